Context: an optimization exercise on an open-source flow, tuned for small area and a short achievable clock period. The choices shown serve that exercise and are no tape-out recipe.
RTL that was checked went through simulation tests only; none was proved equivalent to the original.
Runs are listed by start time; runs that overlapped did not see each other's results, and the first one shown may already differ from the original design.
Some runs may be left out. An edit can pass the tests and still lose a function that they never use.
Only the layout flow was run in runs 1 to 3, 5 to 7 and 11; the RTL was not checked for function there.
Power is estimated from default activity; no workload was simulated.

==> run.sh <==
#!/bin/bash
# synth_recipe.tcl (not shown) runs the flow's synth.tcl, then flattens the netlist and writes it again
# the make line also repeats each setting of config.mk as NAME=value (left out here)
make -C /OpenROAD-flow-scripts/flow DESIGN_CONFIG=/design/flow/config.mk WORK_HOME=/design/flow/orfs CLKGATE_MAP_FILE= SYNTH_SCRIPT=/design/flow/synth_recipe.tcl finish
==> config.mk <==
export PLATFORM = sky130hd
export DESIGN_NAME = processor
export DESIGN_NICKNAME = processor
export VERILOG_FILES = /design/flow/design.v
export SDC_FILE = /design/flow/constraint.sdc
export NUM_CORES = 4
export LEC_CHECK = 0
export CAP_MARGIN = 20
export CORE_MARGIN = 2
export CORE_UTILIZATION = 40
export SLEW_MARGIN = 20
==> constraint.sdc <==
create_clock -name core_clock -period 8.5 [get_ports {clk}]
set_input_delay 1.7000 -clock core_clock [delete_from_list [all_inputs] [get_ports {clk}]]
set_output_delay 1.7000 -clock core_clock [all_outputs]
set_load 0.01 [all_outputs]
==> design.v <==
module processor (clk, reset, imem_addr, imem_data, dmem_addr, dmem_wdata, dmem_we, dmem_re, dmem_rdata);
	input clk, reset;
	output [9:0] imem_addr;
	input [31:0] imem_data;
	output [9:0] dmem_addr;
	output [31:0] dmem_wdata;
	output dmem_we, dmem_re;
	input [31:0] dmem_rdata;
	wire [31:0] I = imem_data;
	reg [31:0] pc_p;	 
	reg [11:0] pc_t;	 
	reg        pc_tk;	 
	wire [31:0] pc = pc_tk ? {20'd0, pc_t} : pc_p;
	reg [31:0] rf [0:15];
	reg        ex_ld, ex_st, ex_wr, ex_fw, ex_jal;
	reg [5:0]  ex_op;
	reg        ex_add, ex_ykeep, ex_yinv, ex_cin;
	reg [31:0] ex_a, ex_b;
	reg [3:0]  ex_dst;
	reg        wb_wr, wb_fw, wb_jal;
	reg [31:0] wb_val, wb_pc;
	reg [3:0]  wb_dst;
	reg [1:0]  fl_q;	 
	reg        f0_q, f5_q;
	wire [1:0] cls = I[31:30];
	wire [2:0] jk = I[22:20];
	wire is_alu = (cls == 2'b00);
	wire is_lit = (cls == 2'b01);
	wire is_mem = (cls == 2'b10);
	wire is_jmp = (cls == 2'b11);
	wire is_st  = is_mem & I[8];
	wire is_ld  = is_mem & ~I[8];
	wire is_jal = is_jmp & (jk == 3'b011);
	reg [3:0] ra_idx;
	always @(*) begin
		case (cls)
			2'b00: ra_idx = I[7:4];
			2'b01: ra_idx = I[19:16];
			2'b10: ra_idx = I[8] ? I[7:4] : I[3:0];
			default: ra_idx = I[15:12];
		endcase
	end
	wire [3:0] rb_idx = I[3:0];
	reg [3:0] dst;
	always @(*) begin
		case (cls)
			2'b00: dst = I[11:8];
			2'b01: dst = I[19:16];
			2'b10: dst = I[7:4];
			default: dst = 4'b1111;
		endcase
	end
	reg [5:0] op;
	always @(*) begin
		case (cls)
			2'b00: op = I[17:12];
			2'b01: op = (jk == 3'b000) ? 6'b100000 : {5'b01111, I[21]};
			default: op = 6'b100000;
		endcase
	end
	wire d_add   = (op == 6'd0) | (op == 6'd2) | (op == 6'd3) | (op == 6'd4) | (op == 6'd5) | (op == 6'd6);
	wire d_ykeep = (op == 6'd0) | (op == 6'd2) | (op == 6'd4) | (op == 6'd5);
	wire d_yinv  = (op == 6'd4) | (op == 6'd5) | (op == 6'd6);
	wire d_cin   = (op == 6'd2) | (op == 6'd3) | (op == 6'd4);
	wire fw = (cls == 2'b00) | (cls == 2'b01) | (I[31:8] == 24'h800000) | (I[31:20] == 12'hC03);
	wire wr = is_alu | is_lit | is_ld | is_jal;
	wire [31:0] ra_raw = rf[ra_idx];
	wire [31:0] rb_raw = rf[rb_idx];
	wire [31:0] ex_res;
	wire [31:0] pc1 = pc + 32'd1;
	reg [31:0] a_in, b_in;
	always @(*) begin
		if (is_jal)
			a_in = pc1;
		else if (ex_fw && ex_dst == ra_idx)
			a_in = ex_res;
		else if (wb_fw && wb_dst == ra_idx)
			a_in = wb_val;
		else
			a_in = ra_raw;
		if (is_lit)
			b_in = {{16{I[15]}}, I[15:0]};
		else if (ex_fw && ex_dst == rb_idx)
			b_in = ex_res;
		else if (wb_fw && wb_dst == rb_idx)
			b_in = wb_val;
		else
			b_in = rb_raw;
	end
	wire [31:0] A = ex_a, B = ex_b;
	wire [31:0] Y = (B & {32{ex_ykeep}}) ^ {32{ex_yinv}};
	wire [31:0] S = A + Y + {31'd0, ex_cin};
	wire o_shl = (ex_op == 6'd13) | (ex_op == 6'd28);
	wire o_shr = (ex_op == 6'd14) | (ex_op == 6'd29);
	wire o_lch = (ex_op == 6'd31);
	reg [3:0] t_lo, t_hi;
	reg one;
	always @(*) begin
		one = 1'b0;
		case (ex_op)
			6'd9, 6'd17: t_lo = 4'b1100;
			6'd16: begin t_lo = 4'b0000; one = 1'b1; end
			6'd18: t_lo = 4'b0011;
			6'd19: t_lo = 4'b1000;
			6'd20: t_lo = 4'b0010;
			6'd21: t_lo = 4'b0111;
			6'd22: t_lo = 4'b1110;
			6'd23: t_lo = 4'b1011;
			6'd24: t_lo = 4'b0001;
			6'd25: t_lo = 4'b0110;
			6'd26, 6'd27: t_lo = 4'b1001;
			6'd30: t_lo = 4'b1010;
			6'd31: t_lo = 4'b1100;
			6'd32: t_lo = 4'b1010;
			default: t_lo = 4'b0000;
		endcase
		t_hi = (ex_op == 6'd30) ? 4'b1100 : t_lo;
	end
	reg [31:0] L;
	integer i;
	always @(*) begin
		for (i = 0; i < 32; i = i + 1) begin
			if (o_shl)
				L[i] = (i == 0) ? 1'b0 : A[i - 1];
			else if (o_shr)
				L[i] = (i == 31) ? (A[31] & (ex_op == 6'd14)) : A[i + 1];
			else if (o_lch && i >= 16)
				L[i] = B[i - 16];
			else if (i >= 16)
				L[i] = B[i] ? (A[i] ? t_hi[3] : t_hi[1]) : (A[i] ? t_hi[2] : t_hi[0]);
			else
				L[i] = (B[i] ? (A[i] ? t_lo[3] : t_lo[1]) : (A[i] ? t_lo[2] : t_lo[0])) | ((i == 0) & one);
		end
	end
	wire [31:0] R = ex_add ? S : L;
	wire [31:0] K = {A[30:0] | Y[30:0], ex_cin};
	wire Z_add = ((A ^ Y) ^ K) == 32'd0;
	wire Z = ex_add ? Z_add : (L == 32'd0);
	wire N = R[31];
	wire hold = (ex_op == 6'd9) | (ex_op == 6'd30) | (ex_op == 6'd31) | (ex_op == 6'd32);
	wire ovf = (A[31] == Y[31]) & (R[31] != A[31]);
	wire f0_new = (ex_add & ovf) |
	              ((ex_op == 6'd5) & (A == 32'd0) & (B == 32'h80000000)) |
	              ((ex_op == 6'd13) & (A[31] ^ A[30]));
	wire f5_new = (ex_add & (ex_op != 6'd6) & (A[31] != Y[31]) & ~R[31]) |
	              ((ex_op == 6'd6) & Z_add) |
	              ((ex_op == 6'd28) & A[31]);
	wire [1:0] fl = hold ? fl_q : {N, Z};
	wire f0 = hold ? f0_q : f0_new;
	wire f5 = hold ? f5_q : f5_new;
	wire [5:0] flags = {f5, ~fl[0], fl[0] ^ fl[1], fl[1] & ~fl[0], fl[0] & ~fl[1], f0};
	assign ex_res = ex_ld ? dmem_rdata : R;
	reg cond;
	always @(*) begin
		case (I[19:16])
			4'd1: cond = flags[0];
			4'd2: cond = flags[1];
			4'd3: cond = flags[2];
			4'd4: cond = flags[3];
			4'd5: cond = flags[4];
			4'd6: cond = flags[5];
			default: cond = ~I[20];
		endcase
	end
	wire taken = cond ~^ I[20];
	wire [31:0] target = {20'd0, I[11:0]};
	wire jreg = is_jmp & (jk == 3'b011 || jk == 3'b100);
	wire tk_next = is_jmp & (jk == 3'b000 || (jk != 3'b011 && jk != 3'b100 && taken));
	always @(posedge clk) begin
		if (reset) begin
			pc_p <= 32'd0;
			pc_tk <= 1'b0;
			ex_ld <= 1'b0;
			ex_st <= 1'b0;
			ex_op <= 6'b100000;
			ex_add <= 1'b0;
			ex_ykeep <= 1'b0;
			ex_yinv <= 1'b0;
			ex_cin <= 1'b0;
			ex_wr <= 1'b0;
			ex_jal <= 1'b0;
			ex_fw <= 1'b0;
			wb_wr <= 1'b0;
			wb_jal <= 1'b0;
			wb_fw <= 1'b0;
			fl_q <= 2'b11;
			f0_q <= 1'b0;
			f5_q <= 1'b0;
		end else begin
			pc_p <= jreg ? ra_raw : pc1;
			pc_tk <= tk_next;
			ex_ld <= is_mem;
			ex_st <= is_st;
			ex_op <= op;
			ex_add <= d_add;
			ex_ykeep <= d_ykeep;
			ex_yinv <= d_yinv;
			ex_cin <= d_cin;
			ex_wr <= wr;
			ex_jal <= is_jal;
			ex_fw <= fw;
			wb_wr <= ex_wr;
			wb_jal <= ex_jal;
			wb_fw <= ex_fw;
			fl_q <= fl;
			f0_q <= f0;
			f5_q <= f5;
		end
		ex_a <= a_in;
		pc_t <= I[11:0];
		ex_b <= b_in;
		ex_dst <= dst;
		wb_val <= ex_res;
		wb_pc <= ex_a;
		wb_dst <= ex_dst;
		if (wb_wr)
			rf[wb_dst] <= wb_jal ? wb_pc : wb_val;
	end
	assign imem_addr = pc[9:0];
	assign dmem_addr = ex_a[9:0];
	assign dmem_wdata = ex_b;
	assign dmem_we = ex_st;
	assign dmem_re = ex_ld;
endmodule
==> results_dict.tcl, run 1 <==
set metrics [dict create \
    final_max_slew_viol_count 0 \
    max_freq_mhz 169 \
    status "finished clean" \
    irDropWorstVdd_v 0.000124 \
    dieArea_sq_mm 0.100 \
    clk-insertion-delay-late_ns 0.63 \
    numPlacedInstances 4666 \
    critPathLaunchType "register" \
    antenna_left 0 \
    min_path_type "reg2reg" \
    p_leak_nw 15.2 \
    setup_tns_ns 0 \
    design_area_sq_mm 0.0436 \
    vias 30578 \
    synth-async-reset-ratio 0 \
    synth-edff-count 512 \
    clk_pin_slew_ns 0.06 \
    grt_max_degree 131 \
    firstDrtPassIters 6 \
    skew_ns 0.0223 \
    setup_viol 0 \
    yosys_register_bits 720 \
    vias_per_cell 6.38 \
    htreeDepth 3 \
    power.density_mw_per_mm2 218 \
    min_period_ns 5.93 \
    grt_pass1_vias 28628 \
    rows 114 \
    tightest_slew_ns 1.16 \
    cts_tree "done" \
    drt_iter0_drc 3802 \
    routabilityCongestion 0.963 \
    fillers 8856 \
    synthFlopType "edfxtp_1" \
    io_buffers 119 \
    numClockSinks 720 \
    cts_resized 0 \
    grt_setup_unrepaired "false" \
    nets 3602 \
    hpwl_microns 85200 \
    grt-ovfl-total 0 \
    antenna_cells 0 \
    final-instance-count-excl-fill 4792 \
    post-route-period-util 0.697 \
    ios 120 \
    postSynthAreaPerCell_sq_um 11.1 \
    final_common_cell "edfxtp_1" \
    track_usage 0.264 \
    place_area_sq_mm 0.0414 \
    hold_buffers 0 \
    synth_cell_type_count 83 \
    area_growth_syn_to_layout_pct 11.8 \
    multiInputGateArea_sq_mm 0.0181 \
    initial_core_util 0.404 \
    yosysSeqAreaShare 0.501 \
    max_slew_margin 0.220 \
    clock_path_buffers 3 \
    maxCapViolations 0 \
    yosys_warnings 17 \
    ff_latch_area_sq_mm 0.0195 \
    die_x_microns 316 \
    postCtsSetupRepairBufs 0 \
    finalHoldViolations 0 \
    antenna_found_initial 1 \
    routed_wirelength_microns 135000 \
    syn_inst 3512 \
    core_sq_mm 0.0967 \
    drcViolationCount 0 \
    cp-end-kind "register" \
    layout_common_cells "512 x edfxtp_1, 453 x nand2_1, 203 x dfxtp_1" \
    crit_fanout 27 \
    synth_area_sq_mm 0.0390 \
    required_ns 9.02 \
    critPathKind "reg2reg" \
    cp_data_arrival_time_ns 6.45 \
    cts-buffers-inserted 73 \
    dieHeight_microns 316 \
    cts_root_buffer "clkbuf_16" \
    avgRoutedWirePerCell_microns 28.2 \
    grt_pass1_wl_microns 196000 \
    syn_nets 3649 \
    drive_gt1_frac 0.133 \
]
-- per-stage QoR --
step	utilization	hold WS, ns	power, mW	worst slack, ns
global route	0.451	0.428	9.81	2.42
finish	0.451	0.407	9.50	2.57
floorplan	-	0.354	5.54	3.89
CTS	0.451	0.407	9.49	2.86
detailed placement	0.428	0.403	6.37	2.22
global placement	0.428	0.400	6.37	2.31
-- where the power goes --
group	internal [mW]	total, mW	switching [mW]
registers	4.08	4.36	0.279
clock network	1.79	3.13	1.35
logic	0.716	2.01	1.29
total	6.58	9.50	2.92
-- cells in the mapped netlist (all sizes together) (8+ instances only) --
master / n / area [sq um]
a221oi: 11 / 109
a211oi: 177 / 1330
inv: 94 / 353
mux2: 60 / 676
o21ai: 157 / 786
and3: 142 / 888
buf: 66 / 309
o31ai: 8 / 60.1
a21o: 58 / 435
xor2: 56 / 490
nand2: 454 / 1700
nand4: 22 / 138
mux4: 176 / 3960
nor4: 35 / 225
xnor2: 67 / 587
dfxtp: 208 / 4160
a21oi: 153 / 766
ha: 69 / 863
nor2b: 19 / 119
a31oi: 83 / 519
nand3b: 10 / 87.6
nor2: 177 / 664
o211ai: 40 / 300
a311oi: 64 / 561
or3: 15 / 93.8
clkbuf: 247 / 927
o22ai: 17 / 106
nand2b: 20 / 125
o221ai: 16 / 140
nand3: 59 / 295
mux2i: 64 / 641
nor3: 35 / 175
edfxtp: 512 / 15400
-- kinds of logic (layout without fill, tap and decap cells) --
| group | count (synthesis) | in the layout | share of synthesized area |
|---|---|---|---|
| buffers and inverters | 408 | 412 | 0.0408 |
| adder cells (fa/ha/maj) | 71 | 71 | 0.0231 |
| AO/OA/AOI/OAI | 861 | 861 | 0.148 |
| flip-flops | 720 | 720 | 0.501 |
| XOR/XNOR | 123 | 123 | 0.0276 |
| multiplexers | 300 | 300 | 0.135 |
| AND/OR/NAND/NOR | 1029 | 1029 | 0.124 |
-- critical path, stage by stage, from the launching register on --
cell     delay, ns
dfxtp_1       0.89
nor2b_1       0.51
nand2_1       0.53
a21oi_1       0.30
nor4_1        0.07
nor3_1        0.89
nand4_1       0.42
nor4_2        0.79
nor2_1        0.19
ha_1          0.25
mux2_2        0.26
a31oi_1       0.17
o31ai_1       0.12
o21a_1        0.20
a211o_1       0.22
-- registers in the layout (all words and copies together), names as in the netlist, 2 cells and up --
| name | cells |
|---|---|
| wb_pc | 32 |
| ex_op | 6 |
| fl_q | 2 |
| rf | 512 |
| ex_dst | 4 |
| pc_p | 32 |
| wb_dst | 4 |
| pc_t | 12 |
| wb_val | 32 |
| t_lo | 4 |
| ex_b | 32 |
| ex_a | 32 |
-- path summary, 6_finish.rpt --
check             startpoint   endpoint  cells past startpoint  slack (ns)
setup / recovery    ex_op[1]      pc_tk                     14        2.57
hold / removal     ex_dst[1]  wb_dst[1]                      0        0.41
setup reg to reg    ex_op[1]      pc_tk                     14        2.57
hold reg to reg    ex_dst[1]  wb_dst[1]                      0        0.41
-- area by class of cell --
cell class,count,area share
Inverter,95,0.00817
Clock inverter,27,0.00591
Clock buffer,99,0.0462
Tap cell,1276,0.0366
Multi-Input combinational cell,2384,0.415
Sequential cell,720,0.448
Timing Repair Buffer,191,0.0404
-- routing by layer --
layer | track usage | wire length [microns] | up-vias
met5 | 0 | 13 | -
met1 | 0.360 | 54300 | 15252
met4 | 0.119 | 6370 | 2
met3 | 0.0347 | 11800 | 350
li1 | - | - | 13295
met2 | 0.422 | 62600 | 1679
==> inputs of run 2 (changes only) <==
--- a/design.v
+++ b/design.v
@@ -15,6 +15,10 @@
 	reg        ex_ld, ex_st, ex_wr, ex_fw, ex_jal;
-	reg [5:0]  ex_op;
-	reg        ex_add, ex_ykeep, ex_yinv, ex_cin;
 	reg [31:0] ex_a, ex_b;
 	reg [3:0]  ex_dst;
+	reg        ex_add, ex_ykeep, ex_yinv, ex_cin;	 
+	reg        ex_shl, ex_shr, ex_asr, ex_lch;	 
+	reg [3:0]  ex_tlo, ex_thi;	 
+	reg        ex_one;	 
+	reg        ex_hold;	 
+	reg        ex_f0m5, ex_f0asl, ex_f5z, ex_f5lsl;	 
 	reg        wb_wr, wb_fw, wb_jal;
@@ -60,6 +64,40 @@
 	end
-	wire d_add   = (op == 6'd0) | (op == 6'd2) | (op == 6'd3) | (op == 6'd4) | (op == 6'd5) | (op == 6'd6);
-	wire d_ykeep = (op == 6'd0) | (op == 6'd2) | (op == 6'd4) | (op == 6'd5);
-	wire d_yinv  = (op == 6'd4) | (op == 6'd5) | (op == 6'd6);
-	wire d_cin   = (op == 6'd2) | (op == 6'd3) | (op == 6'd4);
+	reg d_add, d_ykeep, d_yinv, d_cin, d_shl, d_shr, d_asr, d_lch, d_one, d_hold;
+	reg d_f0m5, d_f0asl, d_f5z, d_f5lsl;
+	reg [3:0] d_tlo, d_thi;
+	always @(*) begin
+		d_add = 1'b0; d_ykeep = 1'b0; d_yinv = 1'b0; d_cin = 1'b0;
+		d_shl = 1'b0; d_shr = 1'b0; d_asr = 1'b0; d_lch = 1'b0; d_one = 1'b0; d_hold = 1'b0;
+		d_f0m5 = 1'b0; d_f0asl = 1'b0; d_f5z = 1'b0; d_f5lsl = 1'b0;
+		d_tlo = 4'b0000;
+		case (op)
+			6'd0: begin d_add = 1'b1; d_ykeep = 1'b1; end
+			6'd2: begin d_add = 1'b1; d_ykeep = 1'b1; d_cin = 1'b1; end
+			6'd3: begin d_add = 1'b1; d_cin = 1'b1; end
+			6'd4: begin d_add = 1'b1; d_ykeep = 1'b1; d_yinv = 1'b1; d_cin = 1'b1; end
+			6'd5: begin d_add = 1'b1; d_ykeep = 1'b1; d_yinv = 1'b1; d_f0m5 = 1'b1; end
+			6'd6: begin d_add = 1'b1; d_yinv = 1'b1; d_f5z = 1'b1; end
+			6'd9: begin d_tlo = 4'b1100; d_hold = 1'b1; end
+			6'd13: begin d_shl = 1'b1; d_f0asl = 1'b1; end
+			6'd14: begin d_shr = 1'b1; d_asr = 1'b1; end
+			6'd16: d_one = 1'b1;
+			6'd17: d_tlo = 4'b1100;
+			6'd18: d_tlo = 4'b0011;
+			6'd19: d_tlo = 4'b1000;
+			6'd20: d_tlo = 4'b0010;
+			6'd21: d_tlo = 4'b0111;
+			6'd22: d_tlo = 4'b1110;
+			6'd23: d_tlo = 4'b1011;
+			6'd24: d_tlo = 4'b0001;
+			6'd25: d_tlo = 4'b0110;
+			6'd26, 6'd27: d_tlo = 4'b1001;
+			6'd28: begin d_shl = 1'b1; d_f5lsl = 1'b1; end
+			6'd29: d_shr = 1'b1;
+			6'd30: begin d_tlo = 4'b1010; d_hold = 1'b1; end
+			6'd31: begin d_tlo = 4'b1100; d_lch = 1'b1; d_hold = 1'b1; end
+			6'd32: begin d_tlo = 4'b1010; d_hold = 1'b1; end
+			default: ;
+		endcase
+		d_thi = (op == 6'd30) ? 4'b1100 : d_tlo;
+	end
 	wire fw = (cls == 2'b00) | (cls == 2'b01) | (I[31:8] == 24'h800000) | (I[31:20] == 12'hC03);
@@ -92,28 +130,2 @@
 	wire [31:0] S = A + Y + {31'd0, ex_cin};
-	wire o_shl = (ex_op == 6'd13) | (ex_op == 6'd28);
-	wire o_shr = (ex_op == 6'd14) | (ex_op == 6'd29);
-	wire o_lch = (ex_op == 6'd31);
-	reg [3:0] t_lo, t_hi;
-	reg one;
-	always @(*) begin
-		one = 1'b0;
-		case (ex_op)
-			6'd9, 6'd17: t_lo = 4'b1100;
-			6'd16: begin t_lo = 4'b0000; one = 1'b1; end
-			6'd18: t_lo = 4'b0011;
-			6'd19: t_lo = 4'b1000;
-			6'd20: t_lo = 4'b0010;
-			6'd21: t_lo = 4'b0111;
-			6'd22: t_lo = 4'b1110;
-			6'd23: t_lo = 4'b1011;
-			6'd24: t_lo = 4'b0001;
-			6'd25: t_lo = 4'b0110;
-			6'd26, 6'd27: t_lo = 4'b1001;
-			6'd30: t_lo = 4'b1010;
-			6'd31: t_lo = 4'b1100;
-			6'd32: t_lo = 4'b1010;
-			default: t_lo = 4'b0000;
-		endcase
-		t_hi = (ex_op == 6'd30) ? 4'b1100 : t_lo;
-	end
 	reg [31:0] L;
@@ -122,12 +134,12 @@
 		for (i = 0; i < 32; i = i + 1) begin
-			if (o_shl)
+			if (ex_shl)
 				L[i] = (i == 0) ? 1'b0 : A[i - 1];
-			else if (o_shr)
-				L[i] = (i == 31) ? (A[31] & (ex_op == 6'd14)) : A[i + 1];
-			else if (o_lch && i >= 16)
+			else if (ex_shr)
+				L[i] = (i == 31) ? (A[31] & ex_asr) : A[i + 1];
+			else if (ex_lch && i >= 16)
 				L[i] = B[i - 16];
 			else if (i >= 16)
-				L[i] = B[i] ? (A[i] ? t_hi[3] : t_hi[1]) : (A[i] ? t_hi[2] : t_hi[0]);
+				L[i] = B[i] ? (A[i] ? ex_thi[3] : ex_thi[1]) : (A[i] ? ex_thi[2] : ex_thi[0]);
 			else
-				L[i] = (B[i] ? (A[i] ? t_lo[3] : t_lo[1]) : (A[i] ? t_lo[2] : t_lo[0])) | ((i == 0) & one);
+				L[i] = (B[i] ? (A[i] ? ex_tlo[3] : ex_tlo[1]) : (A[i] ? ex_tlo[2] : ex_tlo[0])) | ((i == 0) & ex_one);
 		end
@@ -139,13 +151,12 @@
 	wire N = R[31];
-	wire hold = (ex_op == 6'd9) | (ex_op == 6'd30) | (ex_op == 6'd31) | (ex_op == 6'd32);
 	wire ovf = (A[31] == Y[31]) & (R[31] != A[31]);
 	wire f0_new = (ex_add & ovf) |
-	              ((ex_op == 6'd5) & (A == 32'd0) & (B == 32'h80000000)) |
-	              ((ex_op == 6'd13) & (A[31] ^ A[30]));
-	wire f5_new = (ex_add & (ex_op != 6'd6) & (A[31] != Y[31]) & ~R[31]) |
-	              ((ex_op == 6'd6) & Z_add) |
-	              ((ex_op == 6'd28) & A[31]);
-	wire [1:0] fl = hold ? fl_q : {N, Z};
-	wire f0 = hold ? f0_q : f0_new;
-	wire f5 = hold ? f5_q : f5_new;
+	              (ex_f0m5 & (A == 32'd0) & (B == 32'h80000000)) |
+	              (ex_f0asl & (A[31] ^ A[30]));
+	wire f5_new = (ex_add & ~ex_f5z & (A[31] != Y[31]) & ~R[31]) |
+	              (ex_f5z & Z_add) |
+	              (ex_f5lsl & A[31]);
+	wire [1:0] fl = ex_hold ? fl_q : {N, Z};
+	wire f0 = ex_hold ? f0_q : f0_new;
+	wire f5 = ex_hold ? f5_q : f5_new;
 	wire [5:0] flags = {f5, ~fl[0], fl[0] ^ fl[1], fl[1] & ~fl[0], fl[0] & ~fl[1], f0};
@@ -165,3 +176,2 @@
 	wire taken = cond ~^ I[20];
-	wire [31:0] target = {20'd0, I[11:0]};
 	wire jreg = is_jmp & (jk == 3'b011 || jk == 3'b100);
@@ -174,3 +184,5 @@
 			ex_st <= 1'b0;
-			ex_op <= 6'b100000;
+			ex_wr <= 1'b0;
+			ex_jal <= 1'b0;
+			ex_fw <= 1'b0;
 			ex_add <= 1'b0;
@@ -179,5 +191,14 @@
 			ex_cin <= 1'b0;
-			ex_wr <= 1'b0;
-			ex_jal <= 1'b0;
-			ex_fw <= 1'b0;
+			ex_shl <= 1'b0;
+			ex_shr <= 1'b0;
+			ex_asr <= 1'b0;
+			ex_lch <= 1'b0;
+			ex_tlo <= 4'b1010;
+			ex_thi <= 4'b1010;
+			ex_one <= 1'b0;
+			ex_hold <= 1'b1;
+			ex_f0m5 <= 1'b0;
+			ex_f0asl <= 1'b0;
+			ex_f5z <= 1'b0;
+			ex_f5lsl <= 1'b0;
 			wb_wr <= 1'b0;
@@ -193,3 +214,5 @@
 			ex_st <= is_st;
-			ex_op <= op;
+			ex_wr <= wr;
+			ex_jal <= is_jal;
+			ex_fw <= fw;
 			ex_add <= d_add;
@@ -198,5 +221,14 @@
 			ex_cin <= d_cin;
-			ex_wr <= wr;
-			ex_jal <= is_jal;
-			ex_fw <= fw;
+			ex_shl <= d_shl;
+			ex_shr <= d_shr;
+			ex_asr <= d_asr;
+			ex_lch <= d_lch;
+			ex_tlo <= d_tlo;
+			ex_thi <= d_thi;
+			ex_one <= d_one;
+			ex_hold <= d_hold;
+			ex_f0m5 <= d_f0m5;
+			ex_f0asl <= d_f0asl;
+			ex_f5z <= d_f5z;
+			ex_f5lsl <= d_f5lsl;
 			wb_wr <= ex_wr;
@@ -209,5 +241,5 @@
 		ex_a <= a_in;
-		pc_t <= I[11:0];
 		ex_b <= b_in;
 		ex_dst <= dst;
+		pc_t <= I[11:0];
 		wb_val <= ex_res;
==> results_dict.tcl, run 2 <==
set metrics [dict create \
    rows 113 \
    max_freq_mhz 175 \
    avgRoutedWirePerCell_microns 30.9 \
    postLayoutCoreUtil 0.458 \
    synth-async-reset-ratio 0 \
    status "finished clean" \
    cp_data_arrival_time_ns 6.23 \
    irDropWorstVdd_v 0.000156 \
    synth_area_sq_mm 0.0385 \
    critPathLaunchType "register" \
    yosysSeqAreaShare 0.511 \
    skew_ns 0.0239 \
    drive_gt1_frac 0.209 \
    required_ns 9.00 \
    track_usage 0.264 \
    seq_power_share 0.451 \
    grt_pass1_vias 26572 \
    clock_path_buffers 3 \
    grt-ovfl-total 0 \
    tightest_slew_ns 1.29 \
    grt_setup_unrepaired "false" \
    setup_tns_ns 0 \
    total_power_mw 9.67 \
    htreeDepth 3 \
    holdWs_ns 0.416 \
    grtUsageMet1 0.350 \
    min_period_ns 5.72 \
    yosys_warnings 17 \
    grt-busiest-layer "met2" \
    synth_top_cell_by_area "edfxtp_1" \
    numClockSinks 727 \
    cts_root_buffer "clkbuf_16" \
    cts_resized 0 \
    dieHeight_microns 314 \
    clk_pin_slew_ns 0.07 \
    p_int_mw 6.87 \
    vias 26357 \
    syn_inst 2876 \
    final_common_cell "edfxtp_1" \
    dp_slack_ns 2.52 \
    p_leak_nw 14.8 \
    synthFlopType "edfxtp_1" \
    firstDrtPassIters 8 \
    drt_iter0_drc 2958 \
    cts-buffers-inserted 74 \
    syn_nets 3014 \
    grt_use_met3 0.0439 \
    synth_most_common_cell "edfxtp_1" \
    dieArea_sq_mm 0.0988 \
    drcViolationCount 0 \
    p_switching_mw 2.80 \
    synth_cell_type_count 81 \
    antenna_found_initial 1 \
    max_slew_margin 0.139 \
    numPlacedInstances 4109 \
    antenna_cells 0 \
    cp-end-kind "register" \
    synth_area_leaders "edfxtp_1 40%, mux4_2 19%, dfxtp_1 11%" \
    place_area_sq_mm 0.0411 \
    postCtsSetupRepairBufs 0 \
    vias_per_cell 6.21 \
    grt_pass1_wl_microns 189000 \
    grt_use_met2 0.426 \
    routabilityCongestion 1.01 \
    cts_tree "done" \
    design_area_sq_mm 0.0437 \
    critPathKind "reg2reg" \
    combPwrFrac 0.194 \
    ios 120 \
    final_max_slew_viol_count 0 \
    synth_top_area_share 0.399 \
    clk-insertion-delay-late_ns 0.62 \
    setup_viol 0 \
    maxCapViolations 0 \
    core_sq_mm 0.0953 \
    yosys_register_bits 727 \
    synth-edff-count 512 \
    power.density_mw_per_mm2 221 \
    fillers 8438 \
    hpwl_microns 84600 \
    finalHoldViolations 0 \
    area_growth_syn_to_layout_pct 13.3 \
    final-instance-count-excl-fill 4247 \
    nets 3058 \
    initial_core_util 0.404 \
    io_buffers 119 \
    grt_max_degree 130 \
    post-route-period-util 0.674 \
    routed_wirelength_microns 131000 \
    synth_common_cells "512 x edfxtp_1, 318 x mux4_2, 217 x nand2_1, 215 x dfxtp_1, 157 x mux2i_1" \
    clkPwrFrac 0.355 \
    largest_reg_flops 512 \
    layout_common_cells "512 x edfxtp_1, 318 x mux4_2, 217 x nand2_1" \
    antenna_left 0 \
    crit_fanout 22 \
    top_register "rf" \
    min_path_type "reg2reg" \
    setup_ws_ns 2.78 \
    hold_buffers 0 \
    switching_share 0.290 \
    die_x_microns 314 \
    postSynthAreaPerCell_sq_um 13.4 \
]
run 2: changes by cell type after synthesis, moves of 73 or more:
cell / before / now
clkbuf_1: 247 / 123
and3_1: 142 / 11
a211oi_1: 177 / 38
a31oi_1: 83 / 10
nand2_1: 454 / 217
mux2i_1: 64 / 157
mux4_2: 176 / 318
run 2: cells by family (layout without fill, tap and decap cells):
logic type      Yosys count  in the layout  share of synthesized area
mux                     544            544                      0.248
buf+inv                 320            426                     0.0344
fa+ha+maj                72             72                     0.0238
flops                   727            727                      0.511
compound gates          451            451                     0.0745
xor+xnor                127            127                     0.0289
simple gates            635            635                     0.0802
run 2: worst paths after layout:
check	start	to	slack [ns]	depth (start not counted)
max	ex_yinv	pc_tk	2.78	23
min reg2reg	ex_dst[1]	wb_dst[1]	0.42	0
max reg2reg	ex_yinv	pc_tk	2.78	23
min	ex_dst[1]	wb_dst[1]	0.42	0
run 2: cell type report:
class	count	area [sq um]	share of cell area
clock inverter	35	405	0.00928
multi-input combinational	1829	17700	0.406
tap	1265	1580	0.0362
inverter	106	398	0.00911
timing repair buffer	182	1700	0.0390
sequential	727	19700	0.451
clock buffer	103	2160	0.0495
run 2: worst max-delay path, stage by stage (launching register included):
cell and delay, ns:
dfxtp_2 0.84, xnor2_1 0.22, inv_1 0.07, ha_1 0.38, and3_1 0.20, a21boi_0 0.27
nor4_1 0.10, or2_2 0.33, a21oi_2 0.37, a21o_1 0.32, a21oi_1 0.19, xor2_1 0.22
a211oi_1 0.47, nor2_1 0.10, ha_1 0.30, nor3_1 0.04, a31oi_1 0.15, nor2_1 0.06
a41oi_1 0.19, a21oi_1 0.11, a41oi_2 0.16, o41a_2 0.16, a21oi_1 0.06, o31a_1 0.27
run 2: power by group through the flow:
stage	clock network [mW]	registers, mW	logic (mW)
after floorplan	0	4.30	1.18
after global placement	0	4.42	1.82
after detailed placement	0	4.43	1.84
after CTS	3.48	4.35	1.85
after global routing	3.61	4.37	2.00
final	3.43	4.36	1.87
run 2: routing by layer:
layer / part of all wire / vias to the layer above / wire length [microns]
li1: - / 11187 / -
met1: 0.40 / 13681 / 52900
met2: 0.47 / 1252 / 62200
met3: 0.075 / 237 / 9890
met4: 0.048 / 0 / 6340
met5: 0 / - / 0
==> inputs of run 3 (changes only) <==
--- a/config.mk
+++ b/config.mk
@@ -10,2 +10,3 @@
 export CORE_UTILIZATION = 40
+export SETUP_SLACK_MARGIN = 4.0
 export SLEW_MARGIN = 20
==> results_dict.tcl, run 3 <==
set metrics [dict create \
    yosysSeqAreaShare 0.511 \
    max_freq_mhz 212 \
    syn_inst 2876 \
    drt_iter0_drc 3229 \
    required_ns 9.01 \
    crit_fanout 17 \
    cts_root_buffer "clkbuf_16" \
    nets 3090 \
    synth_common_cells "512 x edfxtp_1, 318 x mux4_2, 217 x nand2_1, 215 x dfxtp_1, 157 x mux2i_1" \
    setup_ws_ns 3.78 \
    dieArea_sq_mm 0.0988 \
    drive_gt1_frac 0.245 \
    htreeDepth 3 \
    grt_setup_unrepaired "true" \
    layout_common_cells "512 x edfxtp_1, 318 x mux4_2, 213 x nand2_1" \
    synth_xor_area_frac 0.0289 \
    setup_tns_ns 0 \
    postSynthAreaPerCell_sq_um 13.4 \
    critPathLaunchType "register" \
    antenna_found_initial 2 \
    synth_area_sq_mm 0.0385 \
    firstDrtPassIters 5 \
    synthMuxAreaShare 0.248 \
    min_path_type "reg2reg" \
    postLayoutCoreUtil 0.467 \
    seq_power_share 0.456 \
    switching_share 0.292 \
    dp_slack_ns 2.49 \
    cts_tree "done" \
    numPlacedInstances 4104 \
    dieHeight_microns 314 \
    critPathKind "reg2reg" \
    post-route-period-util 0.555 \
    min_period_ns 4.72 \
    p_switching_mw 2.81 \
    combPwrFrac 0.203 \
    vias 26596 \
    status "finished clean" \
    grt_pass1_wl_microns 189000 \
    largest_reg_flops 512 \
    avgRoutedWirePerCell_microns 30.7 \
    vias_per_cell 6.22 \
    initial_core_util 0.404 \
    synth_cell_type_count 81 \
    syn_nets 3014 \
    yosys_register_bits 727 \
    cp_data_arrival_time_ns 5.23 \
    core_sq_mm 0.0953 \
    die_x_microns 314 \
    top_register "rf" \
    drcViolationCount 0 \
    final-instance-count-excl-fill 4276 \
    yosys_warnings 17 \
    power.density_mw_per_mm2 216 \
    area_growth_syn_to_layout_pct 15.4 \
    irDropWorstVdd_v 0.000110 \
    hpwl_microns 83600 \
    setup_viol 0 \
    synth_top_family_by_area "multiplexers" \
    synth_top_cell_by_area "edfxtp_1" \
    synth_top_area_share 0.399 \
    synth-edff-count 512 \
    io_buffers 119 \
    total_power_mw 9.60 \
    antenna_left 0 \
    max_slew_margin 0.326 \
    synth-async-reset-ratio 0 \
    clk-insertion-delay-late_ns 0.62 \
    final_common_cell "edfxtp_1" \
    tightest_slew_ns 1.01 \
    hold_buffers 0 \
    routabilityCongestion 1.02 \
    track_usage 0.263 \
    clock_path_buffers 3 \
    synthAdderAreaFrac 0.0238 \
    yosys.area_share.simple 0.0802 \
    maxCapViolations 0 \
    finalHoldViolations 0 \
    rows 113 \
    synth_most_common_cell "edfxtp_1" \
    p_leak_nw 15.2 \
    grt_pass1_vias 26827 \
    clk_pin_slew_ns 0.06 \
    synth_area_leaders "edfxtp_1 40%, mux4_2 19%, dfxtp_1 11%" \
    ios 120 \
    cp-end-kind "register" \
    routed_wirelength_microns 131000 \
    numClockSinks 727 \
    cts-buffers-inserted 75 \
    synthFlopType "edfxtp_1" \
    skew_ns 0.0190 \
    p_int_mw 6.79 \
    final_max_slew_viol_count 0 \
    clkPwrFrac 0.341 \
    synth_compound_area_frac 0.0745 \
    grt-ovfl-total 0 \
    grt_max_degree 95 \
]
## run 3: changes by cell type in the layout (fill, tap and decap cells not counted), moves of 6 or more
cell and change:
clkdlybuf4s50_1 -10, dlymetal6s2s_1 +6, dfxtp_1 -16, buf_4 +15, xnor2_2 +11, dfxtp_2 +11, ha_4 +9, buf_6 +7
xnor2_1 -12, ha_1 -14
## run 3: final cells by class
type                       instances  area (sq um)
sequential                       727         19700
multi-input combinational       1829         18200
fill                            8412         50800
clock inverter                    35           315
tap                             1265          1580
inverter                         106           398
antenna                            2          5.00
clock buffer                      99          2100
timing repair buffer             213          2160
## run 3: cell families (layout without fill, tap and decap cells)
group           count (synthesis)  after routing
mux                           544            544
simple gates                  635            635
flops                         727            727
fa+ha+maj                      72             72
buf+inv                       320            453
other cells                     0              2
xor+xnor                      127            127
compound gates                451            451
## run 3: critical path, cell delays in order (launching register included)
cell	delay, ns
dfxtp_1	0.74
nor4b_1	0.41
nor3_1	0.10
o21ai_0	0.63
nand3_1	0.28
a2111oi_0	0.36
nand2_1	0.28
nand3_1	0.23
inv_1	0.08
ha_1	0.29
nor3_2	0.04
a31oi_1	0.17
nor2_1	0.06
a41oi_1	0.19
a21oi_1	0.11
a41oi_2	0.17
o41a_2	0.18
a21oi_1	0.06
o31a_1	0.23
## run 3: per-stage QoR
stage	hold WS, ns	cell area (sq um)
2_1_floorplan	0.329	38600
3_3_place_gp	0.365	41100
3_5_place_dp	0.377	41100
4_1_cts	0.399	44100
5_1_grt	0.410	44500
6_report	0.401	44500
## run 3: worst paths after layout
check	from	to	slack [ns]	depth (start not counted)
max	ex_lch	pc_tk	3.78	18
min	ex_a[9]	wb_pc[9]	0.40	0
max reg2reg	ex_lch	pc_tk	3.78	18
min reg2reg	ex_a[9]	wb_pc[9]	0.40	0
## run 3: repair_timing
| action | in CTS | in global routing |
|---|---|---|
| resized for setup | 78 | 69 |
| setup endpoints to repair | 89 | 43 |
| pin swaps | 6 | 20 |
| buffers inserted | 18 | 15 |
| gates cloned | 1 | 2 |
## run 3: power by group through the flow
stage / clock, mW / combinational (mW) / sequential, mW
2_1_floorplan: 0 / 1.19 / 4.30
3_3_place_gp: 0 / 1.80 / 4.43
3_5_place_dp: 0 / 1.82 / 4.43
4_1_cts: 3.32 / 1.88 / 4.36
5_1_grt: 3.46 / 2.08 / 4.38
6_report: 3.28 / 1.95 / 4.37
## run 3: layer usage
layer | vias up | share of wire | global-route usage
met5 | - | 0 | 0
met4 | 0 | 0.057 | 0.134
met3 | 281 | 0.072 | 0.0371
met2 | 1295 | 0.48 | 0.432
met1 | 13743 | 0.39 | 0.340
li1 | 11277 | - | -
==> inputs of run 4 (changes only) <==
--- a/design.v
+++ b/design.v
@@ -12,2 +12,3 @@
 	reg        pc_tk;	 
+	reg        pc_tk_o;	 
 	wire [31:0] pc = pc_tk ? {20'd0, pc_t} : pc_p;
@@ -129,3 +130,16 @@
 	wire [31:0] Y = (B & {32{ex_ykeep}}) ^ {32{ex_yinv}};
-	wire [31:0] S = A + Y + {31'd0, ex_cin};
+	wire [31:0] ag = A & Y;
+	wire [31:0] ap = A ^ Y;
+	wire [31:0] g0 = {ag[31:1], ag[0] | (ap[0] & ex_cin)};
+	wire [31:0] g1 = g0 | (ap & {g0[30:0], 1'b0});
+	wire [31:0] p1 = ap & {ap[30:0], 1'b0};
+	wire [31:0] g2 = g1 | (p1 & {g1[29:0], 2'b0});
+	wire [31:0] p2 = p1 & {p1[29:0], 2'b0};
+	wire [31:0] g3 = g2 | (p2 & {g2[27:0], 4'b0});
+	wire [31:0] p3 = p2 & {p2[27:0], 4'b0};
+	wire [31:0] g4 = g3 | (p3 & {g3[23:0], 8'b0});
+	wire [31:0] p4 = p3 & {p3[23:0], 8'b0};
+	wire [31:0] g5 = g4 | (p4 & {g4[15:0], 16'b0});
+	wire [31:0] c = {g5[30:0], ex_cin};
+	wire [31:0] S = ap ^ c;
 	reg [31:0] L;
@@ -151,29 +165,32 @@
 	wire N = R[31];
-	wire ovf = (A[31] == Y[31]) & (R[31] != A[31]);
-	wire f0_new = (ex_add & ovf) |
-	              (ex_f0m5 & (A == 32'd0) & (B == 32'h80000000)) |
-	              (ex_f0asl & (A[31] ^ A[30]));
-	wire f5_new = (ex_add & ~ex_f5z & (A[31] != Y[31]) & ~R[31]) |
-	              (ex_f5z & Z_add) |
-	              (ex_f5lsl & A[31]);
+	wire e0 = (ex_f0m5 & (A == 32'd0) & (B == 32'h80000000)) | (ex_f0asl & (A[31] ^ A[30]));
+	wire e5 = (ex_f5z & Z_add) | (ex_f5lsl & A[31]);
+	wire [5:0] flags_q = {f5_q, ~fl_q[0], fl_q[0] ^ fl_q[1], fl_q[1] & ~fl_q[0], fl_q[0] & ~fl_q[1], f0_q};
+	wire [5:0] flags_new = {(ex_add & ~ex_f5z & (A[31] != Y[31]) & ~N) | e5, ~Z, Z | N, N, Z, (ex_add & (A[31] == Y[31]) & (N != A[31])) | e0};
+	wire [5:0] flags = ex_hold ? flags_q : flags_new;
 	wire [1:0] fl = ex_hold ? fl_q : {N, Z};
-	wire f0 = ex_hold ? f0_q : f0_new;
-	wire f5 = ex_hold ? f5_q : f5_new;
-	wire [5:0] flags = {f5, ~fl[0], fl[0] ^ fl[1], fl[1] & ~fl[0], fl[0] & ~fl[1], f0};
+	wire f0 = flags[0];
+	wire f5 = flags[5];
+	wire n_c0 = ex_add ? ap[31] : L[31];
+	wire n_c1 = ex_add ? ~ap[31] : L[31];
+	wire [5:0] flags_c0 = ex_hold ? flags_q : {(ex_add & ~ex_f5z & (A[31] != Y[31]) & ~n_c0) | e5, ~Z, Z | n_c0, n_c0, Z, (ex_add & (A[31] == Y[31]) & (n_c0 != A[31])) | e0};
+	wire [5:0] flags_c1 = ex_hold ? flags_q : {(ex_add & ~ex_f5z & (A[31] != Y[31]) & ~n_c1) | e5, ~Z, Z | n_c1, n_c1, Z, (ex_add & (A[31] == Y[31]) & (n_c1 != A[31])) | e0};
 	assign ex_res = ex_ld ? dmem_rdata : R;
-	reg cond;
+	reg tc0, tc1;
 	always @(*) begin
 		case (I[19:16])
-			4'd1: cond = flags[0];
-			4'd2: cond = flags[1];
-			4'd3: cond = flags[2];
-			4'd4: cond = flags[3];
-			4'd5: cond = flags[4];
-			4'd6: cond = flags[5];
-			default: cond = ~I[20];
-		endcase
-	end
-	wire taken = cond ~^ I[20];
+			4'd1: begin tc0 = flags_c0[0]; tc1 = flags_c1[0]; end
+			4'd2: begin tc0 = flags_c0[1]; tc1 = flags_c1[1]; end
+			4'd3: begin tc0 = flags_c0[2]; tc1 = flags_c1[2]; end
+			4'd4: begin tc0 = flags_c0[3]; tc1 = flags_c1[3]; end
+			4'd5: begin tc0 = flags_c0[4]; tc1 = flags_c1[4]; end
+			4'd6: begin tc0 = flags_c0[5]; tc1 = flags_c1[5]; end
+			default: begin tc0 = ~I[20]; tc1 = ~I[20]; end
+		endcase
+	end
+	wire cjmp = is_jmp & (jk != 3'b000) & (jk != 3'b011) & (jk != 3'b100);
 	wire jreg = is_jmp & (jk == 3'b011 || jk == 3'b100);
-	wire tk_next = is_jmp & (jk == 3'b000 || (jk != 3'b011 && jk != 3'b100 && taken));
+	wire tk_c0 = (is_jmp & (jk == 3'b000)) | (cjmp & (tc0 ~^ I[20]));
+	wire tk_c1 = (is_jmp & (jk == 3'b000)) | (cjmp & (tc1 ~^ I[20]));
+	wire tk_next = c[31] ? tk_c1 : tk_c0;
 	always @(posedge clk) begin
@@ -181,3 +198,4 @@
 			pc_p <= 32'd0;
-			pc_tk <= 1'b0;
+			pc_t <= 12'd0;
+			pc_tk_o <= 1'b0;
 			ex_ld <= 1'b0;
@@ -211,3 +229,4 @@
 			pc_p <= jreg ? ra_raw : pc1;
-			pc_tk <= tk_next;
+			pc_t <= I[11:0];
+			pc_tk_o <= tk_next;
 			ex_ld <= is_mem;
@@ -243,3 +262,3 @@
 		ex_dst <= dst;
-		pc_t <= I[11:0];
+		pc_tk <= tk_next;
 		wb_val <= ex_res;
@@ -250,3 +269,3 @@
 	end
-	assign imem_addr = pc[9:0];
+	assign imem_addr = pc_tk_o ? pc_t[9:0] : pc_p[9:0];
 	assign dmem_addr = ex_a[9:0];
--- a/config.mk
+++ b/config.mk
@@ -9,4 +9,4 @@
 export CORE_MARGIN = 2
-export CORE_UTILIZATION = 40
-export SETUP_SLACK_MARGIN = 4.0
+export CORE_UTILIZATION = 60
+export SETUP_SLACK_MARGIN = 5.0
 export SLEW_MARGIN = 20
==> results_dict.tcl, run 4 <==
set metrics [dict create \
    largest_reg_flops 512 \
    status "finished clean" \
    setup_tns_ns 0 \
    htreeDepth 3 \
    grt_max_degree 67 \
    setup_viol 0 \
    synth_compound_area_frac 0.117 \
    cp_common_cell "buf_12" \
    path_buf_inv 6 \
    hpwl_microns 87000 \
    rr_startpoint "pc_tk" \
    max_freq_mhz 249 \
    tightest_slew_ns 1.03 \
    ios 120 \
    maxCapViolations 0 \
    cts_root_buffer "clkbuf_16" \
    dieArea_sq_mm 0.0686 \
    synth_xor_area_frac 0.0262 \
    yosys.area_share.simple 0.156 \
    synth-edff-count 512 \
    synthMuxAreaShare 0.144 \
    synth_area_leaders "edfxtp_1 39%, dfxtp_1 11%, mux4_2 10%" \
    clk_pin_slew_ns 0.07 \
    numPlacedInstances 4327 \
    grt_pass1_wl_microns 242000 \
    vias_per_cell 7.90 \
    min_path_type "reg2reg" \
    firstDrtPassIters 10 \
    min_delay_worst_endpoint "wb_dst[3]" \
    top_register "rf" \
    track_usage 0.494 \
    nets 3958 \
    grt_pass1_vias 35204 \
    layout_common_cells "562 x nand2_1, 512 x edfxtp_1, 183 x mux4_2" \
    critical-path-top-delay-family "compound AO/OA/AOI/OAI gates" \
    antenna_found_initial 15 \
    final-instance-count-excl-fill 4747 \
    hold_buffers 0 \
    syn_inst 3573 \
    synthAdderAreaFrac 0.0233 \
    rows 94 \
    initial_core_util 0.607 \
    yosys_register_bits 728 \
    io_buffers 119 \
    setup_ws_ns 4.48 \
    post-route-period-util 0.473 \
    drt_iter0_drc 7050 \
    synth_top_area_share 0.385 \
    ff2ff_path_depth 12 \
    synthFlopType "edfxtp_1" \
    drive_gt1_frac 0.339 \
    synth_most_common_cell "nand2_1" \
    vias 37520 \
    postSynthAreaPerCell_sq_um 11.2 \
    synth-async-reset-ratio 0 \
    area_growth_syn_to_layout_pct 31.5 \
    final_max_slew_viol_count 0 \
    cp_data_arrival_time_ns 4.56 \
    critPathLaunchType "input pin" \
    crit_start "imem_data[30]" \
    finalHoldViolations 0 \
    reg2reg_setup_slack_ns 4.78 \
    clk-insertion-delay-late_ns 0.68 \
    die_x_microns 262 \
    synth_top_family_by_area "simple AND/OR/NAND/NOR gates" \
    irDropWorstVdd_v 0.000294 \
    required_ns 9.04 \
    p_leak_nw 18.9 \
    core_sq_mm 0.0657 \
    synth_area_sq_mm 0.0399 \
    crit_fanout 7 \
    grt_setup_unrepaired "true" \
    routed_wirelength_microns 183000 \
    routabilityCongestion 0.986 \
    grt-ovfl-total 0 \
    drcViolationCount 0 \
    syn_nets 3712 \
    min-delay-start "ex_dst[3]" \
    dp_slack_ns 2.25 \
    critPathKind "in2reg" \
    postLayoutCoreUtil 0.798 \
    numClockSinks 728 \
    antenna_left 0 \
    avgRoutedWirePerCell_microns 38.6 \
    synth_cell_type_count 85 \
    cp-end-kind "register" \
    yosysSeqAreaShare 0.494 \
    path_cells "buf_8 > buf_12 > mux2_4 > o22a_4 > buf_12 > buf_12 > clkbuf_16 > and2_4 > nand2_2 > and3_4 > a311oi_2 > o31ai_2 > buf_4 > o211ai_1 > a31o_2" \
    fillers 3463 \
    power.density_mw_per_mm2 212 \
    yosys_warnings 17 \
    synth_common_cells "640 x nand2_1, 512 x edfxtp_1, 216 x dfxtp_1, 183 x mux4_2, 171 x clkbuf_1" \
    dieHeight_microns 262 \
    min_period_ns 4.02 \
    cts-buffers-inserted 75 \
    cts_tree "done" \
    whs_path_depth 0 \
    final_common_cell "nand2_1" \
    skew_ns 0.0554 \
    synth_top_cell_by_area "edfxtp_1" \
    max_slew_margin 0.312 \
    worst_path_max_delay_cell "o31ai_2" \
    clock_path_buffers 3 \
    timing.rr.end "ex_a[30]" \
    crit_path_max_incr_delay_ns 0.38 \
]
==> run 4: cells by family (layout without fill, tap and decap cells) <==
logic type | count (synthesis) | after routing
adders and majority gates | 73 | 73
xor gates and xnor gates | 118 | 118
buffers and inverters | 391 | 672
and+or+nand+nor | 1302 | 1321
AOI/OAI and AO/OA | 640 | 643
muxes | 321 | 321
DFF | 728 | 728
other | 0 | 7
==> run 4: how the worst max path moves through the flow <==
| stage | endpoint | slack (ns) | cells after the start |
|---|---|---|---|
| floorplan | ex_a[11] | 4.77 | 12 |
| global placement | ex_a[30] | 2.34 | 11 |
| detailed placement | ex_a[20] | 2.25 | 11 |
| CTS | ex_a[12] | 4.82 | 14 |
| global route | ex_a[30] | 4.43 | 12 |
| finish | ex_a[2] | 4.48 | 15 |
==> run 4: final cells by class <==
| class | count | area, sq um | share of cell area |
|---|---|---|---|
| Antenna cell | 7 | 17.5 | 0.000334 |
| Clock buffer | 93 | 2090 | 0.0398 |
| Clock inverter | 41 | 434 | 0.00828 |
| Inverter | 99 | 379 | 0.00723 |
| Multi-Input combinational cell | 2476 | 22600 | 0.431 |
| Sequential cell | 728 | 19800 | 0.377 |
| Tap cell | 864 | 1080 | 0.0206 |
| Timing Repair Buffer | 439 | 6110 | 0.116 |
==> run 4: what timing repair did <==
| action | CTS | global route |
|---|---|---|
| endpoints found under the setup margin | 179 | 114 |
| cloned | 82 | 12 |
| pin swaps | 152 | 208 |
| setup buffers | 121 | 63 |
| gates resized for setup | 621 | 343 |
==> run 4: through the flow <==
| step | total power, mW | hold slack [ns] | area (sq um) |
|---|---|---|---|
| after floorplan | 5.69 | 0.329 | 40700 |
| after global placement | 6.42 | 0.392 | 41800 |
| after detailed placement | 6.46 | 0.391 | 41800 |
| after CTS | 10.5 | 0.409 | 50000 |
| after global routing | 11.3 | 0.418 | 52400 |
| final | 11.1 | 0.414 | 52500 |
==> run 4: worst register-to-register path: stages, from the launching register on <==
cell	delay (ns)
dfxtp_2	0.32
buf_6	0.35
mux2_2	0.39
ha_1	0.19
inv_1	0.07
a221oi_2	0.49
nand4_4	0.31
nor4_4	0.51
nand3_1	0.15
xor2_1	0.26
nor3_1	0.12
o41ai_2	0.36
a21oi_1	0.07
==> run 4: where the power goes <==
group,switching (mW),internal (mW),leakage [nW]
logic,1.85,1.35,11.2
clock network,1.55,1.97,1.23
registers,0.297,4.12,6.46
==> run 4: per-layer routing <==
metal | vias to the layer above | track usage | share of wire | routed length [microns]
met5 | - | 0 | 0.0014 | 250
met1 | 17696 | 0.580 | 0.30 | 55800
met4 | 14 | 0.429 | 0.12 | 21700
met3 | 1479 | 0.170 | 0.16 | 28900
li1 | 14023 | - | - | -
met2 | 4308 | 0.726 | 0.42 | 76700
==> inputs of run 5 (changes only) <==
--- a/design.v
+++ b/design.v
@@ -105,25 +105,25 @@
 	wire wr = is_alu | is_lit | is_ld | is_jal;
-	wire [31:0] ra_raw = rf[ra_idx];
-	wire [31:0] rb_raw = rf[rb_idx];
 	wire [31:0] ex_res;
 	wire [31:0] pc1 = pc + 32'd1;
-	reg [31:0] a_in, b_in;
-	always @(*) begin
-		if (is_jal)
-			a_in = pc1;
-		else if (ex_fw && ex_dst == ra_idx)
-			a_in = ex_res;
-		else if (wb_fw && wb_dst == ra_idx)
-			a_in = wb_val;
-		else
-			a_in = ra_raw;
-		if (is_lit)
-			b_in = {{16{I[15]}}, I[15:0]};
-		else if (ex_fw && ex_dst == rb_idx)
-			b_in = ex_res;
-		else if (wb_fw && wb_dst == rb_idx)
-			b_in = wb_val;
-		else
-			b_in = rb_raw;
-	end
+	wire [31:0] imm = {{16{I[15]}}, I[15:0]};
+	wire [15:0] dec_a = 16'd1 << ra_idx;
+	wire [15:0] dec_b = 16'd1 << rb_idx;
+	wire fa_ex = ~is_jmp & ex_fw & (ex_dst == ra_idx);
+	wire fa_wb = ~is_jmp & ~fa_ex & wb_fw & (wb_dst == ra_idx);
+	wire fb_ex = ~is_lit & ex_fw & (ex_dst == rb_idx);
+	wire fb_wb = ~is_lit & ~fb_ex & wb_fw & (wb_dst == rb_idx);
+	wire [15:0] sa = dec_a & {16{~(fa_ex | fa_wb)}};
+	wire [15:0] sb = dec_b & {16{~(is_lit | fb_ex | fb_wb)}};
+	wire [31:0] a_rd, b_rd;
+	genvar gi;
+	generate
+		for (gi = 0; gi < 32; gi = gi + 1) begin : rd
+			wire [15:0] col = {rf[15][gi], rf[14][gi], rf[13][gi], rf[12][gi], rf[11][gi], rf[10][gi], rf[9][gi], rf[8][gi],
+			                   rf[7][gi], rf[6][gi], rf[5][gi], rf[4][gi], rf[3][gi], rf[2][gi], rf[1][gi], rf[0][gi]};
+			sel_or18 ua ({fa_wb, fa_ex, sa}, {wb_val[gi], ex_res[gi], col}, a_rd[gi]);
+			sel_or19 ub ({is_lit, fb_wb, fb_ex, sb}, {imm[gi], wb_val[gi], ex_res[gi], col}, b_rd[gi]);
+		end
+	endgenerate
+	wire [31:0] a_in = is_jal ? pc1 : a_rd;
+	wire [31:0] b_in = b_rd;
 	wire [31:0] A = ex_a, B = ex_b;
@@ -228,3 +228,3 @@
 		end else begin
-			pc_p <= jreg ? ra_raw : pc1;
+			pc_p <= jreg ? a_rd : pc1;
 			pc_t <= I[11:0];
@@ -275 +275,41 @@
 endmodule
+module aoi3 (s, d, y);
+	input [2:0] s, d;
+	output y;
+	assign y = ~|(s & d);
+endmodule
+module nand6 (a, y);
+	input [5:0] a;
+	output y;
+	assign y = ~&a;
+endmodule
+module nand7 (a, y);
+	input [6:0] a;
+	output y;
+	assign y = ~&a;
+endmodule
+module sel_or18 (s, d, y);
+	input [17:0] s, d;
+	output y;
+	wire [5:0] n;
+	aoi3 g0 (s[2:0], d[2:0], n[0]);
+	aoi3 g1 (s[5:3], d[5:3], n[1]);
+	aoi3 g2 (s[8:6], d[8:6], n[2]);
+	aoi3 g3 (s[11:9], d[11:9], n[3]);
+	aoi3 g4 (s[14:12], d[14:12], n[4]);
+	aoi3 g5 (s[17:15], d[17:15], n[5]);
+	nand6 o (n, y);
+endmodule
+module sel_or19 (s, d, y);
+	input [18:0] s, d;
+	output y;
+	wire [6:0] n;
+	aoi3 g0 (s[2:0], d[2:0], n[0]);
+	aoi3 g1 (s[5:3], d[5:3], n[1]);
+	aoi3 g2 (s[8:6], d[8:6], n[2]);
+	aoi3 g3 (s[11:9], d[11:9], n[3]);
+	aoi3 g4 (s[14:12], d[14:12], n[4]);
+	aoi3 g5 (s[17:15], d[17:15], n[5]);
+	assign n[6] = ~(s[18] & d[18]);
+	nand7 o (n, y);
+endmodule
--- a/config.mk
+++ b/config.mk
@@ -9,4 +9,7 @@
 export CORE_MARGIN = 2
-export CORE_UTILIZATION = 60
+export CORE_UTILIZATION = 40
 export SETUP_SLACK_MARGIN = 5.0
 export SLEW_MARGIN = 20
+export SYNTH_HIERARCHICAL = 1
+export SYNTH_MINIMUM_KEEP_SIZE = 0
+export TNS_END_PERCENT = 0
==> results_dict.tcl, run 5 <==
set metrics [dict create \
    setup_viol 0 \
    grt-ovfl-total 0 \
    clock_path_buffers 3 \
    post-route-period-util 0.596 \
    grt_pass1_wl_microns 200000 \
    drcViolationCount 0 \
    core_sq_mm 0.0851 \
    reg2reg_setup_slack_ns 3.43 \
    rows 107 \
    synth_most_common_cell "edfxtp_1" \
    layout_common_cells "512 x edfxtp_1, 386 x a222oi_1, 268 x nand2_1" \
    total_power_mw 9.57 \
    routabilityCongestion 0.949 \
    synth_common_cells "512 x edfxtp_1, 386 x a222oi_1, 274 x nand2_1, 216 x dfxtp_1, 134 x nor2_1" \
    critPathKind "in2reg" \
    vias_per_cell 6.91 \
    synth_top_area_share 0.448 \
    drive_gt1_frac 0.169 \
    status "finished clean" \
    routed_wirelength_microns 143000 \
    min_delay_worst_endpoint "wb_dst[2]" \
    avgRoutedWirePerCell_microns 33.9 \
    setup_tns_ns 0 \
    top_register "rf" \
    ios 120 \
    drt_iter0_drc 6893 \
    antenna_left 0 \
    cp_data_arrival_time_ns 5.53 \
    synth_top_cell_by_area "edfxtp_1" \
    maxCapViolations 0 \
    rr_startpoint "ex_ykeep" \
    p_leak_nw 13.6 \
    clk-insertion-delay-late_ns 0.64 \
    cts_root_buffer "clkbuf_16" \
    initial_core_util 0.403 \
    timing.rr.end "pc_p[30]" \
    holdWs_ns 0.417 \
    tightest_slew_ns 1.13 \
    cts-buffers-inserted 75 \
    synth_cell_type_count 67 \
    postSynthAreaPerCell_sq_um 12.3 \
    finalHoldViolations 0 \
    min-delay-start "ex_dst[2]" \
    numClockSinks 728 \
    synthFlopType "edfxtp_1" \
    largest_reg_flops 512 \
    dieHeight_microns 297 \
    critPathLaunchType "input pin" \
    track_usage 0.311 \
    irDropWorstVdd_v 0.000134 \
    synth_area_sq_mm 0.0343 \
    max_freq_mhz 197 \
    htreeDepth 3 \
    required_ns 8.96 \
    die_x_microns 297 \
    syn_nets 2935 \
    min_period_ns 5.07 \
    hold_buffers 0 \
    cts_tree "done" \
    ff2ff_path_depth 21 \
    synth_area_leaders "edfxtp_1 45%, dfxtp_1 13%, a222oi_1 11%" \
    nets 3143 \
    min_path_type "reg2reg" \
    synth-edff-count 512 \
    area_growth_syn_to_layout_pct 19.5 \
    synth-async-reset-ratio 0 \
    clk_pin_slew_ns 0.06 \
    yosysSeqAreaShare 0.574 \
    antenna_found_initial 10 \
    yosys_warnings 23 \
    grt_pass1_vias 27538 \
    hpwl_microns 91600 \
    firstDrtPassIters 13 \
    final_common_cell "edfxtp_1" \
    yosys_register_bits 728 \
    grt_max_degree 64 \
    io_buffers 119 \
    syn_inst 2796 \
    skew_ns 0.0310 \
    power.density_mw_per_mm2 233 \
    cp-end-kind "register" \
    vias 29095 \
    crit_fanout 11 \
    max_slew_margin 0.246 \
    whs_path_depth 0 \
    grt_setup_unrepaired "true" \
    final_max_slew_viol_count 0 \
    dieArea_sq_mm 0.0881 \
]
## run 5: per-module statistics from Yosys, one instance, submodules excluded, a selection
module     cells inside  flip-flops and latches
processor          2252                     728
aoi3                  1                       0
sel_or19              1                       0
nand6                 2                       0
nand7                 2                       0
## run 5: through the flow
stage	cell area, sq um	std cells	utilization	setup WS [ns]
2_1_floorplan	34500	2796	-	3.44
3_3_place_gp	37300	4001	0.438	1.61
3_5_place_dp	37400	4006	0.439	1.50
4_1_cts	40600	4200	0.477	3.65
5_1_grt	41000	4211	0.482	3.38
6_report	41000	4213	0.482	3.43
## run 5: layout make-up
class,count,area [sq um]
Fill cell,7544,44100
Sequential cell,728,19700
Multi-Input combinational cell,1860,14800
Timing Repair Buffer,243,2300
Clock buffer,104,2070
Tap cell,1144,1430
Inverter,96,364
Clock inverter,36,290
Antenna cell,2,5.00
## run 5: worst max path at each step
stage | cells past startpoint | to | slack, ns | from
after global routing | 18 | pc_p[21] | 3.38 | imem_data[30]
after global placement | 16 | pc_p[5] | 1.61 | imem_data[31]
after detailed placement | 16 | pc_p[5] | 1.50 | imem_data[31]
final | 18 | pc_p[15] | 3.43 | imem_data[30]
after CTS | 17 | pc_p[5] | 3.65 | imem_data[30]
after floorplan | 16 | pc_p[5] | 3.44 | imem_data[30]
## run 5: critical path, stage by stage
cell	delay [ns]
buf_8	0.10
buf_12	0.13
or2_4	0.24
a21oi_4	0.16
a21oi_4	0.06
o21a_1	0.13
xor2_1	0.14
or4_4	0.57
nand2b_4	0.12
nor2_4	0.05
nand2_4	0.15
buf_4	0.21
nor2_4	0.15
a222oi_1	0.98
and4_1	0.36
nand3_1	0.11
nand2_1	0.09
a21oi_1	0.06
## run 5: timing repair
action                                 4_1_cts  5_1_grt
setup endpoints to repair                  172      152
endpoints found under the hold margin        0        0
pin swaps                                   49       50
gates resized for setup                    152       90
setup buffers                               42       11
cloned                                      12        0
## run 5: cells by family (layout without fill, tap and decap cells)
| family | after synthesis | in the layout | synth area share |
|---|---|---|---|
| flip-flops | 728 | 728 | 0.574 |
| AND/OR/NAND/NOR | 812 | 822 | 0.122 |
| other | 0 | 2 | 0 |
| multiplexers | 108 | 108 | 0.0450 |
| XOR/XNOR | 131 | 131 | 0.0334 |
| AO/OA/AOI/OAI | 726 | 726 | 0.173 |
| adder cells (fa/ha/maj) | 73 | 73 | 0.0271 |
| buffers and inverters | 218 | 479 | 0.0253 |
## run 5: per-layer routing
layer / vias to the layer above / wire length, microns / GRT usage
met5: - / 52 / 0
met4: 8 / 7400 / 0.139
met3: 413 / 18800 / 0.0801
met2: 2343 / 62600 / 0.475
met1: 14367 / 54000 / 0.416
li1: 11964 / - / -
## run 5: where the power goes
group,internal (mW),leakage [nW],switching [mW]
registers,4.14,6.47,0.307
clock network,1.81,1.14,1.42
logic,0.673,5.94,1.23
total,6.62,13.6,2.95
==> inputs of run 6 (changes only) <==
--- a/config.mk
+++ b/config.mk
@@ -14,2 +14,2 @@
 export SYNTH_MINIMUM_KEEP_SIZE = 0
-export TNS_END_PERCENT = 0
+export TNS_END_PERCENT = 10
==> results_dict.tcl, run 6 <==
set metrics [dict create \
    htreeDepth 3 \
    synth_top_area_share 0.448 \
    synth_common_cells "512 x edfxtp_1, 386 x a222oi_1, 274 x nand2_1, 216 x dfxtp_1, 134 x nor2_1" \
    final_common_cell "edfxtp_1" \
    critPathLaunchType "input pin" \
    antenna_found_initial 15 \
    cts_tree "done" \
    min_period_ns 4.86 \
    required_ns 8.95 \
    ff_latch_area_sq_mm 0.0197 \
    yosys_warnings 23 \
    synth_cell_type_count 67 \
    crit_fanout 6 \
    seq_power_share 0.465 \
    fillers 7572 \
    max_freq_mhz 206 \
    grt_pass1_wl_microns 202000 \
    top_register "rf" \
    numPlacedInstances 4010 \
    yosys_register_bits 728 \
    min_path_type "reg2reg" \
    die_x_microns 297 \
    combPwrFrac 0.205 \
    rows 107 \
    yosysSeqAreaShare 0.574 \
    setup_viol 0 \
    largest_reg_flops 512 \
    drcViolationCount 0 \
    cp_data_arrival_time_ns 5.31 \
    layout_common_cells "512 x edfxtp_1, 386 x a222oi_1, 269 x nand2_1" \
    drt_iter0_drc 6944 \
    dp_slack_ns 1.73 \
    routed_wirelength_microns 144000 \
    dieHeight_microns 297 \
    syn_inst 2796 \
    clk-insertion-delay-late_ns 0.62 \
    p_leak_nw 13.9 \
    switching_share 0.308 \
    power.density_mw_per_mm2 230 \
    critPathKind "in2reg" \
    multiInputGateArea_sq_mm 0.0148 \
    grt_setup_unrepaired "true" \
    area_growth_syn_to_layout_pct 20.9 \
    cp-end-kind "register" \
    setup_ws_ns 3.64 \
    clock_path_buffers 3 \
    final_max_slew_viol_count 0 \
    ios 120 \
    tightest_slew_ns 1.11 \
    clkPwrFrac 0.330 \
    p_int_mw 6.61 \
    track_usage 0.313 \
    cts-buffers-inserted 75 \
    synth_top_cell_by_area "edfxtp_1" \
    grt-ovfl-total 0 \
    grt_pass1_vias 27588 \
    core_sq_mm 0.0851 \
    syn_nets 2935 \
    synthFlopType "edfxtp_1" \
    p_switching_mw 2.94 \
    holdWs_ns 0.428 \
    hpwl_microns 92100 \
    initial_core_util 0.403 \
    postSynthAreaPerCell_sq_um 12.3 \
    vias 29334 \
    synth_most_common_cell "edfxtp_1" \
    avgRoutedWirePerCell_microns 33.8 \
    setup_tns_ns 0 \
    dieArea_sq_mm 0.0881 \
    post-route-period-util 0.571 \
    synth-async-reset-ratio 0 \
    maxCapViolations 0 \
    status "finished clean" \
    numClockSinks 728 \
    irDropWorstVdd_v 0.000145 \
    firstDrtPassIters 14 \
    synth-edff-count 512 \
    io_buffers 119 \
    synth_area_leaders "edfxtp_1 45%, dfxtp_1 13%, a222oi_1 11%" \
    grt_max_degree 64 \
    antenna_left 0 \
    finalHoldViolations 0 \
    cts_root_buffer "clkbuf_16" \
    max_slew_margin 0.253 \
    nets 3193 \
    routabilityCongestion 0.941 \
    postLayoutCoreUtil 0.487 \
    final-instance-count-excl-fill 4262 \
    clk_pin_slew_ns 0.06 \
    vias_per_cell 6.88 \
    drive_gt1_frac 0.181 \
    synth_area_sq_mm 0.0343 \
    skew_ns 0.0263 \
]
==> run 6: cell counts after synthesis <==
No cell type changed its count.
==> run 6: worst paths after layout <==
kind / to / slack (ns) / from / depth (start not counted)
max reg2reg: pc_tk_o / 3.68 / ex_ykeep / 17
max: pc_p[19] / 3.64 / imem_data[31] / 19
min: wb_dst[3] / 0.43 / ex_dst[3] / 0
min reg2reg: wb_dst[3] / 0.43 / ex_dst[3] / 0
==> run 6: Yosys stat by module, one instance, submodules excluded, a selection <==
| module | area [sq um] | cells inside |
|---|---|---|
| aoi3 | 10.0 | 1 |
| processor | 29400 | 2252 |
| sel_or19 | 3.75 | 1 |
| nand7 | 15.0 | 2 |
| nand6 | 13.8 | 2 |
==> run 6: cell families after synthesis <==
logic type / Yosys count / synth area share
mux: 108 / 0.0450
fa+ha+maj: 73 / 0.0271
xor+xnor: 131 / 0.0334
buf+inv: 218 / 0.0253
flops: 728 / 0.574
compound gates: 726 / 0.173
simple gates: 812 / 0.122
==> run 6: area by class of cell <==
| type | instances | area share |
|---|---|---|
| diodes | 3 | 0.000181 |
| clock buffers | 112 | 0.0501 |
| clock inverters | 26 | 0.00507 |
| inverters | 96 | 0.00869 |
| multi-input cells | 1860 | 0.357 |
| flip-flops and latches | 728 | 0.475 |
| well taps | 1144 | 0.0345 |
| repair buffers | 293 | 0.0694 |
==> run 6: routing by layer <==
metal  global-route usage  part of all wire  vias to the layer above  wire, microns
li1                     -                 -                    12052              -
met1                0.419              0.37                    14534          54000
met2                0.478              0.44                     2397          63600
met3               0.0801              0.14                      341          19800
met4                0.143             0.048                       10           6880
met5                    0           0.00046                        -             67
==> run 6: worst max-delay path: stages <==
cell	delay [ns]
buf_8	0.10
buf_12	0.13
nand2b_4	0.11
o22ai_4	0.08
a21oi_4	0.20
xnor2_2	0.13
nand3_1	0.09
or4_4	0.56
nand2b_4	0.13
nor2_4	0.04
nand2_4	0.10
nor2_4	0.09
buf_12	0.18
buf_16	0.13
a222oi_1	0.87
and4_1	0.39
nand3_2	0.10
nand2_1	0.09
a21oi_1	0.07
==> run 6: repair_timing <==
item | in CTS | in global routing
gates resized for setup | 225 | 45
endpoints found under the setup margin | 179 | 165
cloned | 15 | 1
hold buffers | 0 | 0
setup buffers | 64 | 31
pin swaps | 77 | 47
endpoints found under the hold margin | 0 | 0
==> run 6: through the flow <==
step	cell area (sq um)	power, mW
5_1_grt	41500	9.80
3_5_place_dp	37400	6.21
2_1_floorplan	34500	5.36
4_1_cts	41100	9.44
6_report	41500	9.55
3_3_place_gp	37300	6.18
==> run 6: power groups by stage <==
stage               combinational (mW)  sequential, mW  clock (mW)
floorplan                         1.01            4.36           0
global placement                  1.68            4.50           0
detailed placement                1.71            4.50           0
CTS                               1.85            4.43        3.16
global route                      2.04            4.46        3.30
finish                            1.96            4.45        3.15
==> inputs of run 7 (changes only) <==
--- a/design.v
+++ b/design.v
@@ -106,3 +106,5 @@
 	wire [31:0] ex_res;
-	wire [31:0] pc1 = pc + 32'd1;
+	wire [31:0] pc_p1 = pc_p + 32'd1;
+	wire [12:0] pc_t1 = {1'b0, pc_t} + 13'd1;
+	wire [31:0] pc1 = pc_tk ? {19'd0, pc_t1} : pc_p1;
 	wire [31:0] imm = {{16{I[15]}}, I[15:0]};
@@ -122,8 +124,8 @@
 			                   rf[7][gi], rf[6][gi], rf[5][gi], rf[4][gi], rf[3][gi], rf[2][gi], rf[1][gi], rf[0][gi]};
-			sel_or18 ua ({fa_wb, fa_ex, sa}, {wb_val[gi], ex_res[gi], col}, a_rd[gi]);
-			sel_or19 ub ({is_lit, fb_wb, fb_ex, sb}, {imm[gi], wb_val[gi], ex_res[gi], col}, b_rd[gi]);
+			sel_or17 ua ({fa_wb, sa}, {wb_val[gi], col}, a_rd[gi]);
+			sel_or18 ub ({is_lit, fb_wb, sb}, {imm[gi], wb_val[gi], col}, b_rd[gi]);
 		end
 	endgenerate
-	wire [31:0] a_in = is_jal ? pc1 : a_rd;
-	wire [31:0] b_in = b_rd;
+	wire [31:0] a_in = is_jal ? pc1 : fa_ex ? ex_res : a_rd;
+	wire [31:0] b_in = fb_ex ? ex_res : b_rd;
 	wire [31:0] A = ex_a, B = ex_b;
@@ -290,4 +292,9 @@
 endmodule
-module sel_or18 (s, d, y);
-	input [17:0] s, d;
+module aoi2 (s, d, y);
+	input [1:0] s, d;
+	output y;
+	assign y = ~|(s & d);
+endmodule
+module sel_or17 (s, d, y);
+	input [16:0] s, d;
 	output y;
@@ -299,9 +306,9 @@
 	aoi3 g4 (s[14:12], d[14:12], n[4]);
-	aoi3 g5 (s[17:15], d[17:15], n[5]);
+	aoi2 g5 (s[16:15], d[16:15], n[5]);
 	nand6 o (n, y);
 endmodule
-module sel_or19 (s, d, y);
-	input [18:0] s, d;
+module sel_or18 (s, d, y);
+	input [17:0] s, d;
 	output y;
-	wire [6:0] n;
+	wire [5:0] n;
 	aoi3 g0 (s[2:0], d[2:0], n[0]);
@@ -312,4 +319,3 @@
 	aoi3 g5 (s[17:15], d[17:15], n[5]);
-	assign n[6] = ~(s[18] & d[18]);
-	nand7 o (n, y);
+	nand6 o (n, y);
 endmodule
--- a/config.mk
+++ b/config.mk
@@ -14,2 +14 @@
 export SYNTH_MINIMUM_KEEP_SIZE = 0
-export TNS_END_PERCENT = 10
==> results_dict.tcl, run 7 <==
set metrics [dict create \
    status "finished clean" \
    critPathKind "in2reg" \
    track_usage 0.329 \
    max_freq_mhz 225 \
    final_max_slew_viol_count 0 \
    critical-path-top-delay-family "simple AND/OR/NAND/NOR gates" \
    synth_area_leaders "edfxtp_1 44%, dfxtp_1 12%, a222oi_1 10%" \
    synth-async-reset-ratio 0 \
    min-delay-start "ex_dst[1]" \
    met1_length_microns 56000 \
    rows 108 \
    place_area_sq_mm 0.0383 \
    clk_pin_slew_ns 0.06 \
    area_growth_syn_to_layout_pct 28.5 \
    grt-ovfl-total 0 \
    synth_area_sq_mm 0.0353 \
    required_ns 9.00 \
    hold_buffers 0 \
    maxCapViolations 0 \
    p_int_mw 7.11 \
    postSynthAreaPerCell_sq_um 12.1 \
    layout_common_cells "512 x edfxtp_1, 352 x a222oi_1, 211 x nand2_1" \
    numPlacedInstances 4125 \
    min_path_type "reg2reg" \
    drive_gt1_frac 0.280 \
    routabilityCongestion 0.961 \
    dieArea_sq_mm 0.0905 \
    top_register "rf" \
    final-instance-count-excl-fill 4425 \
    clock_path_buffers 3 \
    setup_tns_ns 0 \
    p_switching_mw 3.23 \
    grt_setup_unrepaired "true" \
    synth_most_common_cell "edfxtp_1" \
    yosys_warnings 23 \
    core_sq_mm 0.0870 \
    cts-buffers-inserted 76 \
    clk-insertion-delay-late_ns 0.63 \
    irDropWorstVdd_v 0.000159 \
    min_period_ns 4.44 \
    p_leak_nw 15.4 \
    synth-edff-count 512 \
    combPwrFrac 0.234 \
    critPathLaunchType "input pin" \
    cp_data_arrival_time_ns 4.95 \
    numClockSinks 728 \
    io_buffers 119 \
    skew_ns 0.0354 \
    synth_top_area_share 0.436 \
    crit_start "imem_data[8]" \
    synth_cell_type_count 83 \
    cts_root_buffer "clkbuf_16" \
    yosys_register_bits 728 \
    path_cells "buf_12 > clkinv_8 > nand2_8 > o22ai_4 > a21oi_2 > o21a_1 > xor2_1 > or4_4 > nand4_1 > buf_6 > nor2_4 > buf_12 > a222oi_1 > and4_1 > nand3_2 > and3_4 > a21oi_2 > a21bo_2" \
    avgRoutedWirePerCell_microns 35.4 \
    cp-end-kind "register" \
    met2_length_microns 69500 \
    setup_viol 0 \
    max_slew_margin 0.336 \
    dieHeight_microns 301 \
    drcViolationCount 0 \
    nets 3346 \
    yosysSeqAreaShare 0.559 \
    synth_common_cells "512 x edfxtp_1, 352 x a222oi_1, 237 x nand2_1, 216 x dfxtp_1, 166 x nor2_1" \
    routed_wirelength_microns 157000 \
    post-route-period-util 0.523 \
    antenna_left 0 \
    die_x_microns 301 \
    synth_top_cell_by_area "edfxtp_1" \
    syn_nets 3050 \
    tightest_slew_ns 0.997 \
    rr_startpoint "ex_ykeep" \
    antenna_found_initial 6 \
    grt_pass1_wl_microns 214000 \
    crit_fanout 8 \
    design_area_sq_mm 0.0453 \
    firstDrtPassIters 13 \
    vias_per_cell 7.03 \
    htreeDepth 3 \
    switching_share 0.312 \
    seq_power_share 0.439 \
    final_common_cell "edfxtp_1" \
    hpwl_microns 94200 \
    total_power_mw 10.3 \
    clkPwrFrac 0.327 \
    cts_tree "done" \
    finalHoldViolations 0 \
    grt_pass1_vias 29340 \
    initial_core_util 0.405 \
    syn_inst 2910 \
    vias 31117 \
    crit_path_max_incr_delay_ns 0.58 \
    synthFlopType "edfxtp_1" \
    largest_reg_flops 512 \
    postLayoutCoreUtil 0.521 \
    met3WireLength_microns 21000 \
    grt_max_degree 70 \
    path_buf_inv 4 \
    drt_iter0_drc 6599 \
    highest_layer "met5" \
    worst_path_max_delay_cell "or4_4" \
    ios 120 \
    power.density_mw_per_mm2 228 \
]
## run 7: cell types whose count changed in the layout (fill, tap and decap cells not counted), sizes merged, moves of 32 or more
cell,previous run,this run
nand3,72,108
buf,185,235
a222oi,386,352
nand4,64,26
a22oi,5,38
nand2,274,237
mux2,51,83
## run 7: worst paths after layout
path / end / slack (ns) / depth (start not counted)
worst max register to register: ex_a[24] / 4.45 / 18
worst max-delay path: ex_a[28] / 4.06 / 18
worst min-delay path: wb_dst[1] / 0.42 / 0
worst min register to register: wb_dst[1] / 0.42 / 0
## run 7: modules after synthesis (local to each module, per instance), excerpt
module / flip-flops and latches / times used
nand6: 0 / 64
aoi3: 0 / 352
processor: 728 / 1
aoi2: 0 / 32
## run 7: power by group through the flow
stage	sequential (mW)	combinational (mW)	clock (mW)
detailed placement	4.57	1.86	0
global route	4.54	2.51	3.55
floorplan	4.37	1.11	0
finish	4.54	2.42	3.38
CTS	4.51	2.19	3.38
global placement	4.57	1.84	0
## run 7: metal layers
layer	GRT usage	vias to the layer above
met4	0.179	4
met1	0.422	15436
met3	0.0863	528
met5	0	-
li1	-	12537
met2	0.507	2612
## run 7: kinds of logic (layout without fill, tap and decap cells)
logic type,after synthesis,in the layout,share of synthesized area
buf+inv,239,588,0.0269
xor+xnor,134,134,0.0333
simple gates,819,823,0.118
other cells,0,7,0
mux,139,139,0.0540
flops,728,728,0.559
compound gates,777,777,0.183
fa+ha+maj,74,74,0.0267
## run 7: timing repair
item,4_1_cts,5_1_grt
pin swaps,213,188
resized for setup,561,212
setup buffers,89,34
cloned,27,8
setup endpoints to repair,175,131
## run 7: final cells by class
type	instances	area [sq um]
sequential	728	19800
tap	1155	1450
antenna	7	17.5
clock buffer	107	2150
multi-input combinational	1947	17000
clock inverter	28	344
timing repair buffer	350	4230
inverter	103	405
fill	7347	41700
## run 7: per-stage QoR
step                      hold WS, ns  setup WS (ns)
final                           0.421           4.06
after global routing            0.420           4.04
after CTS                       0.418           4.20
after detailed placement        0.397           1.74
after global placement          0.409           1.85
after floorplan                 0.374           3.77
==> inputs of run 8 (changes only) <==
--- a/design.v
+++ b/design.v
@@ -110,10 +110,17 @@
 	wire [31:0] imm = {{16{I[15]}}, I[15:0]};
-	wire [15:0] dec_a = 16'd1 << ra_idx;
-	wire [15:0] dec_b = 16'd1 << rb_idx;
-	wire fa_ex = ~is_jmp & ex_fw & (ex_dst == ra_idx);
-	wire fa_wb = ~is_jmp & ~fa_ex & wb_fw & (wb_dst == ra_idx);
-	wire fb_ex = ~is_lit & ex_fw & (ex_dst == rb_idx);
-	wire fb_wb = ~is_lit & ~fb_ex & wb_fw & (wb_dst == rb_idx);
-	wire [15:0] sa = dec_a & {16{~(fa_ex | fa_wb)}};
-	wire [15:0] sb = dec_b & {16{~(is_lit | fb_ex | fb_wb)}};
+	wire [15:0] d74 = 16'd1 << I[7:4];
+	wire [15:0] d30 = 16'd1 << I[3:0];
+	wire [15:0] d1916 = 16'd1 << I[19:16];
+	wire [15:0] d1512 = 16'd1 << I[15:12];
+	wire ca74 = is_alu | is_st;
+	wire [15:0] dec_a = (d74 & {16{ca74}}) | (d30 & {16{is_ld}}) | (d1916 & {16{is_lit}}) | (d1512 & {16{is_jmp}});
+	wire [15:0] dec_b = d30;
+	wire [15:0] m_ex = {16{ex_fw}} & (16'd1 << ex_dst);
+	wire [15:0] m_wb = {16{wb_fw}} & (16'd1 << wb_dst) & ~m_ex;
+	wire fa_ex = ~is_jmp & |(dec_a & m_ex);
+	wire fa_wb = ~is_jmp & |(dec_a & m_wb);
+	wire fb_ex = ~is_lit & |(d30 & m_ex);
+	wire fb_wb = ~is_lit & |(d30 & m_wb);
+	wire [15:0] sa = dec_a & ~({16{~is_jmp}} & (m_ex | m_wb));
+	wire [15:0] sb = d30 & ~({16{is_lit}} | m_ex | m_wb);
 	wire [31:0] a_rd, b_rd;
==> results_dict.tcl, run 8 <==
set metrics [dict create \
    io_buffers 119 \
    drive_gt1_frac 0.305 \
    rr_startpoint "ex_ykeep" \
    min_path_type "reg2reg" \
    met3WireLength_microns 25200 \
    ff2ff_path_depth 18 \
    min_period_ns 4.12 \
    syn_inst 2997 \
    yosys_register_bits 728 \
    postSynthAreaPerCell_sq_um 12.0 \
    cp-end-kind "register" \
    cts-buffers-inserted 76 \
    grt_max_degree 63 \
    crit_start "imem_data[31]" \
    htreeDepth 3 \
    maxCapViolations 0 \
    met2_length_microns 75300 \
    final_common_cell "edfxtp_1" \
    synth-edff-count 512 \
    p_leak_nw 16.2 \
    synth_most_common_cell "edfxtp_1" \
    track_usage 0.358 \
    cp_data_arrival_time_ns 4.58 \
    die_x_microns 304 \
    synth_top_cell_by_area "edfxtp_1" \
    design_area_sq_mm 0.0473 \
    numClockSinks 728 \
    dieArea_sq_mm 0.0925 \
    critPathKind "in2reg" \
    setup_viol 0 \
    status "finished clean" \
    finalHoldViolations 0 \
    vias_per_cell 7.18 \
    yosys_warnings 23 \
    multiInputGateArea_sq_mm 0.0186 \
    layout_common_cells "512 x edfxtp_1, 356 x a222oi_1, 201 x buf_4" \
    min-delay-start "ex_jal" \
    setup_tns_ns 0 \
    place_area_sq_mm 0.0396 \
    clk-insertion-delay-late_ns 0.66 \
    top_register "rf" \
    irDropWorstVdd_v 0.000139 \
    synth_cell_type_count 91 \
    nets 3507 \
    routabilityCongestion 0.973 \
    synth_area_leaders "edfxtp_1 43%, dfxtp_1 12%, a222oi_1 9.9%" \
    cts_tree "done" \
    clock_path_buffers 3 \
    hold_buffers 0 \
    initial_core_util 0.402 \
    area_growth_syn_to_layout_pct 31.4 \
    firstDrtPassIters 10 \
    ios 120 \
    post-route-period-util 0.484 \
    drcViolationCount 0 \
    skew_ns 0.0413 \
    drt_iter0_drc 7669 \
    synth-async-reset-ratio 0 \
    antenna_found_initial 3 \
    fillers 7453 \
    grt-ovfl-total 0 \
    clk_pin_slew_ns 0.06 \
    highest_layer "met5" \
    max_freq_mhz 243 \
    final_max_slew_viol_count 0 \
    vias 33136 \
    required_ns 8.96 \
    grt_pass1_vias 31925 \
    synth_area_sq_mm 0.0360 \
    whs_path_depth 1 \
    rows 110 \
    largest_reg_flops 512 \
    dieHeight_microns 304 \
    met1_length_microns 59800 \
    grt_pass1_wl_microns 237000 \
    antenna_left 0 \
    critPathLaunchType "input pin" \
    max_slew_margin 0.170 \
    crit_fanout 8 \
    power.density_mw_per_mm2 210 \
    yosysSeqAreaShare 0.547 \
    postLayoutCoreUtil 0.528 \
    avgRoutedWirePerCell_microns 37.7 \
    cts_root_buffer "clkbuf_16" \
    holdWs_ns 0.460 \
    synthFlopType "edfxtp_1" \
    grt_setup_unrepaired "true" \
    synth_common_cells "512 x edfxtp_1, 356 x a222oi_1, 241 x nand2_1, 216 x dfxtp_1, 134 x nor2_1" \
    synth_top_area_share 0.427 \
    ff_latch_area_sq_mm 0.0198 \
    tightest_slew_ns 1.24 \
    core_sq_mm 0.0896 \
    hpwl_microns 104000 \
    syn_nets 3137 \
    routed_wirelength_microns 174000 \
]
[run 8: cell count changes after synthesis, sizes merged, moves of 8 or more]
| cell | before | now |
|---|---|---|
| xnor2 | 92 | 71 |
| nor4 | 32 | 41 |
| nand3 | 108 | 116 |
| o22ai | 5 | 24 |
| mux2 | 83 | 75 |
| a21boi | 2 | 10 |
| o21ai | 89 | 113 |
| nor2 | 166 | 134 |
[run 8: layout make-up]
| type | instances | share of cell area |
|---|---|---|
| tap | 1176 | 0.0311 |
| multi-input combinational | 2042 | 0.393 |
| antenna | 7 | 0.000370 |
| timing repair inverter | 2 | 0.000370 |
| timing repair buffer | 420 | 0.0952 |
| clock inverter | 30 | 0.00753 |
| sequential | 728 | 0.418 |
| clock buffer | 112 | 0.0459 |
| inverter | 97 | 0.00809 |
[run 8: power by group]
part / total [mW] / leakage (nW) / switching (mW) / internal [mW]
Clock: 3.37 / 1.24 / 1.47 / 1.90
Combinational: 2.11 / 8.45 / 1.25 / 0.860
Sequential: 4.46 / 6.47 / 0.346 / 4.11
Total: 9.93 / 16.2 / 3.07 / 6.87
[run 8: stage by stage]
step	std cells	worst slack [ns]	total power [mW]
2_1_floorplan	2997	4.22	5.24
3_3_place_gp	4242	1.71	6.05
3_5_place_dp	4246	2.01	6.07
4_1_cts	4555	4.48	9.67
5_1_grt	4607	4.35	10.1
6_report	4614	4.38	9.93
[run 8: worst max-delay path, stage by stage]
cell and delay [ns]:
buf_16 0.10, nor2b_4 0.24, buf_4 0.16, buf_6 0.09
nor4b_4 0.05, buf_4 0.16, a221oi_4 0.29, buf_6 0.16
a21oi_4 0.03, buf_12 0.18, buf_12 0.16, a222oi_1 0.40
and4_1 0.28, nand3_1 0.13, mux2_4 0.30, nand2_1 0.07
o21ai_1 0.09
[run 8: path summary, 6_finish.rpt]
check	slack (ns)	end
setup / recovery	4.38	ex_a[1]
hold / removal	0.46	wb_jal
setup reg to reg	4.54	pc_tk_o
hold reg to reg	0.46	wb_jal
[run 8: kinds of logic after synthesis]
kind of cell	count (synthesis)	synth area share
buf+inv	231	0.0265
simple gates	851	0.124
mux	138	0.0534
compound gates	854	0.193
flops	728	0.547
xor+xnor	121	0.0298
fa+ha+maj	74	0.0261
[run 8: layer usage]
layer | track usage | up-vias
met1 | 0.434 | 16274
met4 | 0.237 | 4
met3 | 0.116 | 705
met5 | 0 | -
li1 | - | 13167
met2 | 0.548 | 2986
[run 8: modules after synthesis (local to each module, per instance), a selection]
module | times used | cell area [sq um] | cells | flops+latches
processor | 1 | 31200 | 2485 | 728
aoi3 | 352 | 10.0 | 1 | 0
aoi2 | 32 | 12.5 | 1 | 0
nand6 | 64 | 13.8 | 2 | 0
[run 8: what timing repair did]
item / 4_1_cts / 5_1_grt
resized for setup: 561 / 230
setup endpoints to repair: 190 / 143
pin swaps: 162 / 116
endpoints found under the hold margin: 0 / 0
cloned: 16 / 3
buffers inserted: 151 / 49
==> inputs of run 9 (changes only) <==
==> design.v: back to that of run 4 <==
--- a/config.mk
+++ b/config.mk
@@ -12,3 +12 @@
 export SLEW_MARGIN = 20
-export SYNTH_HIERARCHICAL = 1
-export SYNTH_MINIMUM_KEEP_SIZE = 0
==> results_dict.tcl, run 9 <==
set metrics [dict create \
    skew_ns 0.0386 \
    cts-buffers-inserted 76 \
    yosys.area_share.simple 0.156 \
    postSynthAreaPerCell_sq_um 11.2 \
    max_slew_margin 0.253 \
    syn_nets 3712 \
    antenna_left 0 \
    critical-path-top-delay-family "compound AO/OA/AOI/OAI gates" \
    path_buf_inv 5 \
    p_int_mw 7.37 \
    min_period_ns 3.71 \
    yosys_warnings 17 \
    avgRoutedWirePerCell_microns 32.8 \
    reg2reg_setup_slack_ns 4.79 \
    min_path_type "reg2reg" \
    grt_setup_unrepaired "true" \
    nets 3945 \
    p_leak_nw 18.6 \
    power.density_mw_per_mm2 207 \
    final-instance-count-excl-fill 5160 \
    drt_iter0_drc 4654 \
    synth_common_cells "640 x nand2_1, 512 x edfxtp_1, 216 x dfxtp_1, 183 x mux4_2, 171 x clkbuf_1" \
    seq_power_share 0.406 \
    clk_pin_slew_ns 0.06 \
    cts_root_buffer "clkbuf_16" \
    vias 34164 \
    grt_pass1_wl_microns 231000 \
    yosysSeqAreaShare 0.494 \
    path_cells "buf_12 > mux2_4 > o22a_4 > buf_12 > and2_4 > buf_12 > buf_12 > buf_16 > nand2_1 > and3_1 > a311oi_1 > o31ai_2 > o211ai_1 > a31o_2" \
    synth_area_leaders "edfxtp_1 39%, dfxtp_1 11%, mux4_2 10%" \
    grt_max_degree 62 \
    grt_pass1_vias 31845 \
    min_delay_worst_endpoint "wb_dst[0]" \
    syn_inst 3573 \
    combPwrFrac 0.277 \
    io_buffers 119 \
    synthMuxAreaShare 0.144 \
    maxCapViolations 0 \
    antenna_found_initial 8 \
    critPathKind "in2reg" \
    switching_share 0.319 \
    min-delay-start "ex_dst[0]" \
    final_max_slew_viol_count 0 \
    synth_top_family_by_area "simple AND/OR/NAND/NOR gates" \
    tightest_slew_ns 1.12 \
    synth_cell_type_count 85 \
    synthFlopType "edfxtp_1" \
    numPlacedInstances 4752 \
    hpwl_microns 87700 \
    synth-async-reset-ratio 0 \
    clock_path_buffers 3 \
    routed_wirelength_microns 169000 \
    core_sq_mm 0.0986 \
    synth_xor_area_frac 0.0262 \
    setup_tns_ns 0 \
    synth_top_cell_by_area "edfxtp_1" \
    fillers 8142 \
    firstDrtPassIters 13 \
    rows 115 \
    required_ns 9.03 \
    synth_compound_area_frac 0.117 \
    crit_fanout 6 \
    synth_area_sq_mm 0.0399 \
    timing.rr.end "ex_b[27]" \
    hold_buffers 0 \
    routabilityCongestion 0.971 \
    clkPwrFrac 0.317 \
    critPathLaunchType "input pin" \
    track_usage 0.310 \
    initial_core_util 0.405 \
    synth-edff-count 512 \
    area_growth_syn_to_layout_pct 30.9 \
    drcViolationCount 0 \
    die_x_microns 320 \
    layout_common_cells "588 x nand2_1, 512 x edfxtp_1, 183 x mux4_2, 183 x dfxtp_1, 157 x buf_4" \
    whs_path_depth 0 \
    drive_gt1_frac 0.321 \
    htreeDepth 3 \
    p_switching_mw 3.46 \
    final_common_cell "nand2_1" \
    worst_path_max_delay_cell "o31ai_2" \
    rr_startpoint "ex_ykeep" \
    numClockSinks 728 \
    cp_common_cell "buf_12" \
    cts_tree "done" \
    vias_per_cell 6.62 \
    ios 120 \
    largest_reg_flops 512 \
    synthAdderAreaFrac 0.0233 \
    cp_data_arrival_time_ns 4.24 \
    finalHoldViolations 0 \
    synth_top_area_share 0.385 \
    post-route-period-util 0.437 \
    status "finished clean" \
    synth_most_common_cell "nand2_1" \
    dieHeight_microns 320 \
    setup_viol 0 \
    cp-end-kind "register" \
    top_register "rf" \
    yosys_register_bits 728 \
    grt-ovfl-total 0 \
    irDropWorstVdd_v 0.000149 \
    dieArea_sq_mm 0.102 \
    max_freq_mhz 269 \
    clk-insertion-delay-late_ns 0.64 \
    ff2ff_path_depth 15 \
    crit_path_max_incr_delay_ns 0.42 \
    postLayoutCoreUtil 0.530 \
]
[run 9: cells by family after synthesis]
group                      Yosys count
and+or+nand+nor                   1302
buffers and inverters              391
DFF                                728
muxes                              321
xor gates and xnor gates           118
adders and majority gates           73
AOI/OAI and AO/OA                  640
[run 9: power by group through the flow]
stage	clock network [mW]	logic [mW]	registers, mW
2_1_floorplan	0	1.38	4.31
3_3_place_gp	0	2.01	4.45
3_5_place_dp	0	2.01	4.45
4_1_cts	3.43	2.61	4.38
5_1_grt	3.57	3.09	4.41
6_report	3.43	3.00	4.40
[run 9: worst max-delay path by stage]
stage	start	to	depth (start not counted)	slack [ns]
detailed placement	imem_data[31]	pc_p[10]	12	2.36
floorplan	imem_data[30]	ex_a[11]	12	4.77
CTS	pc_tk_o	imem_addr[8]	2	4.81
finish	imem_data[30]	ex_a[6]	14	4.79
global placement	imem_data[31]	ex_a[8]	12	2.38
global route	imem_data[30]	ex_a[30]	13	4.69
[run 9: metrics by stage]
stage	hold slack [ns]	worst slack, ns	area (sq um)	total power, mW
floorplan	0.329	4.77	40700	5.69
global placement	0.401	2.38	42400	6.46
detailed placement	0.403	2.36	42400	6.46
CTS	0.417	4.81	49700	10.4
global route	0.427	4.69	52200	11.1
finish	0.419	4.79	52200	10.8
[run 9: repair_timing]
item / CTS / global route
setup endpoints to repair: 177 / 116
pin swaps: 125 / 183
buffers inserted: 138 / 42
gates resized for setup: 510 / 326
gates cloned: 59 / 23
[run 9: layout make-up]
cell class,count,area [sq um],area share
Multi-Input combinational cell,2468,22000,0.422
Clock inverter,40,355,0.00681
Tap cell,1287,1610,0.0308
Timing Repair Buffer,433,5880,0.113
Clock buffer,100,2180,0.0417
Inverter,99,398,0.00762
Antenna cell,5,12.5,0.000240
Sequential cell,728,19800,0.378
[run 9: layer usage]
| layer | up-vias | track usage | wire [microns] |
|---|---|---|---|
| met2 | 2507 | 0.494 | 77100 |
| met5 | - | 0 | 0 |
| met4 | 0 | 0.217 | 15300 |
| li1 | 13979 | - | - |
| met3 | 654 | 0.0563 | 17700 |
| met1 | 17024 | 0.382 | 59300 |
==> inputs of run 10 (changes only) <==
==> design.v: back to that of run 8 <==
==> results_dict.tcl, run 10 <==
set metrics [dict create \
    synth-edff-count 512 \
    maxCapViolations 0 \
    grt_max_degree 66 \
    initial_core_util 0.404 \
    critPathLaunchType "input pin" \
    cp-end-kind "register" \
    max_slew_margin 0.0847 \
    synth_xor_area_frac 0.0272 \
    top_register "rf" \
    timing.rr.end "pc_tk" \
    antenna_found_initial 8 \
    synthMuxAreaShare 0.0384 \
    firstDrtPassIters 9 \
    post-route-period-util 0.479 \
    vias 35012 \
    ios 120 \
    ff2ff_path_depth 15 \
    clk_pin_slew_ns 0.06 \
    finalHoldViolations 0 \
    syn_inst 3338 \
    htreeDepth 3 \
    synth_top_cell_by_area "edfxtp_1" \
    clk-insertion-delay-late_ns 0.66 \
    worst_path_max_delay_cell "and2_2" \
    rows 111 \
    dieArea_sq_mm 0.0954 \
    area_growth_syn_to_layout_pct 36.2 \
    io_buffers 119 \
    min_delay_worst_endpoint "wb_jal" \
    synthFlopType "edfxtp_1" \
    whs_path_depth 1 \
    max_freq_mhz 246 \
    crit_path_max_incr_delay_ns 0.50 \
    track_usage 0.351 \
    reg2reg_setup_slack_ns 4.67 \
    synth_area_leaders "edfxtp_1 41%, dfxtp_1 12%, a22oi_1 5.1%" \
    grt-ovfl-total 0 \
    largest_reg_flops 512 \
    rr_startpoint "ex_ykeep" \
    synth-async-reset-ratio 0 \
    postSynthAreaPerCell_sq_um 11.1 \
    path_cells "buf_2 > inv_4 > nand2_1 > o2111ai_4 > and2_2 > a22o_4 > a221oi_4 > nand4_1 > a211o_1 > a221o_1" \
    setup_viol 0 \
    vias_per_cell 6.93 \
    antenna_left 0 \
    final_common_cell "edfxtp_1" \
    yosys_warnings 17 \
    grt_pass1_wl_microns 238000 \
    irDropWorstVdd_v 0.000140 \
    routed_wirelength_microns 183000 \
    critical-path-top-delay-family "compound AO/OA/AOI/OAI gates" \
    layout_common_cells "512 x edfxtp_1, 270 x buf_4, 236 x a22oi_1" \
    power.density_mw_per_mm2 195 \
    yosysSeqAreaShare 0.530 \
    synth_compound_area_frac 0.209 \
    syn_nets 3478 \
    clock_path_buffers 3 \
    required_ns 9.02 \
    dieHeight_microns 309 \
    synth_area_sq_mm 0.0372 \
    synth_top_family_by_area "compound AO/OA/AOI/OAI gates" \
    avgRoutedWirePerCell_microns 36.1 \
    critPathKind "in2reg" \
    synth_top_area_share 0.413 \
    synth_common_cells "512 x edfxtp_1, 255 x a22oi_1, 227 x nand2_1, 216 x dfxtp_1, 188 x clkbuf_1" \
    yosys.area_share.simple 0.129 \
    cts_root_buffer "clkbuf_16" \
    grt_setup_unrepaired "true" \
    synthAdderAreaFrac 0.0253 \
    total_power_mw 9.85 \
    p_leak_nw 17.9 \
    tightest_slew_ns 1.37 \
    path_buf_inv 2 \
    synth_most_common_cell "edfxtp_1" \
    drive_gt1_frac 0.308 \
    setup_tns_ns 0 \
    drcViolationCount 0 \
    hpwl_microns 99400 \
    skew_ns 0.0373 \
    cts-buffers-inserted 76 \
    core_sq_mm 0.0919 \
    min_path_type "reg2reg" \
    routabilityCongestion 1.02 \
    drt_iter0_drc 5616 \
    numClockSinks 728 \
    synth_cell_type_count 97 \
    min-delay-start "ex_jal" \
    crit_fanout 11 \
    nets 3880 \
    final_max_slew_viol_count 0 \
    cp_data_arrival_time_ns 4.59 \
    status "finished clean" \
    grt_pass1_vias 32075 \
    min_period_ns 4.07 \
    cts_tree "done" \
    die_x_microns 309 \
    yosys_register_bits 728 \
]
run 10: what timing repair did:
action / CTS / global route
setup buffers: 155 / 160
hold buffers: 0 / 0
resized for setup: 577 / 322
endpoints found under the hold margin: 0 / 0
setup endpoints to repair: 180 / 124
pin swaps: 114 / 207
gates cloned: 21 / 26
run 10: cell families (layout without fill, tap and decap cells):
family | Yosys count | in the layout
AO/OA/AOI/OAI | 1026 | 1026
multiplexers | 98 | 98
other | 0 | 8
adder cells (fa/ha/maj) | 74 | 74
XOR/XNOR | 114 | 114
AND/OR/NAND/NOR | 924 | 926
flip-flops | 728 | 728
buffers and inverters | 374 | 835
run 10: worst max path at each step:
stage                       start        to  slack [ns]  depth (start not counted)
finish               imem_data[7]  ex_a[31]        4.43                         10
global route         imem_data[7]  ex_a[31]        4.50                         10
global placement    imem_data[31]  ex_a[22]        2.29                         11
CTS                 imem_data[31]  ex_a[30]        4.70                         11
floorplan           imem_data[30]  ex_a[31]        4.46                         11
detailed placement  imem_data[31]  ex_a[22]        2.27                         11
run 10: per-stage QoR:
stage | hold slack (ns) | worst slack, ns | instance area [sq um] | std cells | utilization
floorplan | 0.351 | 4.46 | 38000 | 3338 | -
global placement | 0.418 | 2.29 | 40400 | 4543 | 0.439
detailed placement | 0.426 | 2.27 | 40400 | 4543 | 0.439
CTS | 0.439 | 4.70 | 47000 | 4858 | 0.511
global route | 0.465 | 4.50 | 50600 | 5045 | 0.550
finish | 0.440 | 4.43 | 50600 | 5052 | 0.551
run 10: layout make-up:
class	instances	area (sq um)
diodes	8	20.0
clock buffers	99	2110
clock inverters	40	415
fillers	7561	41300
inverters	116	442
multi-input cells	2238	19400
flip-flops and latches	728	19800
well taps	1243	1560
repair buffers	580	6890
run 10: per-layer routing:
| metal | global-route usage | up-vias | share of wire |
|---|---|---|---|
| met1 | 0.431 | 17016 | 0.34 |
| met5 | 0 | - | 0.00015 |
| met4 | 0.240 | 4 | 0.088 |
| met3 | 0.0980 | 816 | 0.14 |
| met2 | 0.538 | 3186 | 0.43 |
| li1 | - | 13990 | - |
run 10: power breakdown:
part / switching, mW / internal, mW
clock network: 1.47 / 1.95
registers: 0.307 / 4.10
logic: 1.19 / 0.838
total: 2.96 / 6.89
==> inputs of run 11 (changes only) <==
--- a/design.v
+++ b/design.v
@@ -17,2 +17,3 @@
 	reg [31:0] ex_a, ex_b;
+	reg [31:0] ex_pc1;	 
 	reg [3:0]  ex_dst;
@@ -135,3 +136,3 @@
 	endgenerate
-	wire [31:0] a_in = is_jal ? pc1 : fa_ex ? ex_res : a_rd;
+	wire [31:0] a_in = fa_ex ? ex_res : a_rd;
 	wire [31:0] b_in = fb_ex ? ex_res : b_rd;
@@ -270,2 +271,3 @@
 		ex_b <= b_in;
+		ex_pc1 <= pc1;
 		ex_dst <= dst;
@@ -273,3 +275,3 @@
 		wb_val <= ex_res;
-		wb_pc <= ex_a;
+		wb_pc <= ex_pc1;
 		wb_dst <= ex_dst;
--- a/config.mk
+++ b/config.mk
@@ -12 +12,3 @@
 export SLEW_MARGIN = 20
+export SYNTH_HIERARCHICAL = 1
+export SYNTH_MINIMUM_KEEP_SIZE = 0
==> results_dict.tcl, run 11 <==
set metrics [dict create \
    synth_common_cells "512 x edfxtp_1, 352 x a222oi_1, 248 x dfxtp_1, 242 x nand2_1, 135 x nor2_1" \
    crit_fanout 7 \
    numClockSinks 760 \
    grt_pass1_wl_microns 229000 \
    place_area_sq_mm 0.0400 \
    syn_inst 3016 \
    cts_root_buffer "clkbuf_16" \
    synth_cell_type_count 80 \
    die_x_microns 306 \
    postSynthAreaPerCell_sq_um 12.1 \
    tightest_slew_ns 1.09 \
    routabilityCongestion 1.01 \
    power.density_mw_per_mm2 212 \
    nets 3472 \
    area_growth_syn_to_layout_pct 29.0 \
    max_slew_margin 0.275 \
    avgRoutedWirePerCell_microns 36.4 \
    max_freq_mhz 233 \
    synth-edff-count 512 \
    min_path_type "reg2reg" \
    whs_path_depth 0 \
    core_sq_mm 0.0903 \
    synth-async-reset-ratio 0 \
    grt-ovfl-total 0 \
    dieArea_sq_mm 0.0938 \
    synth_area_leaders "edfxtp_1 42%, dfxtp_1 14%, a222oi_1 9.6%" \
    p_int_mw 7.06 \
    vias_per_cell 7.11 \
    synth_top_cell_by_area "edfxtp_1" \
    layout_common_cells "512 x edfxtp_1, 352 x a222oi_1, 214 x dfxtp_1" \
    antenna_left 0 \
    antenna_found_initial 8 \
    cp_common_cell "buf_6" \
    status "finished clean" \
    clk_pin_slew_ns 0.06 \
    skew_ns 0.0342 \
    critPathKind "in2reg" \
    switching_share 0.292 \
    yosys_register_bits 760 \
    clock_path_buffers 3 \
    finalHoldViolations 0 \
    routed_wirelength_microns 167000 \
    synth_top_area_share 0.421 \
    setup_viol 0 \
    drcViolationCount 0 \
    ios 120 \
    drive_gt1_frac 0.300 \
    maxCapViolations 0 \
    ff2ff_path_depth 15 \
    cp_data_arrival_time_ns 4.83 \
    p_switching_mw 2.91 \
    io_buffers 119 \
    min-delay-start "ex_pc1[8]" \
    track_usage 0.341 \
    numPlacedInstances 4261 \
    grt_setup_unrepaired "true" \
    min_delay_worst_endpoint "wb_pc[8]" \
    crit_path_max_incr_delay_ns 0.49 \
    cts_tree "done" \
    timing.rr.end "pc_tk_o" \
    antenna_cells 0 \
    synth_area_sq_mm 0.0366 \
    critPathLaunchType "input pin" \
    post-route-period-util 0.504 \
    p_leak_nw 16.0 \
    yosysSeqAreaShare 0.556 \
    clkPwrFrac 0.359 \
    grt_pass1_vias 31528 \
    syn_nets 3156 \
    largest_reg_flops 512 \
    setup_tns_ns 0 \
    reg2reg_setup_slack_ns 4.38 \
    worst_path_max_delay_cell "nor4_4" \
    grt_max_degree 59 \
    synth_most_common_cell "edfxtp_1" \
    postLayoutCoreUtil 0.522 \
    combPwrFrac 0.188 \
    htreeDepth 3 \
    rr_startpoint "ex_ykeep" \
    final_common_cell "edfxtp_1" \
    cts-buffers-inserted 80 \
    initial_core_util 0.405 \
    min_period_ns 4.29 \
    final-instance-count-excl-fill 4576 \
    dp_slack_ns 1.70 \
    irDropWorstVdd_v 0.000132 \
    holdWs_ns 0.307 \
    vias 32517 \
    fillers 7650 \
    final_max_slew_viol_count 0 \
    dieHeight_microns 306 \
    firstDrtPassIters 14 \
    total_power_mw 9.97 \
    required_ns 9.05 \
    top_register "rf" \
    hpwl_microns 101000 \
    rows 110 \
    setup_ws_ns 4.21 \
    design_area_sq_mm 0.0471 \
    drt_iter0_drc 6234 \
    cp-end-kind "register" \
    yosys_warnings 23 \
    path_cells "buf_8 > buf_12 > or3b_4 > nor2_4 > and3_4 > a311oi_4 > o22ai_2 > nor4_4 > a32oi_4 > buf_6 > buf_16 > buf_6 > a22oi_2 > and4_1 > nand3_2 > mux2_4" \
    synthFlopType "edfxtp_1" \
    clk-insertion-delay-late_ns 0.66 \
    seq_power_share 0.454 \
]
[run 11: area by class of cell]
cell class                      count  area [sq um]  area share
Multi-Input combinational cell   2026         18300       0.388
Inverter                           91           345     0.00733
Clock buffer                      115          2370      0.0503
Tap cell                         1176          1470      0.0312
Timing Repair Buffer              373          3920      0.0832
Sequential cell                   760         20400       0.433
Clock inverter                     35           337     0.00714
[run 11: power groups by stage]
| stage | combinational, mW | sequential (mW) | clock, mW |
|---|---|---|---|
| 2_1_floorplan | 0.870 | 4.42 | 0 |
| 3_3_place_gp | 1.44 | 4.57 | 0 |
| 3_5_place_dp | 1.47 | 4.56 | 0 |
| 4_1_cts | 1.73 | 4.50 | 3.59 |
| 5_1_grt | 1.94 | 4.52 | 3.74 |
| 6_report | 1.87 | 4.52 | 3.57 |
[run 11: metal layers]
layer	up-vias	GRT usage	share of wire
li1	13041	-	-
met5	-	0	0.00031
met3	668	0.0926	0.13
met1	16115	0.422	0.36
met2	2685	0.534	0.45
met4	8	0.202	0.070
[run 11: per-module statistics from Yosys (local to each module, per instance), excerpt]
module | times used | cells
aoi3 | 352 | 1
processor | 1 | 2504
nand6 | 64 | 2
aoi2 | 32 | 1
[run 11: worst max-delay path by stage]
| stage | start | end | slack [ns] | depth (start not counted) |
|---|---|---|---|---|
| 5_1_grt | imem_data[31] | ex_a[31] | 4.22 | 15 |
| 3_5_place_dp | imem_data[31] | ex_a[7] | 1.70 | 16 |
| 3_3_place_gp | imem_data[31] | ex_a[1] | 1.81 | 16 |
| 6_report | imem_data[31] | ex_a[19] | 4.21 | 16 |
| 2_1_floorplan | imem_data[30] | ex_a[31] | 3.50 | 15 |
| 4_1_cts | imem_data[31] | ex_a[19] | 4.39 | 18 |
[run 11: critical path, delay by kind of cell]
family	cells	cell delay, ns
buffers and inverters	5	0.68
and+or+nand+nor	6	1.35
muxes	1	0.29
AOI/OAI and AO/OA	4	0.80
[run 11: cell families (layout without fill, tap and decap cells)]
family / Yosys count / in the layout / synth area share
AOI/OAI and AO/OA: 807 / 807 / 0.181
xor gates and xnor gates: 121 / 121 / 0.0294
adders and majority gates: 74 / 74 / 0.0257
buffers and inverters: 230 / 614 / 0.0248
DFF: 760 / 760 / 0.556
muxes: 163 / 163 / 0.0597
and+or+nand+nor: 861 / 861 / 0.123
[run 11: repair_timing]
| action | CTS | global route |
|---|---|---|
| gates cloned | 16 | 1 |
| buffers inserted | 104 | 44 |
| gates resized for setup | 579 | 149 |
| pin swaps | 153 | 70 |
| hold buffers | 0 | 0 |
| setup endpoints to repair | 184 | 131 |
==> inputs of run 12 (changes only) <==
--- a/design.v
+++ b/design.v
@@ -17,3 +17,2 @@
 	reg [31:0] ex_a, ex_b;
-	reg [31:0] ex_pc1;	 
 	reg [3:0]  ex_dst;
@@ -136,3 +135,3 @@
 	endgenerate
-	wire [31:0] a_in = fa_ex ? ex_res : a_rd;
+	wire [31:0] a_in = is_jal ? pc1 : fa_ex ? ex_res : a_rd;
 	wire [31:0] b_in = fb_ex ? ex_res : b_rd;
@@ -271,3 +270,2 @@
 		ex_b <= b_in;
-		ex_pc1 <= pc1;
 		ex_dst <= dst;
@@ -275,3 +273,3 @@
 		wb_val <= ex_res;
-		wb_pc <= ex_pc1;
+		wb_pc <= ex_a;
 		wb_dst <= ex_dst;
--- a/config.mk
+++ b/config.mk
@@ -10,3 +10,3 @@
 export CORE_UTILIZATION = 40
-export SETUP_SLACK_MARGIN = 5.0
+export SETUP_SLACK_MARGIN = 4.2
 export SLEW_MARGIN = 20
==> results_dict.tcl, run 12 <==
set metrics [dict create \
    cp-end-kind "register" \
    htreeDepth 3 \
    synth-edff-count 512 \
    fillers 7894 \
    max_freq_mhz 231 \
    drcViolationCount 0 \
    clk-insertion-delay-late_ns 0.64 \
    yosys_register_bits 728 \
    rows 110 \
    synth_area_sq_mm 0.0360 \
    min_path_type "reg2reg" \
    synth_common_cells "512 x edfxtp_1, 356 x a222oi_1, 241 x nand2_1, 216 x dfxtp_1, 134 x nor2_1" \
    finalHoldViolations 0 \
    cts_root_buffer "clkbuf_16" \
    dieArea_sq_mm 0.0925 \
    yosysSeqAreaShare 0.547 \
    path_cells "clkbuf_4 > nand2b_4 > or2_4 > o22ai_1 > nor4_2 > a31oi_4 > buf_6 > a222oi_1 > and4_1 > nand3_1 > mux2_2" \
    layout_common_cells "512 x edfxtp_1, 356 x a222oi_1, 236 x nand2_1" \
    setup_tns_ns 0 \
    drive_gt1_frac 0.193 \
    grt_pass1_vias 30890 \
    postSynthAreaPerCell_sq_um 12.0 \
    final_max_slew_viol_count 0 \
    numClockSinks 728 \
    skew_ns 0.0425 \
    tightest_slew_ns 1.23 \
    post-route-period-util 0.508 \
    setup_viol 0 \
    critical-path-top-delay-family "simple AND/OR/NAND/NOR gates" \
    largest_reg_flops 512 \
    dp_slack_ns 1.76 \
    nets 3379 \
    die_x_microns 304 \
    path_depth 11 \
    yosys_warnings 23 \
    routed_wirelength_microns 168000 \
    clk_pin_slew_ns 0.06 \
    avgRoutedWirePerCell_microns 37.4 \
    power.density_mw_per_mm2 218 \
    final_common_cell "edfxtp_1" \
    area_growth_syn_to_layout_pct 21.5 \
    antenna_left 0 \
    grt_setup_unrepaired "true" \
    multiInputGateArea_sq_mm 0.0168 \
    whs_path_depth 1 \
    worst_path_max_delay_cell "a222oi_1" \
    maxCapViolations 0 \
    status "finished clean" \
    dieHeight_microns 304 \
    synth_area_leaders "edfxtp_1 43%, dfxtp_1 12%, a222oi_1 9.9%" \
    crit_path_max_incr_delay_ns 0.45 \
    crit_fanout 32 \
    synthFlopType "edfxtp_1" \
    clock_path_buffers 3 \
    cp_data_arrival_time_ns 4.85 \
    initial_core_util 0.402 \
    synth_cell_type_count 91 \
    cts-buffers-inserted 78 \
    grt_pass1_wl_microns 230000 \
    critPathKind "in2reg" \
    path_buf_inv 2 \
    grt_max_degree 63 \
    grt-ovfl-total 0 \
    required_ns 9.03 \
    core_sq_mm 0.0896 \
    synth_most_common_cell "edfxtp_1" \
    top_register "rf" \
    track_usage 0.345 \
    antenna_found_initial 8 \
    synth_top_cell_by_area "edfxtp_1" \
    irDropWorstVdd_v 0.000182 \
    p_leak_nw 14.5 \
    setup_ws_ns 4.18 \
    routabilityCongestion 0.976 \
    hpwl_microns 106000 \
    syn_inst 2997 \
    drt_iter0_drc 6974 \
    cts_tree "done" \
    syn_nets 3137 \
    ff2ff_path_depth 10 \
    vias 31943 \
    firstDrtPassIters 14 \
    min_period_ns 4.32 \
    vias_per_cell 7.12 \
    max_slew_margin 0.180 \
    critPathLaunchType "input pin" \
    io_buffers 119 \
    synth-async-reset-ratio 0 \
    ios 120 \
    synth_top_area_share 0.427 \
    ff_latch_area_sq_mm 0.0197 \
]
[run 12: per-module statistics from Yosys (local to each module, per instance), excerpt]
| module | cells inside | copies in the design |
|---|---|---|
| nand6 | 2 | 64 |
| aoi3 | 1 | 352 |
| aoi2 | 1 | 32 |
| processor | 2485 | 1 |
[run 12: stage by stage]
| stage | hold WS (ns) | cell area, sq um | instances | total power [mW] | utilization |
|---|---|---|---|---|---|
| after CTS | 0.450 | 43000 | 4446 | 9.43 | 0.480 |
| after detailed placement | 0.435 | 39600 | 4253 | 6.10 | 0.442 |
| after floorplan | 0.329 | 36400 | 2997 | 5.24 | - |
| after global routing | 0.468 | 43700 | 4482 | 9.78 | 0.488 |
| final | 0.449 | 43700 | 4484 | 9.55 | 0.488 |
| after global placement | 0.417 | 39500 | 4250 | 6.07 | 0.441 |
[run 12: repair_timing]
item                       CTS  global route
hold buffers                 0             0
pin swaps                   23            19
gates cloned                 1             5
setup buffers               46            30
setup endpoints to repair  116            86
gates resized for setup    143            90
[run 12: per-layer routing]
layer	vias up	track usage	share of wire
li1	12925	-	-
met1	15811	0.440	0.36
met5	-	0	0.00016
met4	4	0.188	0.062
met2	2656	0.535	0.44
met3	547	0.0939	0.13
[run 12: layout make-up]
class | count | area share
tap | 1176 | 0.0336
clock buffer | 106 | 0.0503
antenna | 3 | 0.000172
timing repair inverter | 2 | 0.000515
clock inverter | 40 | 0.00686
sequential | 728 | 0.451
multi-input combinational | 2039 | 0.383
inverter | 97 | 0.00892
timing repair buffer | 293 | 0.0658
[run 12: logic make-up after synthesis]
| kind of cell | Yosys count | synth area share |
|---|---|---|
| and+or+nand+nor | 851 | 0.124 |
| buffers and inverters | 231 | 0.0265 |
| AOI/OAI and AO/OA | 854 | 0.193 |
| xor gates and xnor gates | 121 | 0.0298 |
| adders and majority gates | 74 | 0.0261 |
| DFF | 728 | 0.547 |
| muxes | 138 | 0.0534 |
[run 12: worst paths after layout]
kind / end / slack (ns) / startpoint
worst max-delay path: ex_b[27] / 4.18 / imem_data[3]
worst min-delay path: wb_jal / 0.45 / ex_jal
worst max register to register: pc_tk_o / 4.21 / ex_a[30]
worst min register to register: wb_jal / 0.45 / ex_jal
[run 12: power breakdown]
part           switching (mW)  internal [mW]  leakage [nW]
Combinational            1.16          0.652          6.78
Sequential              0.290           4.10          6.46
Clock                    1.47           1.87          1.22
Total                    2.93           6.62          14.5
[run 12: worst register-to-register path, stage by stage, from the launching register on]
cell      delay [ns]
dfxtp_1         0.64
mux4_2          0.59
nor2b_1         0.17
o31ai_1         0.74
nor4bb_1        0.50
o21a_1          0.28
a22oi_2         0.18
a21bo_1         0.22
o311ai_2        0.13
nand4_1         0.26
a311oi_4        0.46
==> inputs of run 13 (changes only) <==
--- a/config.mk
+++ b/config.mk
@@ -10,3 +10,3 @@
 export CORE_UTILIZATION = 40
-export SETUP_SLACK_MARGIN = 4.2
+export SETUP_SLACK_MARGIN = 4.5
 export SLEW_MARGIN = 20
==> results_dict.tcl, run 13 <==
set metrics [dict create \
    initial_core_util 0.402 \
    finalHoldViolations 0 \
    cp_data_arrival_time_ns 4.68 \
    avgRoutedWirePerCell_microns 37.3 \
    cp-end-kind "register" \
    numClockSinks 728 \
    required_ns 9.01 \
    clock_path_buffers 3 \
    met3WireLength_microns 23000 \
    grt_max_degree 63 \
    dieArea_sq_mm 0.0925 \
    yosys_warnings 23 \
    irDropWorstVdd_v 0.000137 \
    hold_buffers 0 \
    skew_ns 0.0480 \
    die_x_microns 304 \
    firstDrtPassIters 14 \
    maxCapViolations 0 \
    max_freq_mhz 239 \
    critPathKind "reg2reg" \
    grt_pass1_wl_microns 231000 \
    yosys_register_bits 728 \
    final_max_slew_viol_count 0 \
    clk-insertion-delay-late_ns 0.66 \
    nets 3405 \
    rows 110 \
    synth_common_cells "512 x edfxtp_1, 356 x a222oi_1, 241 x nand2_1, 216 x dfxtp_1, 134 x nor2_1" \
    p_leak_nw 15.0 \
    synth_most_common_cell "edfxtp_1" \
    synthFlopType "edfxtp_1" \
    routabilityCongestion 0.962 \
    grt_setup_unrepaired "true" \
    setup_tns_ns 0 \
    synth_top_cell_by_area "edfxtp_1" \
    ios 120 \
    crit_path_max_incr_delay_ns 0.59 \
    track_usage 0.349 \
    drcViolationCount 0 \
    critPathLaunchType "register" \
    min_period_ns 4.18 \
    htreeDepth 3 \
    yosysSeqAreaShare 0.547 \
    crit_fanout 8 \
    dieHeight_microns 304 \
    place_area_sq_mm 0.0396 \
    grt_pass1_vias 30696 \
    max_slew_margin 0.178 \
    min_path_type "reg2reg" \
    syn_nets 3137 \
    synth_area_sq_mm 0.0360 \
    drive_gt1_frac 0.231 \
    syn_inst 2997 \
    highest_layer "met5" \
    tightest_slew_ns 1.22 \
    cts-buffers-inserted 77 \
    synth_area_leaders "edfxtp_1 43%, dfxtp_1 12%, a222oi_1 9.9%" \
    area_growth_syn_to_layout_pct 24.7 \
    hpwl_microns 103000 \
    setup_viol 0 \
    routed_wirelength_microns 168000 \
    drt_iter0_drc 6943 \
    cp_common_cell "nand4_1" \
    cts_tree "done" \
    layout_common_cells "512 x edfxtp_1, 356 x a222oi_1, 230 x nand2_1" \
    antenna_found_initial 4 \
    fillers 7784 \
    core_sq_mm 0.0896 \
    top_register "rf" \
    cts_root_buffer "clkbuf_16" \
    power.density_mw_per_mm2 217 \
    synth-async-reset-ratio 0 \
    grt-ovfl-total 0 \
    status "finished clean" \
    synth-edff-count 512 \
    io_buffers 119 \
    design_area_sq_mm 0.0449 \
    post-route-period-util 0.491 \
    final_common_cell "edfxtp_1" \
    largest_reg_flops 512 \
    met2_length_microns 73100 \
    vias 32142 \
    clk_pin_slew_ns 0.06 \
    synth_top_area_share 0.427 \
    antenna_left 0 \
    path_cells "buf_4 > mux4_1 > or4_1 > o21ai_2 > nand4_1 > nor4_2 > a22oi_2 > a21bo_1 > o311ai_4 > nand4_1 > a311oi_2" \
    synth_cell_type_count 91 \
    vias_per_cell 7.14 \
    met1_length_microns 60000 \
    postSynthAreaPerCell_sq_um 12.0 \
    worst_path_max_delay_cell "mux4_1" \
]
[run 13: cell counts after synthesis]
Identical to the previous run, type by type.
[run 13: layout make-up]
class,count,area (sq um),area share
Timing Repair inverter,2,20.0,0.000446
Sequential cell,728,19700,0.439
Multi-Input combinational cell,2038,17400,0.387
Tap cell,1176,1470,0.0328
Antenna cell,1,2.50,0.0000557
Clock buffer,105,2160,0.0482
Inverter,97,393,0.00875
Timing Repair Buffer,321,3370,0.0750
Clock inverter,36,380,0.00847
[run 13: Yosys stat by module (local to each module, per instance), excerpt]
module / cells inside / area, sq um
nand6: 2 / 13.8
processor: 2485 / 31200
aoi3: 1 / 10.0
aoi2: 1 / 12.5
[run 13: where the power goes]
part           switching, mW  leakage, nW  internal, mW
combinational           1.15         7.28         0.718
sequential             0.317         6.47          4.10
clock                   1.46         1.25          1.98
total                   2.93         15.0          6.80
[run 13: cells by family (layout without fill, tap and decap cells)]
group | Yosys count | count (layout) | synth area share
AOI/OAI and AO/OA | 854 | 854 | 0.193
and+or+nand+nor | 851 | 851 | 0.124
DFF | 728 | 728 | 0.547
buffers and inverters | 231 | 561 | 0.0265
muxes | 138 | 138 | 0.0534
xor gates and xnor gates | 121 | 121 | 0.0298
adders and majority gates | 74 | 74 | 0.0261
other | 0 | 1 | 0
[run 13: worst max-delay path: cells and delay by family, from the launching register on]
kind / cells / cell delay, ns
flip-flops: 1 / 0.48
buffers and inverters: 1 / 0.31
AND/OR/NAND/NOR: 4 / 1.26
AO/OA/AOI/OAI: 5 / 1.41
multiplexers: 1 / 0.59
[run 13: what timing repair did]
action                     in CTS  in global routing
pin swaps                      47                 40
setup endpoints to repair     137                 95
gates resized for setup       266                126
gates cloned                    7                  4
hold endpoints to repair        0                  0
setup buffers                  81                 29
[run 13: stage by stage]
step           hold WS (ns)   util  std cells  total power [mW]  setup WS, ns
2_1_floorplan         0.329      -       2997              5.24          4.22
3_3_place_gp          0.425  0.441       4238              6.03          1.84
3_5_place_dp          0.438  0.441       4241              6.05          1.77
4_1_cts               0.456  0.491       4470              9.56          4.46
5_1_grt               0.461  0.501       4503              9.96          4.35
6_report              0.452  0.501       4504              9.73          4.32
[run 13: path summary, 6_finish.rpt]
check	cells past startpoint	slack [ns]	from	end
min reg2reg	1	0.45	ex_jal	wb_jal
max	11	4.32	ex_a[3]	pc_tk_o
min	1	0.45	ex_jal	wb_jal
max reg2reg	11	4.32	ex_a[3]	pc_tk_o
[run 13: metal layers]
| metal | up-vias | track usage |
|---|---|---|
| met1 | 15882 | 0.436 |
| li1 | 12944 | - |
| met5 | - | 0 |
| met4 | 2 | 0.213 |
| met2 | 2720 | 0.531 |
| met3 | 594 | 0.105 |
==> inputs of run 14 (changes only) <==
--- a/config.mk
+++ b/config.mk
@@ -7,3 +7,3 @@
 export LEC_CHECK = 0
-export CAP_MARGIN = 20
+export CAP_MARGIN = 5
 export CORE_MARGIN = 2
@@ -11,3 +11,3 @@
 export SETUP_SLACK_MARGIN = 4.5
-export SLEW_MARGIN = 20
+export SLEW_MARGIN = 5
 export SYNTH_HIERARCHICAL = 1
==> results_dict.tcl, run 14 <==
set metrics [dict create \
    status "finished clean" \
    setup_viol 0 \
    nets 3470 \
    place_area_sq_mm 0.0395 \
    layout_common_cells "512 x edfxtp_1, 356 x a222oi_1, 225 x nand2_1" \
    largest_reg_flops 512 \
    dieArea_sq_mm 0.0925 \
    critical-path-top-delay-family "compound AO/OA/AOI/OAI gates" \
    avgRoutedWirePerCell_microns 36.9 \
    synth_cell_type_count 91 \
    grt_setup_unrepaired "true" \
    routabilityCongestion 0.962 \
    yosys_warnings 23 \
    top_register "rf" \
    antenna_found_initial 4 \
    fillers 7659 \
    cts_root_buffer "clkbuf_16" \
    min_path_type "reg2reg" \
    firstDrtPassIters 12 \
    vias_per_cell 7.12 \
    critPathLaunchType "register" \
    grt_max_degree 63 \
    power.density_mw_per_mm2 219 \
    synth_top_area_share 0.427 \
    syn_nets 3137 \
    yosysSeqAreaShare 0.547 \
    vias 32553 \
    worst_path_max_delay_cell "mux4_1" \
    final_max_slew_viol_count 0 \
    dp_slack_ns 1.79 \
    postLayoutCoreUtil 0.513 \
    synth_area_sq_mm 0.0360 \
    skew_ns 0.0448 \
    synthFlopType "edfxtp_1" \
    setup_tns_ns 0 \
    drive_gt1_frac 0.256 \
    crit_fanout 8 \
    ios 120 \
    synth-edff-count 512 \
    rows 110 \
    cp-end-kind "register" \
    synth_area_leaders "edfxtp_1 43%, dfxtp_1 12%, a222oi_1 9.9%" \
    synth_most_common_cell "edfxtp_1" \
    hpwl_microns 103000 \
    grt-ovfl-total 0 \
    initial_core_util 0.402 \
    required_ns 9.03 \
    clk_pin_slew_ns 0.07 \
    crit_path_max_incr_delay_ns 0.59 \
    routed_wirelength_microns 169000 \
    design_area_sq_mm 0.0460 \
    setup_ws_ns 4.32 \
    numClockSinks 728 \
    drt_iter0_drc 6731 \
    grt_pass1_wl_microns 231000 \
    cts-buffers-inserted 77 \
    path_buf_inv 1 \
    multiInputGateArea_sq_mm 0.0176 \
    irDropWorstVdd_v 0.000141 \
    core_sq_mm 0.0896 \
    tightest_slew_ns 1.38 \
    critPathKind "reg2reg" \
    p_leak_nw 15.6 \
    ff_latch_area_sq_mm 0.0197 \
    max_slew_margin 0.0706 \
    io_buffers 119 \
    grt_pass1_vias 31096 \
    cp_common_cell "mux2i_2" \
    die_x_microns 304 \
    htreeDepth 3 \
    cp_data_arrival_time_ns 4.72 \
    post-route-period-util 0.492 \
    yosys_register_bits 728 \
    area_growth_syn_to_layout_pct 27.6 \
    dieHeight_microns 304 \
    maxCapViolations 0 \
    hold_buffers 0 \
    clk-insertion-delay-late_ns 0.68 \
    min_period_ns 4.18 \
    final_common_cell "edfxtp_1" \
    track_usage 0.349 \
    postSynthAreaPerCell_sq_um 12.0 \
    max_freq_mhz 239 \
    synth-async-reset-ratio 0 \
    synth_top_cell_by_area "edfxtp_1" \
    finalHoldViolations 0 \
    drcViolationCount 0 \
    cts_tree "done" \
    syn_inst 2997 \
    antenna_left 0 \
    path_cells "buf_4 > mux4_1 > or4_1 > o21ai_1 > nand4_1 > nor4_2 > a22oi_2 > mux2i_2 > o311ai_4 > mux2i_2 > a311oi_2" \
    total_power_mw 10.1 \
    synth_common_cells "512 x edfxtp_1, 356 x a222oi_1, 241 x nand2_1, 216 x dfxtp_1, 134 x nor2_1" \
    clock_path_buffers 3 \
]
[run 14: worst paths after layout]
check | start | end | slack, ns | depth (start not counted)
worst max-delay path | ex_a[3] | pc_tk_o | 4.32 | 11
worst min-delay path | ex_jal | wb_jal | 0.45 | 1
worst max register to register | ex_a[3] | pc_tk_o | 4.32 | 11
worst min register to register | ex_jal | wb_jal | 0.45 | 1
[run 14: cell type report]
cell class,instances,share of cell area
Tap cell,1176,0.0320
Clock buffer,107,0.0491
Timing Repair Buffer,386,0.0853
Sequential cell,728,0.429
Antenna cell,4,0.000218
Multi-Input combinational cell,2038,0.384
Clock inverter,37,0.0116
Timing Repair inverter,2,0.000381
Inverter,97,0.00838
[run 14: worst register-to-register path: cells and delay by family, from the launching register on]
| family | cells | cell delay (ns) |
|---|---|---|
| compound gates | 4 | 1.24 |
| buf+inv | 1 | 0.30 |
| flops | 1 | 0.46 |
| mux | 3 | 1.12 |
| simple gates | 3 | 0.98 |
[run 14: power breakdown]
part	internal (mW)	switching, mW	total [mW]	leakage [nW]
sequential	4.10	0.320	4.42	6.47
clock	2.19	1.52	3.71	1.37
combinational	0.759	1.17	1.93	7.72
[run 14: through the flow]
step | hold WS (ns) | cells
floorplan | 0.329 | 2997
global placement | 0.425 | 4238
detailed placement | 0.438 | 4239
CTS | 0.450 | 4502
global route | 0.457 | 4571
finish | 0.449 | 4575
[run 14: modules after synthesis (local to each module, per instance), a selection]
module / flops+latches / cell area [sq um] / copies in the design
aoi2: 0 / 12.5 / 32
aoi3: 0 / 10.0 / 352
nand6: 0 / 13.8 / 64
processor: 728 / 31200 / 1
[run 14: logic make-up (layout without fill, tap and decap cells)]
family          count (synthesis)  in the layout  synth area share
mux                           138            138            0.0534
fa+ha+maj                      74             74            0.0261
other cells                     0              4                 0
xor+xnor                      121            121            0.0298
simple gates                  851            851             0.124
flops                         728            728             0.547
compound gates                854            854             0.193
buf+inv                       231            629            0.0265
[run 14: what timing repair did]
item,CTS,global route
resized for setup,308,156
buffers inserted,111,65
pin swaps,58,87
gates cloned,8,4
endpoints found under the setup margin,138,96
endpoints found under the hold margin,0,0
[run 14: layer usage]
layer	wire length, microns	vias to the layer above	GRT usage
met5	0	-	0
met4	12800	0	0.227
met3	22700	610	0.0951
met2	73200	2811	0.530
met1	60400	16046	0.439
li1	-	13086	-

## static timing again, ports no longer ideal
Ports are ideal in the flow. The routed layouts listed here were re-timed in OpenROAD.
Step 1 (the two cells are an assumption about what drives the block):
set clk [get_ports {clk}]
set_driving_cell -lib_cell sky130_fd_sc_hd__clkbuf_16 $clk
set_driving_cell -lib_cell sky130_fd_sc_hd__buf_2 [delete_from_list [all_inputs] $clk]
Step 2 moves the port delays by t, midway between the first and last clock arrival at a register: inputs arrive t later, outputs are due t later. That takes back most of the time a late clock gives input paths.
Slacks: ideal / step 1 / step 2; pairs: ideal / step 1.
run | shift t [ns] | slack for setup (ns) | worst register clock-pin slew, ns | worst data-port slew with drivers (ns)
run 1 | 0.689 | 2.572 / 2.572 / 2.024 | 0.07 / 0.07 | 0.05
run 2 | 0.673 | 2.775 / 2.775 / 2.506 | 0.07 / 0.07 | 0.06
run 3 | 0.682 | 3.782 / 3.782 / 3.466 | 0.07 / 0.07 | 0.14
run 4 | 0.716 | 4.480 / 4.405 / 3.689 | 0.07 / 0.07 | 0.33
run 5 | 0.693 | 3.432 / 3.433 / 2.765 | 0.07 / 0.07 | 0.07
run 6 | 0.667 | 3.645 / 3.618 / 2.952 | 0.07 / 0.07 | 0.11
run 7 | 0.674 | 4.058 / 4.020 / 3.345 | 0.07 / 0.07 | 0.12
run 8 | 0.708 | 4.383 / 4.372 / 3.664 | 0.06 / 0.06 | 0.10
run 9 | 0.684 | 4.786 / 4.736 / 4.051 | 0.07 / 0.07 | 0.32
run 10 | 0.719 | 4.433 / 4.314 / 3.595 | 0.07 / 0.07 | 0.24
run 11 | 0.716 | 4.214 / 4.239 / 3.524 | 0.07 / 0.07 | 0.10
run 12 | 0.683 | 4.178 / 4.176 / 3.493 | 0.07 / 0.07 | 0.08
run 13 | 0.706 | 4.324 / 4.324 / 3.633 | 0.07 / 0.07 | 0.15
run 14 | 0.728 | 4.318 / 4.318 / 3.690 | 0.07 / 0.07 | 0.14
After both steps every run listed still meets setup and hold. For run 10, which loses most, drivers alone change the setup slack by -0.119 ns; drivers and shift together by -0.838 ns.
